Background: an optimization exercise with open tools, aiming at small area. Do not read the settings as production practice.
At most, simulation tests tie the RTL to the original design; equivalence was not proved.
Order is by start time. A run may have started before the one above it ended, and the first run may already hold edits.
Not every run is shown, and edits may drop behaviour that the tests do not exercise.
Only the layout flow was run in run 1; the RTL was not checked for function there.
No driver is modelled on the clock port, so clocking that relies on it looks cheaper here than on a real chip.
No activity file was given, so power comes from the tool's default toggle rates.

[flow/run.sh]
#!/bin/bash
# synth_recipe.tcl (not shown) runs the flow's synth.tcl, then flattens the netlist and writes it again
# the make line also repeats each setting of config.mk as NAME=value (left out here)
make -C /OpenROAD-flow-scripts/flow DESIGN_CONFIG=/design/flow/config.mk WORK_HOME=/design/flow/orfs CLKGATE_MAP_FILE= SYNTH_SCRIPT=/design/flow/synth_recipe.tcl finish
[flow/design.v]
module Main(
  input  i_Clk,
  input  i_Reset,
  input  i_Switch_1,
  input  i_Switch_2,
  input  i_Switch_3,
  input  i_Switch_4,
  input  io_PMOD_1,
  output io_PMOD_2,
  output o_LED_1,
  output o_LED_2,
  output o_LED_3,
  output o_LED_4,
  output o_VGA_HSync,
  output o_VGA_VSync,
  output o_VGA_Red_0,
  output o_VGA_Red_1,
  output o_VGA_Red_2,
  output o_VGA_Grn_0,
  output o_VGA_Grn_1,
  output o_VGA_Grn_2,
  output o_VGA_Blu_0,
  output o_VGA_Blu_1,
  output o_VGA_Blu_2);
  reg [9:0] x;
  reg [9:0] y;
  wire x_end = x[9] & x[8] & x[5];             
  wire y_end = y[9] & y[3] & y[2] & y[0];      
  wire x_eq1 = ~|x[9:1];
  wire y_eq1 = ~|y[9:1];
  wire x_ge640 = x[9] & (x[8] | x[7]);
  wire x_gt640 = x[9] & (x[8] | (x[7] & |x[6:0]));
  wire y_ge480 = y[9] | &y[8:5];
  wire y_gt480 = y[9] | (&y[8:5] & |y[4:0]);
  always @(posedge i_Clk) begin
    if (i_Reset || x_end)
      x <= 1;
    else
      x <= x + 10'd1;
  end
  always @(posedge i_Clk) begin
    if (i_Reset || (x_end && y_end))
      y <= 1;
    else
      y <= y + x_end;
  end
  wire hr = x_end;
  wire hb = x_ge640 & ~x_end;
  wire vr = (y_eq1 & ~x_end) | (y_end & x_end);
  wire vb = (y_gt480 | (y_ge480 & x_end)) & ~(y_end & x_end);
  wire hr_d = x_eq1;
  wire hb_d = x_gt640;
  wire vr_d = y_eq1;
  wire vb_d = y_gt480;
  assign o_VGA_HSync = x < 657 || x > 752;
  assign o_VGA_VSync = y < 491 || y > 492;
  assign io_PMOD_2   = o_VGA_VSync;
  reg [5:0] paddle;
  wire paddle_on = |paddle;
  wire paddle_video = ~io_PMOD_1 & paddle_on & x >= 32 & x <= 42;
  wire paddle_inc = hr & ~io_PMOD_1 & paddle_on;
  always @(posedge i_Clk) begin
    if (i_Reset || vr)
      paddle <= 9;
    else
      paddle <= paddle + paddle_inc;
  end
  reg [9:0] bh;
  reg [1:0] speed;
  reg [8:0] bv;
  reg hdir_q, vdir_q;
  wire ball_h = bh > 698 && bh <= 708;
  wire ball_v = bv > 267 && bv <= 277;
  wire ball   = ball_h && ball_v;
  wire hit    = ball && paddle_video;
  reg hdir, vdir;
  always @* begin
    hdir = hdir_q;
    vdir = vdir_q;
    if (ball_v && vr_d) vdir = 1'b0;
    if (ball_v && vb_d) vdir = 1'b1;
    if (ball_h && hb_d) hdir = 1'b1;
    if (ball_h && hr_d) hdir = 1'b0;
    if (hit) hdir = 1'b0;
    if (i_Switch_1) begin hdir = 1'b1; vdir = 1'b1; end
    if (i_Switch_2) begin hdir = 1'b1; vdir = 1'b0; end
    if (i_Switch_3) begin hdir = 1'b0; vdir = 1'b1; end
    if (i_Switch_4) begin hdir = 1'b0; vdir = 1'b0; end
    if (i_Reset)    begin hdir = 1'b0; vdir = 1'b1; end
  end
  always @(posedge i_Clk) begin
    hdir_q <= hdir;
    vdir_q <= vdir;
  end
  wire move = vb & |speed;
  wire bh_en = ~hb;
  wire [10:0] bh_inc = bh + bh_en;
  wire bh_wrap = bh_inc[10];
  always @(posedge i_Clk) begin
    if (i_Reset)
      bh <= 383;
    else if (bh_wrap)
      bh <= move ? (hdir ? 10'd385 : 10'd383) : 10'd384;
    else
      bh <= bh_inc[9:0];
  end
  always @(posedge i_Clk) begin
    if (i_Reset || (y_end && x_end))
      speed <= 3;
    else if (bh_wrap && move)
      speed <= speed - 2'd1;
  end
  wire bv_en = hr & ~vb;
  wire [9:0] bv_inc = bv + bv_en;
  wire bv_wrap = bv_inc[9];
  always @(posedge i_Clk) begin
    if (i_Reset)
      bv <= 32;
    else if (bv_wrap)
      bv <= vdir ? 9'd33 : 9'd31;
    else
      bv <= bv_inc[8:0];
  end
  wire [3:0] ny = y[3:0] + 4'd3;
  wire net_video = ny[3] && x >= 317 && x <= 324;
  reg  [23:0] lfsr;
  wire tick = lfsr == 24'hb862c1;
  wire lfsr_load = i_Reset || tick;
  always @(posedge i_Clk) begin
    if (lfsr_load)
      lfsr <= 0;
    else
      lfsr <= {~lfsr[22:0], ~(lfsr[23] ^ lfsr[22] ^ lfsr[21] ^ lfsr[16])};
  end
  reg [1:0] led;
  reg [2:0] five;
  always @(posedge i_Clk) begin
    if (i_Reset) begin
      led  <= 0;
      five <= 0;
    end else if (tick) begin
      led  <= led + 2'd1;
      five <= five == 4 ? 3'd0 : five + 3'd1;
    end
  end
  assign o_LED_4 = led == 0;
  assign o_LED_3 = led == 1;
  assign o_LED_2 = led == 2;
  assign o_LED_1 = led == 3;
  wire [9:0] dig;
  assign dig[0] = led[0] == 1'b0 && five == 3'd0;
  assign dig[1] = led[0] == 1'b1 && five == 3'd1;
  assign dig[2] = led[0] == 1'b0 && five == 3'd2;
  assign dig[3] = led[0] == 1'b1 && five == 3'd3;
  assign dig[4] = led[0] == 1'b0 && five == 3'd4;
  assign dig[5] = led[0] == 1'b1 && five == 3'd0;
  assign dig[6] = led[0] == 1'b0 && five == 3'd1;
  assign dig[7] = led[0] == 1'b1 && five == 3'd2;
  assign dig[8] = led[0] == 1'b0 && five == 3'd3;
  assign dig[9] = led[0] == 1'b1 && five == 3'd4;
  wire [6:0] seg;
  assign seg[6] = dig[0] | dig[2] | dig[3] | dig[5] | dig[6] | dig[7] | dig[8] | dig[9];
  assign seg[5] = dig[0] | dig[1] | dig[2] | dig[3] | dig[4] | dig[7] | dig[8] | dig[9];
  assign seg[4] = dig[0] | dig[1] | dig[3] | dig[4] | dig[5] | dig[6] | dig[7] | dig[8] | dig[9];
  assign seg[3] = dig[0] | dig[2] | dig[3] | dig[5] | dig[6] | dig[8] | dig[9];
  assign seg[2] = dig[0] | dig[2] | dig[6] | dig[8];
  assign seg[1] = dig[0] | dig[4] | dig[5] | dig[6] | dig[8] | dig[9];
  assign seg[0] = dig[2] | dig[3] | dig[4] | dig[5] | dig[6] | dig[8] | dig[9];
  wire in_digit = x[9:5] == 5'b00111 || x[9:5] == 5'b01100;
  wire [2:0] col = {x[4:3] == 2'd0, 1'b0, x[4:3] == 2'd3};
  wire [6:0] row = y[9:3] - 7'd3;
  wire col_l = x[4:3] == 2'd0;
  wire col_r = x[4:3] == 2'd3;
  wire r_a = row == 0;
  wire r_top = row <= 3;
  wire r_bot = row >= 3 && row <= 6;
  wire r_d = row == 6;
  wire r_g = row == 3;
  wire score_video = in_digit && (
       seg[6] && r_a
    || seg[5] && col_r && r_top
    || seg[4] && col_r && r_bot
    || seg[3] && r_d
    || seg[2] && col_l && r_bot
    || seg[1] && col_l && r_top
    || seg[0] && r_g);
  wire video = x <= 640 && y <= 480
    && (paddle_video || ball || net_video || score_video);
  assign o_VGA_Red_0 = video;
  assign o_VGA_Red_1 = video;
  assign o_VGA_Red_2 = video;
  assign o_VGA_Grn_0 = video;
  assign o_VGA_Grn_1 = video;
  assign o_VGA_Grn_2 = video;
  assign o_VGA_Blu_0 = video;
  assign o_VGA_Blu_1 = video;
  assign o_VGA_Blu_2 = video;
endmodule
[flow/config.mk]
export PLATFORM = sky130hd
export DESIGN_NAME = Main
export DESIGN_NICKNAME = Main
export VERILOG_FILES = /design/flow/design.v
export SDC_FILE = /design/flow/constraint.sdc
export NUM_CORES = 4
export LEC_CHECK = 0
export CAP_MARGIN = 20
export CORE_MARGIN = 2
export CORE_UTILIZATION = 40
export SLEW_MARGIN = 20
[flow/constraint.sdc]
create_clock -name core_clock -period 10.0 [get_ports {i_Clk}]
set_input_delay 2.0000 -clock core_clock [delete_from_list [all_inputs] [get_ports {i_Clk}]]
set_output_delay 2.0000 -clock core_clock [all_outputs]
set_load 0.01 [all_outputs]
==> results of run 1 <==
## layout make-up
cell class | count | area, um2 | area share (%)
clock inverters | 7 | 65.1 | 1.46
flip-flops and latches | 78 | 1560 | 35.0
repair buffers | 23 | 228 | 5.11
inverters | 20 | 75.1 | 1.68
well taps | 133 | 166 | 3.73
multi-input cells | 349 | 2240 | 50.2
clock buffers | 9 | 124 | 2.78
## routing by layer
| metal | part of all wire (%) | wire length [um] | GRT usage, % |
|---|---|---|---|
| met1 | 47 | 3790 | 20.1 |
| met2 | 47 | 3800 | 25.4 |
| met3 | 4.1 | 329 | 4.20 |
| met4 | 1.3 | 107 | 5.50 |
| met5 | 0 | 0 | 0 |
## kinds of logic (layout without fill, tap and decap cells)
family / after synthesis / in the layout / share of synthesized area [%]
flip-flops: 78 / 78 / 38.9
AO/OA/AOI/OAI: 68 / 68 / 11.5
buffers and inverters: 51 / 59 / 5.70
XOR/XNOR: 35 / 35 / 7.63
AND/OR/NAND/NOR: 211 / 211 / 25.9
multiplexers: 8 / 8 / 1.99
adder cells (fa/ha/maj): 27 / 27 / 8.41
## layout by cell type (no fill, tap or decap), types with 4 or more instances in the layout
cell type / instances
nor4_1: 4
a31oi_1: 4
dfxtp_1: 78
xor2_1: 18
nor3_1: 10
nand4_1: 10
nand2_1: 36
nand2b_1: 5
or3_1: 4
and2_1: 5
o21a_1: 4
xnor2_1: 17
ha_1: 27
mux2i_1: 8
nand3_1: 23
nor4b_1: 5
clkdlybuf4s50_1: 22
o211ai_1: 5
clkbuf_8: 9
and3_1: 5
a21oi_1: 18
a21o_1: 4
nor2_1: 83
inv_1: 19
o21ai_0: 12
## registers in the layout, summed over array words and instances, names as in the netlist
name    flops
paddle      6
five        3
x          10
y          10
lfsr       24
bh         10
speed       2
vdir_q      1
hdir_q      1
bv          9
led         2
## final timing paths
path                 end  slack, ns
max          o_VGA_Grn_1       3.65
min              lfsr[5]       0.41
max reg2reg        bh[7]       7.04
min reg2reg      lfsr[5]       0.41
## power by group through the flow
stage | logic (W) | registers, W | clock network [W]
finish | 0.0000675 | 0.000348 | 0.000227
global route | 0.0000789 | 0.000351 | 0.000252
CTS | 0.0000684 | 0.000348 | 0.000238
detailed placement | 0.0000679 | 0.000355 | 0
global placement | 0.0000656 | 0.000354 | 0
floorplan | 0.0000559 | 0.000349 | 0
## through the flow
stage | cell area, um2 | util, % | instances | setup slack (ns) | hold WS (ns)
after global placement | 4260 | 43.6 | 603 | 3.37 | 0.392
final | 4460 | 45.6 | 619 | 3.65 | 0.408
after CTS | 4450 | 45.5 | 619 | 3.19 | 0.409
after floorplan | 4020 | - | 478 | 4.25 | 0.383
after detailed placement | 4260 | 43.6 | 603 | 3.20 | 0.397
after global routing | 4460 | 45.6 | 619 | 3.44 | 0.422
## worst register-to-register path: cells and delay by family, from the launching register on
family	cells	cell delay, ns
AO/OA/AOI/OAI	2	0.66
adder cells (fa/ha/maj)	2	0.39
flip-flops	1	0.55
AND/OR/NAND/NOR	6	1.27
==> results.toml, run 1 <==
[layout]
nNetsFinal = 515
fill_cells = 969
drive_gt1_share_pct = 5.76
diodes = 0
areaGrowthSynthToFinish_pct = 10.9

[critical_path]
arrival_ns = 4.35
crit_chain = "clkdlybuf4s50_1, a21oi_1, nand2_1, o22ai_1, a31oi_1, o41ai_2, clkdlybuf4s50_1"
path_common_cell = "clkdlybuf4s50_1"
critPathKind = "in -> out"
critPathTopFamily = "compound AO/OA/AOI/OAI gates"
r2r_cells = 10
worst-path-buf-inv = 2
end_kind = "primary output"
slowest_delay_ns = 0.67
crit_start = "io_PMOD_1"
cp_slowest_cell = "clkdlybuf4s50_1"
worstPathRequired_ns = 8.00
start_kind = "primary input"
worstReg2RegStart = "x[8]"
cp.depth = 7
cp_max_fo = 9

[routing]
first_pass_iters = 4
ant_nets = 0
vias = 3189
drt_iter0_drc = 177
drt-total-wl_um = 8020
detail_route.wl_per_cell_um = 13.0
drcViolationCount = 0
via_per_inst = 5.15

[timing]
fin_setup_tns_ns = 0
rsz0062_at_grt = "no"
slew_violations = 0
hold_violations = 0
fin_crit_sh_pct = 63.5
finalCriticalPeriod_ns = 6.35
max_freq_mhz = 158
skew_ns = 0.00795
finalSetupViolations = 0
relSlewSlack_pct = 42.2
worst_pin_slew_ns = 0.860

[floorplanning]
start_util_pct = 41.1
ios = 23
die_area_um2 = 10900
core_area_um2 = 9770
die_w_um = 104
row_count = 36
die_h_um = 104

[global_routing]
grt_first_pass_wirelength_um = 13900
grt_overflow_total = 0
grt_pass1_vias = 3018
grt.total_usage_pct = 15.7
grt_max_degree = 26
antenna_found_initial = 0

[min_path]
hold_start = "lfsr[4]"
hold_class = "reg -> reg"
min_delay_path_depth = 1

[place]
place_hpwl_um = 5770
io_buffer_count = 22
place.gp.congestion = 0.880

[power_and_ir_drop]
p_clk_share_pct = 35.3
total_power_w = 0.000642
powerDensity_nw_per_um2 = 144
combPwrFrac_pct = 10.5
switching_share_pct = 28.7
cellLeakagePower_nw = 1.73
p_switching_w = 0.000184
p_int_w = 0.000458
ir_worst_vdd_uv = 81.2
seqPwrFrac_pct = 54.2

[synth]
syn_nets = 512
ys.flop_type = "dfxtp_1"
post-synth-top-count-cell = "nor2_1"
seq_area_frac_synth_pct = 38.9
postSynthRegisterBits = 78
synth.area.top_cells = "dfxtp_1, ha_1, nor2_1"
yosysTopAreaCell = "dfxtp_1"
yosysWarnings = 1
synth_cells = 478
synth_area_um2 = 4020
synth_top_cell_area_share_pct = 38.9
synth_area_per_cell_um2 = 8.41
netlist-cell-type-count = 57
synth_edf_count = 0
synth-async-reset-ratio_pct = 0
synth_common_cells = "nor2_1, dfxtp_1, nand2_1"

[clock_tree]
clk_pin_slew_ns = 0.09
cts_sinks = 78
tritoncts = "yes"
htreeDepth = 3
cts_buffers = 9
cts.repair.resized = 0
post_cts_buffers = 0
cts_max_path_buffers = 2
hold_buffers = 0
cts-root-buf = "clkbuf_8"
clock_latency_ns = 0.36

[job]
maxCapViolations = 0

[outcome]
status = "timing/DRC/antenna clean"
==> run 2: changes to the inputs <==
--- a/flow/design.v
+++ b/flow/design.v
@@ -32,17 +32,22 @@
   wire x_gt640 = x[9] & (x[8] | (x[7] & |x[6:0]));
   wire y_ge480 = y[9] | &y[8:5];
   wire y_gt480 = y[9] | (&y[8:5] & |y[4:0]);
-  always @(posedge i_Clk) begin
-    if (i_Reset || x_end)
-      x <= 1;
-    else
-      x <= x + 10'd1;
-  end
-  always @(posedge i_Clk) begin
-    if (i_Reset || (x_end && y_end))
-      y <= 1;
-    else
-      y <= y + x_end;
+  wire [9:0] x_inc, y_inc;
+  wire [10:0] x_c, y_c;
+  assign x_c[0] = 1'b1;
+  assign y_c[0] = x_end;
+  genvar i;
+  generate for (i = 0; i < 10; i = i + 1) begin : g_xy
+    assign x_inc[i] = x[i] ^ x_c[i];
+    assign x_c[i+1] = x[i] & x_c[i];
+    assign y_inc[i] = y[i] ^ y_c[i];
+    assign y_c[i+1] = y[i] & y_c[i];
+  end endgenerate
+  wire x_load = i_Reset | x_end;
+  wire y_load = i_Reset | (x_end & y_end);
+  always @(posedge i_Clk) begin
+    x <= {x_inc[9:1] & {9{~x_load}}, x_inc[0] | x_load};
+    y <= {y_inc[9:1] & {9{~y_load}}, y_inc[0] | y_load};
   end
   wire hr = x_end;
   wire hb = x_ge640 & ~x_end;
@@ -58,21 +63,25 @@
   reg [5:0] paddle;
   wire paddle_on = |paddle;
   wire paddle_video = ~io_PMOD_1 & paddle_on & x >= 32 & x <= 42;
-  wire paddle_inc = hr & ~io_PMOD_1 & paddle_on;
-  always @(posedge i_Clk) begin
-    if (i_Reset || vr)
-      paddle <= 9;
-    else
-      paddle <= paddle + paddle_inc;
-  end
+  wire [5:0] p_inc;
+  wire [6:0] p_c;
+  assign p_c[0] = hr & ~io_PMOD_1 & paddle_on;
+  generate for (i = 0; i < 6; i = i + 1) begin : g_p
+    assign p_inc[i] = paddle[i] ^ p_c[i];
+    assign p_c[i+1] = paddle[i] & p_c[i];
+  end endgenerate
+  wire p_load = i_Reset | vr;
+  always @(posedge i_Clk)
+    paddle <= {p_inc[5:4] & {2{~p_load}}, p_inc[3] | p_load,
+               p_inc[2:1] & {2{~p_load}}, p_inc[0] | p_load};
   reg [9:0] bh;
   reg [1:0] speed;
   reg [8:0] bv;
   reg hdir_q, vdir_q;
-  wire ball_h = bh > 698 && bh <= 708;
-  wire ball_v = bv > 267 && bv <= 277;
-  wire ball   = ball_h && ball_v;
-  wire hit    = ball && paddle_video;
+  wire ball_h = bh >= 316 && bh <= 325;
+  wire ball_v = bv >= 237 && bv <= 246;
+  wire ball   = ball_h & ball_v;
+  wire hit    = ball & paddle_video;
   reg hdir, vdir;
   always @* begin
     hdir = hdir_q;
@@ -93,36 +102,40 @@
     vdir_q <= vdir;
   end
   wire move = vb & |speed;
-  wire bh_en = ~hb;
-  wire [10:0] bh_inc = bh + bh_en;
-  wire bh_wrap = bh_inc[10];
-  always @(posedge i_Clk) begin
-    if (i_Reset)
-      bh <= 383;
-    else if (bh_wrap)
-      bh <= move ? (hdir ? 10'd385 : 10'd383) : 10'd384;
-    else
-      bh <= bh_inc[9:0];
-  end
+  wire [9:0] bh_inc;
+  wire [10:0] bh_c;
+  assign bh_c[0] = ~hb;
+  generate for (i = 0; i < 10; i = i + 1) begin : g_bh
+    assign bh_inc[i] = bh[i] ^ bh_c[i];
+    assign bh_c[i+1] = bh[i] & bh_c[i];
+  end endgenerate
+  wire bh_wrap = ~hb & bh[9] & bh[7];    
+  wire bh_clr  = i_Reset | bh_wrap;
+  always @(posedge i_Clk)
+    bh <= {bh_inc[9:2] & {8{~bh_clr}},
+           ~i_Reset & (bh_wrap ? move & hdir : bh_inc[1]),
+           ~i_Reset & (bh_wrap ? ~move : bh_inc[0])};
   always @(posedge i_Clk) begin
     if (i_Reset || (y_end && x_end))
       speed <= 3;
     else if (bh_wrap && move)
       speed <= speed - 2'd1;
   end
-  wire bv_en = hr & ~vb;
-  wire [9:0] bv_inc = bv + bv_en;
-  wire bv_wrap = bv_inc[9];
-  always @(posedge i_Clk) begin
-    if (i_Reset)
-      bv <= 32;
-    else if (bv_wrap)
-      bv <= vdir ? 9'd33 : 9'd31;
-    else
-      bv <= bv_inc[8:0];
-  end
-  wire [3:0] ny = y[3:0] + 4'd3;
-  wire net_video = ny[3] && x >= 317 && x <= 324;
+  wire [8:0] bv_inc;
+  wire [9:0] bv_c;
+  assign bv_c[0] = hr & ~vb;
+  generate for (i = 0; i < 9; i = i + 1) begin : g_bv
+    assign bv_inc[i] = bv[i] ^ bv_c[i];
+    assign bv_c[i+1] = bv[i] & bv_c[i];
+  end endgenerate
+  wire bv_wrap = bv_c[0] & bv[8] & bv[7] & bv[6] & bv[5];    
+  wire bv_clr  = i_Reset | bv_wrap;
+  always @(posedge i_Clk)
+    bv <= {bv_inc[8:2] & {7{~bv_clr}},
+           ~i_Reset & (bv_wrap ? vdir : bv_inc[1]),
+           i_Reset | (~bv_wrap & bv_inc[0])};
+  wire net_row = y[3] ? ~(y[2] & (y[1] | y[0])) : (y[2] & (y[1] | y[0]));
+  wire net_video = net_row && x >= 317 && x <= 324;
   reg  [23:0] lfsr;
   wire tick = lfsr == 24'hb862c1;
   wire lfsr_load = i_Reset || tick;
@@ -167,15 +180,14 @@
   assign seg[1] = dig[0] | dig[4] | dig[5] | dig[6] | dig[8] | dig[9];
   assign seg[0] = dig[2] | dig[3] | dig[4] | dig[5] | dig[6] | dig[8] | dig[9];
   wire in_digit = x[9:5] == 5'b00111 || x[9:5] == 5'b01100;
-  wire [2:0] col = {x[4:3] == 2'd0, 1'b0, x[4:3] == 2'd3};
-  wire [6:0] row = y[9:3] - 7'd3;
+  wire [6:0] row = y[9:3];    
   wire col_l = x[4:3] == 2'd0;
   wire col_r = x[4:3] == 2'd3;
-  wire r_a = row == 0;
-  wire r_top = row <= 3;
-  wire r_bot = row >= 3 && row <= 6;
-  wire r_d = row == 6;
-  wire r_g = row == 3;
+  wire r_a = row == 3;
+  wire r_top = row >= 3 && row <= 6;
+  wire r_bot = row >= 6 && row <= 9;
+  wire r_d = row == 9;
+  wire r_g = row == 6;
   wire score_video = in_digit && (
        seg[6] && r_a
     || seg[5] && col_r && r_top
--- a/flow/config.mk
+++ b/flow/config.mk
@@ -7,5 +7,5 @@
 export LEC_CHECK = 0
 export CAP_MARGIN = 20
 export CORE_MARGIN = 2
-export CORE_UTILIZATION = 40
+export CORE_UTILIZATION = 65
 export SLEW_MARGIN = 20
==> run 2 against run 1 <==
Die area fell by 40%. Non-clock buffer count unchanged. First-iteration DRC count down 44%. Via count decreased by 14%. Critical path depth shrank 1. Power decreased by 9.6%. Wire length down 19%. Worst hold slack improved by 0.0030 ns. Sequential cell count stayed put. Final cell count decreased by 21%. Setup slack improved by 0.40 ns. Combinational power decreased by 61%.
==> results.toml, run 2 <==
[synth]
synth_top_cell_area_share_pct = 40.8
synth_top_family_by_area = "simple AND/OR/NAND/NOR gates"
synth_cells = 401
synth_common_cells = "dfxtp_1, ha_1, nor2_1"
syn_nets = 460
post-synth-top-count-cell = "dfxtp_1"
synth.area.top_cells = "dfxtp_1, ha_1, and2_1"
synth_area_um2 = 3820
synth_simple_gate_area_share_pct = 23.8
muxShareOfSynthArea_pct = 1.31
synth-async-reset-ratio_pct = 0
seq_area_frac_synth_pct = 40.8
postSynthRegisterBits = 78
synth_edf_count = 0
synthAdderAreaFrac_pct = 17.0
synth-compound-area-share_pct = 9.91
yosysTopAreaCell = "dfxtp_1"
synthXorXnorAreaFrac_pct = 2.52
ys.flop_type = "dfxtp_1"
netlist-cell-type-count = 63
yosysWarnings = 1
synth_area_per_cell_um2 = 9.54

[global_routing]
grt_pass1_vias = 2620
antenna_found_initial = 0
busiest_layer = "met2"
grt.total_usage_pct = 22.5
use_met2_pct = 36.6
grt_max_degree = 26
grt_first_pass_wirelength_um = 11400
met3_usage_pct = 4.04
grt_overflow_total = 0
met1_usage_pct = 28.7

[floorplanning]
core_area_um2 = 5610
die_area_um2 = 6510
start_util_pct = 68.2
ios = 23
row_count = 27
die_h_um = 80.7
die_w_um = 80.7

[layout]
top_register = "lfsr"
fill_cells = 413
nNetsFinal = 473
final_common_cell = "dfxtp_1"
areaGrowthSynthToFinish_pct = 9.98
multiInputGateArea_um2 = 2090
drive_gt1_share_pct = 6.44
stdcell_count = 491
final_cell_mix = "dfxtp_1, ha_1, nor2_1, and2_1, clkdlybuf4s50_1"
diodes = 0
largest_reg_flops = 24
register_area_um2 = 1560
finish.instance_area_um2 = 4210

[routing]
ant_nets = 0
vias = 2751
drcViolationCount = 0
detail_route.wl_per_cell_um = 13.3
via_per_inst = 5.60
drt-total-wl_um = 6540
drt_iter0_drc = 99
first_pass_iters = 4

[clock_tree]
cts-root-buf = "clkbuf_8"
cts.repair.resized = 0
hold_buffers = 0
clock_latency_ns = 0.36
htreeDepth = 3
post_cts_buffers = 0
cts_buffers = 9
tritoncts = "yes"
clk_pin_slew_ns = 0.08
cts_max_path_buffers = 2
cts_sinks = 78

[critical_path]
worstPathRequired_ns = 8.00
r2r_cells = 13
r2r-end = "bv[8]"
end_kind = "primary output"
worstReg2RegStart = "y[5]"
arrival_ns = 3.95
r2r_slack_ns = 7.14
critPathKind = "in -> out"
start_kind = "primary input"
cp_max_fo = 9

[timing]
rsz0062_at_grt = "no"
worst_pin_slew_ns = 0.701
fin_setup_tns_ns = 0
hold_slack_ns = 0.411
relSlewSlack_pct = 52.8
fin_crit_sh_pct = 59.5
finalSetupViolations = 0
max_freq_mhz = 168
finalCriticalPeriod_ns = 5.95
hold_violations = 0
skew_ns = 0.00906
slew_violations = 0

[place]
placedCellCount = 475
io_buffer_count = 22
place_hpwl_um = 4710
postPlaceCellArea_um2 = 4020
place.gp.congestion = 0.882

[power_and_ir_drop]
total_power_w = 0.000580
cellLeakagePower_nw = 1.88
ir_worst_vdd_uv = 116
powerDensity_nw_per_um2 = 138

[min_path]
hold_class = "reg -> reg"
min_delay_path_depth = 1
hold_end = "lfsr[2]"
hold_start = "lfsr[1]"

[outcome]
status = "timing/DRC/antenna clean"

[job]
maxCapViolations = 0
run 2: kinds of logic after synthesis:
group,count (synthesis)
AND/OR/NAND/NOR,165
flip-flops,78
AO/OA/AOI/OAI,55
adder cells (fa/ha/maj),52
buffers and inverters,35
XOR/XNOR,11
multiplexers,5
run 2: how the worst max path moves through the flow:
stage               startpoint           to  slack [ns]  depth (start not counted)
floorplan            io_PMOD_1  o_VGA_Blu_1        4.87                          5
detailed placement   io_PMOD_1  o_VGA_Red_2        4.01                          6
CTS                  io_PMOD_1  o_VGA_Red_2        4.00                          6
global placement     io_PMOD_1  o_VGA_Grn_1        4.13                          6
global route         io_PMOD_1  o_VGA_Red_0        3.86                          6
finish               io_PMOD_1  o_VGA_Red_2        4.05                          6
run 2: stage by stage:
| stage | setup slack, ns | util [%] |
|---|---|---|
| finish | 4.05 | 75.0 |
| detailed placement | 4.01 | 71.7 |
| global route | 3.86 | 75.0 |
| floorplan | 4.87 | - |
| CTS | 4.00 | 75.0 |
| global placement | 4.13 | 71.7 |
run 2: worst max-delay path: stages:
cell and delay, ns:
clkdlybuf4s50_1 0.40, a21oi_1 0.15, o2111a_1 0.22, a311oi_1 0.05
o22ai_1 0.47, clkdlybuf4s50_1 0.65
run 2: area by class of cell:
| class | instances | share of cell area (%) |
|---|---|---|
| inverters | 14 | 1.25 |
| well taps | 72 | 2.14 |
| clock buffers | 9 | 2.95 |
| flip-flops and latches | 78 | 37.1 |
| multi-input cells | 288 | 49.6 |
| clock inverters | 7 | 1.49 |
| repair buffers | 23 | 5.42 |
run 2: where the power goes:
part	internal [W]	switching [W]	leakage [nW]
Clock	0.0000952	0.000131	0.0863
Combinational	0.0000120	0.0000141	1.16
Sequential	0.000321	0.00000688	0.638
Total	0.000428	0.000152	1.88
run 2: per-layer routing:
| metal | part of all wire, % | wire [um] |
|---|---|---|
| met1 | 50 | 3240 |
| met2 | 45 | 2970 |
| met3 | 3.1 | 202 |
| met4 | 1.8 | 120 |
| met5 | 0 | 0 |
==> run 3: changes to the inputs <==
==> flow/flow/run.sh (new file) <==
#!/bin/bash
# Standard ORFS layout with two changes: port buffers use the smallest
# buffer cell, and clock tree synthesis inserts no dummy loads.
set -euo pipefail
bash standard.sh \
  BUFFER_PORTS_ARGS="-buffer_cell sky130_fd_sc_hd__buf_1" \
  CTS_ARGS="-sink_clustering_enable -repair_clock_nets -dont_use_dummy_load" \
  finish > standard.log 2>&1
==> flow/standard.sh (new file) <==
#!/bin/bash
# synth_recipe.tcl (not shown) runs the flow's synth.tcl, then flattens the netlist and writes it again
# the make line also repeats each setting of config.mk as NAME=value (left out here)
make -C /OpenROAD-flow-scripts/flow DESIGN_CONFIG=/design/flow/config.mk WORK_HOME=/design/flow/orfs CLKGATE_MAP_FILE= SYNTH_SCRIPT=/design/flow/synth_recipe.tcl "${@:-finish}"
removed: flow/run.sh
==> run 3 against run 2 <==
Wire length is 0.23% higher. Setup slack better by 0.80 ns. Clock power is 22% lower. Critical path depth unchanged. Sequential power barely moved. Register-to-register slack is essentially flat. Power fell by 8.6%. Critical endpoint is now o_VGA_Red_0. Largest power group unchanged.
==> results.toml, run 3 <==
[timing]
fin_crit_sh_pct = 51.4
worst_pin_slew_ns = 0.695
max_freq_mhz = 194
rsz0062_at_grt = "no"
hold_violations = 0
skew_ns = 0.0150
fin_setup_tns_ns = 0
finalSetupViolations = 0
finalCriticalPeriod_ns = 5.14
slew_violations = 0
relSlewSlack_pct = 53.3

[routing]
met1_length_um = 3200
met2_length_um = 3020
drcViolationCount = 0
wl_met3_um = 197
drt-total-wl_um = 6550
detail_route.wl_per_cell_um = 13.5
top_layer = "met4"
via_per_inst = 5.66
first_pass_iters = 4
vias = 2741
ant_nets = 0
drt_iter0_drc = 90

[global_routing]
grt_pass1_vias = 2616
grt.total_usage_pct = 22.5
grt_overflow_total = 0
grt_max_degree = 26
antenna_found_initial = 0
grt_first_pass_wirelength_um = 11200

[synth]
synth_area_um2 = 3820
yosysTopAreaCell = "dfxtp_1"
syn_nets = 460
synth.area.top_cells = "dfxtp_1, ha_1, and2_1"
synth-async-reset-ratio_pct = 0
post-synth-top-count-cell = "dfxtp_1"
synth_top_cell_area_share_pct = 40.8
synth_edf_count = 0
netlist-cell-type-count = 63
synth_area_per_cell_um2 = 9.54
synth_common_cells = "dfxtp_1, ha_1, nor2_1"
synth_cells = 401
ys.flop_type = "dfxtp_1"
postSynthRegisterBits = 78
yosysWarnings = 1
seq_area_frac_synth_pct = 40.8

[critical_path]
critPathTopFamily = "compound AO/OA/AOI/OAI gates"
cp_slowest_cell = "o22ai_1"
cp_max_fo = 9
worst-path-buf-inv = 2
slowest_delay_ns = 0.44
end_kind = "primary output"
critPathKind = "in -> out"
worstPathRequired_ns = 8.00
path_common_cell = "buf_1"
start_kind = "primary input"
arrival_ns = 3.14
crit_chain = "buf_1, a21oi_1, o2111a_1, a311oi_1, o22ai_1, buf_1"

[clock_tree]
hold_buffers = 0
clk_pin_slew_ns = 0.08
cts_max_path_buffers = 2
post_cts_buffers = 0
tritoncts = "yes"
cts.repair.resized = 0
cts_buffers = 9
htreeDepth = 3
clock_latency_ns = 0.35
cts_sinks = 78
cts-root-buf = "clkbuf_8"

[layout]
diodes = 0
top_register = "lfsr"
drive_gt1_share_pct = 4.85
areaGrowthSynthToFinish_pct = 4.74
nNetsFinal = 473
final_cell_mix = "dfxtp_1, ha_1, nor2_1, and2_1, buf_1"
stdcell_count = 484
final_common_cell = "dfxtp_1"
largest_reg_flops = 24

[power_and_ir_drop]
cellLeakagePower_nw = 1.80
ir_worst_vdd_uv = 110
powerDensity_nw_per_um2 = 132

[floorplanning]
ios = 23
die_area_um2 = 6510
start_util_pct = 68.2
core_area_um2 = 5610
die_w_um = 80.7
row_count = 27
die_h_um = 80.7

[outcome]
status = "timing/DRC/antenna clean"

[min_path]
hold_class = "reg -> reg"

[place]
place.gp.congestion = 0.830
placedCellCount = 475
io_buffer_count = 22
place_hpwl_um = 4740

[job]
maxCapViolations = 0
## run 3: cell type report
class                      instances  area [um2]
fill                             456        1600
tap                               72        90.1
clock buffer                       9         124
multi-input combinational        288        2090
inverter                          14        52.6
sequential                        78        1560
timing repair buffer              23        90.1
## run 3: cells by family (layout without fill, tap and decap cells)
| group | Yosys count | in the layout | synth area share (%) |
|---|---|---|---|
| simple gates | 165 | 165 | 23.8 |
| flops | 78 | 78 | 40.8 |
| compound gates | 55 | 55 | 9.92 |
| fa+ha+maj | 52 | 52 | 17.0 |
| buf+inv | 35 | 46 | 4.58 |
| xor+xnor | 11 | 11 | 2.52 |
| mux | 5 | 5 | 1.31 |
## run 3: metrics by stage
stage	hold WS [ns]	worst slack (ns)	instance area [um2]	total power (W)	util, %
final	0.404	4.86	4010	0.000530	71.4
after global routing	0.412	4.64	4010	0.000554	71.4
after CTS	0.400	4.82	4010	0.000536	71.4
after detailed placement	0.398	4.82	3880	0.000360	69.2
after global placement	0.387	4.91	3880	0.000359	69.2
after floorplan	0.383	4.87	3820	0.000352	-
## run 3: routing by layer
| metal | vias up | track usage [%] |
|---|---|---|
| met5 | - | 0 |
| met4 | 0 | 10.8 |
| met1 | 1284 | 28.0 |
| li1 | 1403 | - |
| met3 | 11 | 3.82 |
| met2 | 43 | 37.7 |
## run 3: report_power, final
part	leakage (nW)	internal [W]	switching (W)
registers	0.638	0.000321	0.00000673
clock network	0.0647	0.0000803	0.0000968
logic	1.10	0.0000106	0.0000142
## run 3: worst paths after layout
kind                  to  slack (ns)  cells past startpoint  startpoint
max          o_VGA_Red_0        4.86                      6   io_PMOD_1
min              lfsr[8]        0.40                      1     lfsr[7]
max reg2reg        bv[8]        7.14                     13        y[5]
min reg2reg      lfsr[8]        0.40                      1     lfsr[7]
==> run 4: changes to the inputs <==
==> flow/flow/run.sh (replaced) <==
#!/bin/bash
# Standard ORFS layout with two changes: port buffers use the smallest
# buffer cell, and a smaller clock tree.
set -euo pipefail
bash standard.sh \
  BUFFER_PORTS_ARGS="-buffer_cell sky130_fd_sc_hd__buf_1" \
  CTS_ARGS="-repair_clock_nets -buf_list sky130_fd_sc_hd__clkbuf_16 -root_buf sky130_fd_sc_hd__clkbuf_16 -dont_use_dummy_load" \
  finish > standard.log 2>&1
==> run 4 against run 3 <==
Power rose by 17%. Global-route usage up 0.28 points. Final cell count is the same. Critical path type unchanged. Maximum frequency is essentially flat. Area after synthesis unchanged. Critical endpoint unchanged. Non-clock buffer count stayed put. Sequential share of layout area decreased by 0.96 points. Combinational power grew 2%.
==> results.toml, run 4 <==
[outcome]
status = "timing/DRC/antenna clean"

[synth]
yosysTopAreaCell = "dfxtp_1"
yosysWarnings = 1
synth_top_cell_area_share_pct = 40.8
synth-async-reset-ratio_pct = 0
ys.flop_type = "dfxtp_1"
synth_edf_count = 0
synth_area_um2 = 3820
netlist-cell-type-count = 63
synth.area.top_cells = "dfxtp_1, ha_1, and2_1"
seq_area_frac_synth_pct = 40.8
postSynthRegisterBits = 78
post-synth-top-count-cell = "dfxtp_1"
synth_area_per_cell_um2 = 9.54
synth_cells = 401
syn_nets = 460
synth_common_cells = "dfxtp_1, ha_1, nor2_1"

[min_path]
hold_end = "lfsr[14]"
hold_class = "reg -> reg"
hold_start = "lfsr[13]"
min_delay_path_depth = 1

[clock_tree]
cts_sinks = 78
htreeDepth = 3
clock_latency_ns = 0.33
clk_pin_slew_ns = 0.06
post_cts_buffers = 0
tritoncts = "yes"
cts_max_path_buffers = 2
cts-root-buf = "clkbuf_16"
hold_buffers = 0
cts_buffers = 9
cts.repair.resized = 0

[power_and_ir_drop]
combPwrFrac_pct = 4.1
ir_worst_vdd_uv = 123
total_power_w = 0.000619
p_clk_share_pct = 42.8
p_switching_w = 0.000128
seqPwrFrac_pct = 53.2
switching_share_pct = 20.7
p_int_w = 0.000490
cellLeakagePower_nw = 1.85
powerDensity_nw_per_um2 = 151

[place]
placedCellCount = 475
io_buffer_count = 22
place_hpwl_um = 4740
place.gp.congestion = 0.830

[layout]
areaGrowthSynthToFinish_pct = 7.40
nNetsFinal = 473
largest_reg_flops = 24
multiInputGateArea_um2 = 2090
fill_cells = 434
top_register = "lfsr"
final_util_pct = 73.2
final_common_cell = "dfxtp_1"
register_area_um2 = 1560
stdcell_count = 484
diodes = 0
final_cell_mix = "dfxtp_1, ha_1, nor2_1, and2_1, buf_1"
drive_gt1_share_pct = 4.85

[timing]
hold_violations = 0
skew_ns = 0.0110
fin_crit_sh_pct = 51.5
slew_violations = 0
finalCriticalPeriod_ns = 5.15
relSlewSlack_pct = 52.1
fin_setup_tns_ns = 0
rsz0062_at_grt = "no"
max_freq_mhz = 194
worst_pin_slew_ns = 0.712
finalSetupViolations = 0

[floorplanning]
row_count = 27
start_util_pct = 68.2
core_area_um2 = 5610
die_area_um2 = 6510
ios = 23
die_h_um = 80.7
die_w_um = 80.7

[global_routing]
grt.total_usage_pct = 22.8
grt_pass1_vias = 2641
grt_overflow_total = 0
antenna_found_initial = 0
grt_max_degree = 26
grt_first_pass_wirelength_um = 11300

[routing]
drt-total-wl_um = 6650
drcViolationCount = 0
first_pass_iters = 4
via_per_inst = 5.71
ant_nets = 0
detail_route.wl_per_cell_um = 13.7
vias = 2764
drt_iter0_drc = 97

[critical_path]
critPathKind = "in -> out"
cp_max_fo = 9
r2r-end = "bv[8]"
start_kind = "primary input"
worstReg2RegStart = "y[5]"
worstPathRequired_ns = 8.00
r2r_slack_ns = 7.11
r2r_cells = 13
end_kind = "primary output"
arrival_ns = 3.15

[job]
maxCapViolations = 0
run 4: cell counts after synthesis:
No cell type changed its count.
run 4: layer usage:
| metal | vias to the layer above | track usage [%] | routed length, um |
|---|---|---|---|
| met5 | - | 0 | 0 |
| met4 | 0 | 10.5 | 131 |
| met3 | 13 | 4.27 | 280 |
| met2 | 61 | 38.6 | 3080 |
| met1 | 1280 | 27.9 | 3160 |
| li1 | 1410 | - | - |
run 4: area by class of cell:
class                           instances  area share, %
Multi-Input combinational cell        288           50.8
Sequential cell                        78           38.0
Clock buffer                            9           5.48
Timing Repair Buffer                   23           2.19
Tap cell                               72           2.19
Inverter                               14           1.28
run 4: worst max path at each step:
stage / from / end / cells past startpoint
after floorplan: io_PMOD_1 / o_VGA_Blu_1 / 5
after global placement: io_PMOD_1 / o_VGA_Grn_1 / 6
after global routing: io_PMOD_1 / o_VGA_Red_0 / 6
final: io_PMOD_1 / o_VGA_Red_0 / 6
after CTS: io_PMOD_1 / o_VGA_Red_0 / 6
after detailed placement: io_PMOD_1 / o_VGA_Red_0 / 6
run 4: logic make-up (layout without fill, tap and decap cells):
kind of cell,count (synthesis),count (layout),share of synthesized area [%]
DFF,78,78,40.8
and+or+nand+nor,165,165,23.8
muxes,5,5,1.31
AOI/OAI and AO/OA,55,55,9.92
buffers and inverters,35,46,4.58
xor gates and xnor gates,11,11,2.52
adders and majority gates,52,52,17.0
run 4: critical path: stages:
cell,delay [ns]
buf_1,0.07
a21oi_1,0.16
o2111a_1,0.23
a311oi_1,0.05
o22ai_1,0.44
buf_1,0.20
run 4: power groups by stage:
stage	clock, W	combinational, W	sequential (W)
2_1_floorplan	0	0.0000186	0.000333
3_3_place_gp	0	0.0000238	0.000335
3_5_place_dp	0	0.0000249	0.000335
4_1_cts	0.000270	0.0000253	0.000329
5_1_grt	0.000284	0.0000292	0.000330
6_report	0.000264	0.0000252	0.000329
run 4: per-stage QoR:
step	hold slack (ns)	area, um2	setup WS, ns
final	0.405	4110	4.85
after global routing	0.416	4110	4.64
after floorplan	0.383	3820	4.87
after detailed placement	0.398	3880	4.82
after CTS	0.405	4110	4.82
after global placement	0.387	3880	4.91
==> run 5: changes to the inputs <==
==> flow/flow/run.sh (replaced) <==
#!/bin/bash
# Standard ORFS layout with two changes: port buffers use the smallest
# buffer cell, and a smaller clock tree.
set -euo pipefail
bash standard.sh \
  BUFFER_PORTS_ARGS="-buffer_cell sky130_fd_sc_hd__buf_1" \
  CTS_ARGS="-sink_clustering_enable -repair_clock_nets -sink_clustering_size 80 -sink_clustering_max_diameter 300 -dont_use_dummy_load" \
  finish > standard.log 2>&1
==> run 5 against run 4 <==
Wire length is 1.6% lower. Combinational power is 2% lower. Count of clock-buffer cells in the layout stayed put. Area after synthesis stayed put. Critical path depth stayed put. Worst hold slack worse by 0.0013 ns. Core utilization is 1.8 points lower. First-iteration DRC count is 7.2% lower. Sequential power hardly changed. Design area is 2.5% lower. Final cell count stayed put. Setup slack better by 0.0046 ns. Critical path type unchanged. Largest power group unchanged.
==> results.toml, run 5 <==
[outcome]
status = "timing/DRC/antenna clean"

[min_path]
hold_class = "reg -> reg"
hold_end = "lfsr[8]"
hold_start = "lfsr[7]"
min_delay_path_depth = 1

[synth]
synth_top_cell_area_share_pct = 40.8
netlist-cell-type-count = 63
postSynthRegisterBits = 78
synth_area_per_cell_um2 = 9.54
synth_common_cells = "dfxtp_1, ha_1, nor2_1"
synth_edf_count = 0
synth.area.top_cells = "dfxtp_1, ha_1, and2_1"
yosysWarnings = 1
syn_nets = 460
synth_cells = 401
seq_area_frac_synth_pct = 40.8
synth_area_um2 = 3820
ys.flop_type = "dfxtp_1"
yosysTopAreaCell = "dfxtp_1"
synth-async-reset-ratio_pct = 0
post-synth-top-count-cell = "dfxtp_1"

[power_and_ir_drop]
cellLeakagePower_nw = 1.80
powerDensity_nw_per_um2 = 132
ir_worst_vdd_uv = 110

[layout]
areaGrowthSynthToFinish_pct = 4.74
largest_reg_flops = 24
top_register = "lfsr"
diodes = 0
nNetsFinal = 473
final_cell_mix = "dfxtp_1, ha_1, nor2_1, and2_1, buf_1"
fill_cells = 456
drive_gt1_share_pct = 4.85
final_common_cell = "dfxtp_1"

[critical_path]
r2r_slack_ns = 7.14
r2r-end = "bv[8]"
slowest_delay_ns = 0.44
arrival_ns = 3.14
path_common_cell = "buf_1"
worstPathRequired_ns = 8.00
worst-path-buf-inv = 2
critPathTopFamily = "compound AO/OA/AOI/OAI gates"
critPathKind = "in -> out"
r2r_cells = 13
cp_slowest_cell = "o22ai_1"
cp_max_fo = 9
crit_chain = "buf_1, a21oi_1, o2111a_1, a311oi_1, o22ai_1, buf_1"
start_kind = "primary input"
end_kind = "primary output"
worstReg2RegStart = "y[5]"

[global_routing]
grt_overflow_total = 0
grt_max_degree = 26
grt_pass1_vias = 2616
antenna_found_initial = 0
met3_usage_pct = 3.82
grt.total_usage_pct = 22.5
use_met2_pct = 37.7
busiest_layer = "met2"
met1_usage_pct = 28.0
grt_first_pass_wirelength_um = 11200

[timing]
rsz0062_at_grt = "no"
finalCriticalPeriod_ns = 5.14
fin_crit_sh_pct = 51.4
skew_ns = 0.0150
hold_slack_ns = 0.404
hold_violations = 0
slew_violations = 0
max_freq_mhz = 194
relSlewSlack_pct = 53.3
fin_setup_tns_ns = 0
worst_pin_slew_ns = 0.695
finalSetupViolations = 0

[floorplanning]
die_w_um = 80.7
ios = 23
core_area_um2 = 5610
start_util_pct = 68.2
die_area_um2 = 6510
row_count = 27
die_h_um = 80.7

[routing]
ant_nets = 0
drcViolationCount = 0
via_per_inst = 5.66
first_pass_iters = 4
vias = 2741
drt_iter0_drc = 90
detail_route.wl_per_cell_um = 13.5
drt-total-wl_um = 6550

[clock_tree]
cts.repair.resized = 0
hold_buffers = 0
cts_sinks = 78
cts-root-buf = "clkbuf_8"
tritoncts = "yes"
cts_buffers = 9
htreeDepth = 3
post_cts_buffers = 0
clock_latency_ns = 0.35
cts_max_path_buffers = 2
clk_pin_slew_ns = 0.08

[place]
io_buffer_count = 22
place_hpwl_um = 4740
place.gp.congestion = 0.830

[job]
maxCapViolations = 0
==> run 5: cell counts after synthesis <==
Identical to the previous run, type by type.
==> run 5: logic make-up (layout without fill, tap and decap cells) <==
group	count (synthesis)	after routing	synth area share, %
xor+xnor	11	11	2.52
compound gates	55	55	9.92
fa+ha+maj	52	52	17.0
mux	5	5	1.31
flops	78	78	40.8
buf+inv	35	46	4.58
simple gates	165	165	23.8
==> run 5: routing by layer <==
| metal | vias up | routed length [um] |
|---|---|---|
| met5 | - | 0 |
| met4 | 0 | 134 |
| met3 | 11 | 197 |
| met2 | 43 | 3020 |
| met1 | 1284 | 3200 |
| li1 | 1403 | - |
==> run 5: how the worst max path moves through the flow <==
| stage | start | endpoint | slack, ns | cells past startpoint |
|---|---|---|---|---|
| global placement | io_PMOD_1 | o_VGA_Grn_1 | 4.91 | 6 |
| global route | io_PMOD_1 | o_VGA_Red_0 | 4.64 | 6 |
| floorplan | io_PMOD_1 | o_VGA_Blu_1 | 4.87 | 5 |
| detailed placement | io_PMOD_1 | o_VGA_Red_0 | 4.82 | 6 |
| CTS | io_PMOD_1 | o_VGA_Red_0 | 4.82 | 6 |
| finish | io_PMOD_1 | o_VGA_Red_0 | 4.86 | 6 |
==> run 5: final cells by class <==
cell class                      instances  area (um2)  share of cell area (%)
Multi-Input combinational cell        288        2090                    52.1
Sequential cell                        78        1560                    39.0
Clock buffer                            9         124                    3.09
Timing Repair Buffer                   23        90.1                    2.25
Tap cell                               72        90.1                    2.25
Inverter                               14        52.6                    1.31
==> run 5: metrics by stage <==
stage          utilization (%)  cell area, um2  total power [W]  std cells  setup WS (ns)
5_1_grt                   71.4            4010         0.000554        484           4.64
3_5_place_dp              69.2            3880         0.000360        475           4.82
2_1_floorplan                -            3820         0.000352        401           4.87
6_report                  71.4            4010         0.000530        484           4.86
4_1_cts                   71.4            4010         0.000536        484           4.82
3_3_place_gp              69.2            3880         0.000359        475           4.91
==> run 5: worst reg2reg max path, stage by stage, from the launching register on <==
cell and delay, ns:
dfxtp_1 0.48, and4_1 0.25, or2_2 0.15, a21oi_1 0.12
ha_1 0.20, ha_1 0.19, ha_1 0.18, ha_1 0.18
ha_1 0.18, ha_1 0.18, ha_1 0.18, ha_1 0.18
xor2_1 0.13, and2_1 0.15
==> run 5: power by group <==
part	internal (W)	switching, W	leakage (nW)	total (W)
clock network	0.0000803	0.0000968	0.0647	0.000177
registers	0.000321	0.00000673	0.638	0.000328
logic	0.0000106	0.0000142	1.10	0.0000248
total	0.000412	0.000118	1.80	0.000530
==> run 6: changes to the inputs <==
==> flow/flow/run.sh (replaced) <==
#!/bin/bash
# Standard ORFS layout with two changes: port buffers use the smallest
# buffer cell, and a smaller clock tree.
set -euo pipefail
bash standard.sh \
  BUFFER_PORTS_ARGS="-buffer_cell sky130_fd_sc_hd__buf_1" \
  CTS_ARGS="-sink_clustering_enable -repair_clock_nets -sink_clustering_size 40 -sink_clustering_max_diameter 300 -buf_list sky130_fd_sc_hd__clkbuf_8 -dont_use_dummy_load" \
  finish > standard.log 2>&1
==> run 6 against run 5 <==
Register-to-register slack is essentially flat. Global-route usage did not move. Worst hold slack did not move. Sequential power about the same. Combinational power hardly changed. Still clean on timing, DRC and antenna. Maximum frequency unchanged. Largest cell class unchanged. Power unchanged.
==> results.toml, run 6 <==
[timing]
fin_setup_tns_ns = 0
hold_violations = 0
rsz0062_at_grt = "no"
finalSetupViolations = 0
max_freq_mhz = 194
worst_pin_slew_ns = 0.695
skew_ns = 0.0150
slew_violations = 0
finalCriticalPeriod_ns = 5.14
relSlewSlack_pct = 53.3
fin_crit_sh_pct = 51.4

[critical_path]
worstPathRequired_ns = 8.00
r2r_slack_ns = 7.14
cp-endpoint = "o_VGA_Red_0"
path_common_cell = "buf_1"
start_kind = "primary input"
cp_slowest_cell = "o22ai_1"
critPathKind = "in -> out"
r2r-end = "bv[8]"
slowest_delay_ns = 0.44
crit_start = "io_PMOD_1"
crit_chain = "buf_1, a21oi_1, o2111a_1, a311oi_1, o22ai_1, buf_1"
r2r_cells = 13
end_kind = "primary output"
worstReg2RegStart = "y[5]"
cp_max_fo = 9
arrival_ns = 3.14

[outcome]
status = "timing/DRC/antenna clean"

[power_and_ir_drop]
p_int_w = 0.000412
cellLeakagePower_nw = 1.80
p_switching_w = 0.000118
powerDensity_nw_per_um2 = 132
ir_worst_vdd_uv = 110
p_clk_share_pct = 33.4
combPwrFrac_pct = 4.7
seqPwrFrac_pct = 61.9
switching_share_pct = 22.2

[routing]
drt_iter0_drc = 90
detail_route.wl_per_cell_um = 13.5
via_per_inst = 5.66
first_pass_iters = 4
ant_nets = 0
drt-total-wl_um = 6550
drcViolationCount = 0
vias = 2741

[synth]
postSynthRegisterBits = 78
synth_common_cells = "dfxtp_1, ha_1, nor2_1"
yosysTopAreaCell = "dfxtp_1"
synth.area.top_cells = "dfxtp_1, ha_1, and2_1"
synth_area_um2 = 3820
post-synth-top-count-cell = "dfxtp_1"
syn_nets = 460
synth_area_per_cell_um2 = 9.54
synth_cells = 401
synth_top_cell_area_share_pct = 40.8
yosysWarnings = 1
synth_edf_count = 0
synth-async-reset-ratio_pct = 0
seq_area_frac_synth_pct = 40.8
netlist-cell-type-count = 63
ys.flop_type = "dfxtp_1"

[min_path]
hold_class = "reg -> reg"

[layout]
final_cell_mix = "dfxtp_1, ha_1, nor2_1, and2_1, buf_1"
nNetsFinal = 473
register_area_um2 = 1560
top_register = "lfsr"
finish.instance_area_um2 = 4010
drive_gt1_share_pct = 4.85
fill_cells = 456
final_common_cell = "dfxtp_1"
diodes = 0
areaGrowthSynthToFinish_pct = 4.74
largest_reg_flops = 24
multiInputGateArea_um2 = 2090

[clock_tree]
clk_pin_slew_ns = 0.08
cts-root-buf = "clkbuf_8"
cts.repair.resized = 0
tritoncts = "yes"
hold_buffers = 0
htreeDepth = 3
clock_latency_ns = 0.35
post_cts_buffers = 0
cts_max_path_buffers = 2
cts_buffers = 9
cts_sinks = 78

[global_routing]
grt_overflow_total = 0
grt_first_pass_wirelength_um = 11200
antenna_found_initial = 0
grt_pass1_vias = 2616
grt_max_degree = 26
grt.total_usage_pct = 22.5

[floorplanning]
die_w_um = 80.7
die_h_um = 80.7
row_count = 27
ios = 23
die_area_um2 = 6510
start_util_pct = 68.2
core_area_um2 = 5610

[place]
place.gp.congestion = 0.830
postPlaceCellArea_um2 = 3880
io_buffer_count = 22
place_hpwl_um = 4740

[job]
maxCapViolations = 0
run 6: worst min path at each step:
stage	start	endpoint	slack (ns)	cells past startpoint
6_report	lfsr[7]	lfsr[8]	0.40	1
5_1_grt	lfsr[7]	lfsr[8]	0.41	1
4_1_cts	lfsr[7]	lfsr[8]	0.40	1
3_5_place_dp	lfsr[13]	lfsr[14]	0.40	1
3_3_place_gp	lfsr[19]	lfsr[20]	0.39	1
2_1_floorplan	lfsr[4]	lfsr[5]	0.38	1
run 6: cell type report:
cell class	count	area share (%)
sequential	78	39.0
timing repair buffer	23	2.25
clock buffer	9	3.09
tap	72	2.25
multi-input combinational	288	52.1
inverter	14	1.31
run 6: power groups by stage:
stage               Sequential [W]  Combinational (W)  Clock, W
CTS                       0.000328          0.0000252  0.000183
finish                    0.000328          0.0000248  0.000177
floorplan                 0.000333          0.0000186         0
detailed placement        0.000335          0.0000249         0
global route              0.000329          0.0000290  0.000196
global placement          0.000335          0.0000238         0
run 6: critical path, delay by kind of cell:
kind                   cells  cell delay [ns]
AOI/OAI and AO/OA          4             0.88
buffers and inverters      2             0.27
run 6: per-layer routing:
layer | GRT usage [%] | routed length [um] | part of all wire (%) | vias to the layer above
li1 | - | - | - | 1403
met1 | 28.0 | 3200 | 49 | 1284
met2 | 37.7 | 3020 | 46 | 43
met3 | 3.82 | 197 | 3.0 | 11
met4 | 10.8 | 134 | 2.0 | 0
met5 | 0 | 0 | 0 | -
run 6: stage by stage:
stage                     hold WS, ns  util, %  power, W  setup slack, ns  cells
after floorplan                 0.383        -  0.000352             4.87    401
after global placement          0.387     69.2  0.000359             4.91    475
after detailed placement        0.398     69.2  0.000360             4.82    475
after CTS                       0.400     71.4  0.000536             4.82    484
after global routing            0.412     71.4  0.000554             4.64    484
final                           0.404     71.4  0.000530             4.86    484
run 6: cells by family after synthesis:
logic type,count (synthesis),share of synthesized area [%]
XOR/XNOR,11,2.52
adder cells (fa/ha/maj),52,17.0
multiplexers,5,1.31
AO/OA/AOI/OAI,55,9.92
AND/OR/NAND/NOR,165,23.8
buffers and inverters,35,4.58
flip-flops,78,40.8
==> run 7: changes to the inputs <==
==> flow/flow/run.sh (replaced) <==
#!/bin/bash
# The standard ORFS layout (standard.sh) with three changes:
#  - synthesis is the standard flow's own script, but abc maps the logic with
#    flow/abc.script, an area-oriented script, instead of abc_speed;
#    everything before abc (and so every register) is unchanged;
#  - port buffers use the smallest buffer cell;
#  - clock tree synthesis inserts no dummy loads.
set -euo pipefail
F=$PWD/flow
# synth_recipe.tcl with synth.tcl swapped for a copy that calls abc with
# flow/abc.script.
sed "s|^  log_cmd abc {\*}\$abc_args|  set abc_args [lreplace \$abc_args 1 1 $F/abc.script]\n  log_cmd abc {*}\$abc_args|" \
  "$FLOW_HOME/scripts/synth.tcl" > synth_area.tcl
grep -q "flow/abc.script" synth_area.tcl
sed "s|\$::env(SCRIPTS_DIR)/synth.tcl|$PWD/synth_area.tcl|" synth_recipe.tcl > synth_top.tcl
grep -q synth_area.tcl synth_top.tcl
bash standard.sh \
  SYNTH_SCRIPT="$PWD/synth_top.tcl" \
  BUFFER_PORTS_ARGS="-buffer_cell sky130_fd_sc_hd__buf_1" \
  CTS_ARGS="-sink_clustering_enable -repair_clock_nets -dont_use_dummy_load" \
  finish > standard.log 2>&1
==> flow/flow/abc.script (new file) <==
&get -n
&st
&deepsyn -T 60
&dch -f
&nf -a -R 20
&put
==> run 7 against run 6 <==
Still clean on timing, DRC and antenna. Combinational power down 2%. Maximum frequency is 0.88% lower. Count of clock-buffer cells in the layout did not move. First-iteration DRC count grew 22%. Sequential power about the same. Power decreased by 0.14%. Synthesized cell count is 7.0% lower. Non-clock buffer count stayed put. Setup slack lost 0.046 ns. Largest power group unchanged.
==> results.toml, run 7 <==
[global_routing]
grt_overflow_total = 0
grt_first_pass_wirelength_um = 10900
grt.total_usage_pct = 22.6
grt_pass1_vias = 2503
grt_max_degree = 27
antenna_found_initial = 0

[floorplanning]
die_h_um = 78.1
ios = 23
start_util_pct = 68.6
row_count = 26
core_area_um2 = 5200
die_w_um = 78.1
die_area_um2 = 6100

[routing]
drcViolationCount = 0
ant_nets = 0
vias = 2625
via_per_inst = 5.63
detail_route.wl_per_cell_um = 13.4
drt_iter0_drc = 110
drt-total-wl_um = 6230
first_pass_iters = 4

[power_and_ir_drop]
p_clk_share_pct = 33.4
p_switching_w = 0.000117
powerDensity_nw_per_um2 = 139
p_int_w = 0.000412
seqPwrFrac_pct = 62.0
combPwrFrac_pct = 4.6
cellLeakagePower_nw = 1.71
ir_worst_vdd_uv = 112
switching_share_pct = 22.1

[timing]
slew_violations = 0
skew_ns = 0.0132
max_freq_mhz = 193
fin_setup_tns_ns = 0
finalCriticalPeriod_ns = 5.19
rsz0062_at_grt = "no"
relSlewSlack_pct = 44.0
hold_violations = 0
finalSetupViolations = 0
worst_pin_slew_ns = 0.832
fin_crit_sh_pct = 51.9

[outcome]
status = "timing/DRC/antenna clean"

[synth]
synth_common_cells = "dfxtp_1, ha_1, nor2_1"
synth_area_per_cell_um2 = 9.57
ys.flop_type = "dfxtp_1"
yosysTopAreaCell = "dfxtp_1"
synth_edf_count = 0
synth_cells = 373
synth-async-reset-ratio_pct = 0
synth_top_cell_area_share_pct = 43.8
synth_area_um2 = 3570
syn_nets = 432
postSynthRegisterBits = 78
yosysWarnings = 1
post-synth-top-count-cell = "dfxtp_1"
synth.area.top_cells = "dfxtp_1, ha_1, nor2_1"
seq_area_frac_synth_pct = 43.8
netlist-cell-type-count = 43

[layout]
final_cell_mix = "dfxtp_1, ha_1, nor2_1, nand2_1, buf_1"
final_common_cell = "dfxtp_1"
drive_gt1_share_pct = 2.78
multiInputGateArea_um2 = 1900
nNetsFinal = 457
diodes = 0
finish.instance_area_um2 = 3810
largest_reg_flops = 24
top_register = "lfsr"
areaGrowthSynthToFinish_pct = 6.70
register_area_um2 = 1560
fill_cells = 394

[clock_tree]
cts.repair.resized = 0
cts_buffers = 9
cts-root-buf = "clkbuf_8"
tritoncts = "yes"
htreeDepth = 3
hold_buffers = 0
clk_pin_slew_ns = 0.06
post_cts_buffers = 0
cts_max_path_buffers = 2
clock_latency_ns = 0.34
cts_sinks = 78

[critical_path]
start_kind = "primary input"
r2r-end = "bv[8]"
critPathKind = "in -> out"
worstPathRequired_ns = 8.00
cp-endpoint = "o_VGA_Grn_2"
r2r_slack_ns = 6.76
r2r_cells = 14
crit_start = "io_PMOD_1"
cp_max_fo = 9
arrival_ns = 3.19
end_kind = "primary output"
worstReg2RegStart = "x[5]"

[place]
io_buffer_count = 22
place_hpwl_um = 4640
postPlaceCellArea_um2 = 3680
place.gp.congestion = 0.905

[min_path]
hold_class = "reg -> reg"

[job]
maxCapViolations = 0
-- run 7: cell types whose count changed in the layout (fill, tap and decap cells not counted), moves of 4 or more --
| cell | change |
|---|---|
| and2_1 | -36 |
| and2_0 | +19 |
| and3_1 | +15 |
| clkinv_1 | +13 |
| inv_1 | -13 |
| nand3_1 | +9 |
| nor2_1 | -9 |
| o21ai_0 | +6 |
| nand2_1 | +5 |
| nor4_1 | +5 |
| mux2i_1 | -4 |
| nand4_1 | +4 |
-- run 7: critical path, stage by stage --
cell and delay (ns):
buf_1 0.08, a221oi_1 0.26, nand3_1 0.14, a41oi_1 0.49
buf_1 0.21
-- run 7: worst min path at each step --
stage,to,slack [ns],depth (start not counted),start
final,lfsr[15],0.40,1,lfsr[14]
after global routing,lfsr[10],0.42,1,lfsr[9]
after CTS,lfsr[15],0.40,1,lfsr[14]
after detailed placement,lfsr[15],0.39,1,lfsr[14]
after global placement,lfsr[15],0.39,1,lfsr[14]
after floorplan,lfsr[10],0.38,1,lfsr[9]
-- run 7: power by group through the flow --
stage / clock network, W / registers [W] / logic, W
2_1_floorplan: 0 / 0.000333 / 0.0000180
3_3_place_gp: 0 / 0.000335 / 0.0000242
3_5_place_dp: 0 / 0.000335 / 0.0000247
4_1_cts: 0.000182 / 0.000328 / 0.0000248
5_1_grt: 0.000195 / 0.000329 / 0.0000293
6_report: 0.000177 / 0.000328 / 0.0000244
-- run 7: logic make-up (layout without fill, tap and decap cells) --
family	Yosys count	in the layout	share of synthesized area [%]
compound gates	52	52	9.19
flops	78	78	43.8
buf+inv	22	45	3.26
mux	1	1	0.281
fa+ha+maj	52	52	18.2
simple gates	159	159	23.1
xor+xnor	9	9	2.21
-- run 7: layer usage --
| metal | vias up | share of wire, % | global-route usage, % |
|---|---|---|---|
| met5 | - | 0 | 0 |
| met4 | 0 | 1.2 | 8.42 |
| met3 | 9 | 4.3 | 5.98 |
| met2 | 54 | 47 | 36.6 |
| met1 | 1199 | 48 | 29.0 |
| li1 | 1363 | - | - |
-- run 7: final cells by class --
cell class	instances	share of cell area [%]
flip-flops and latches	78	41.0
clock buffers	9	3.25
repair buffers	23	2.37
inverters	13	1.28
well taps	70	2.30
multi-input cells	273	49.8
-- run 7: stage by stage --
| step | util, % | power, W | cells | hold WS, ns | worst slack [ns] |
|---|---|---|---|---|---|
| after floorplan | - | 0.000351 | 373 | 0.380 | 4.89 |
| after global placement | 70.8 | 0.000359 | 457 | 0.395 | 4.85 |
| after detailed placement | 70.8 | 0.000360 | 457 | 0.393 | 4.78 |
| after CTS | 73.1 | 0.000535 | 466 | 0.403 | 4.77 |
| after global routing | 73.1 | 0.000554 | 466 | 0.423 | 4.61 |
| final | 73.1 | 0.000529 | 466 | 0.403 | 4.81 |
==> run 8: changes to the inputs <==
--- a/flow/flow/run.sh
+++ b/flow/flow/run.sh
@@ -1,8 +1,9 @@
 #!/bin/bash
 # The standard ORFS layout (standard.sh) with three changes:
-#  - synthesis is the standard flow's own script, but abc maps the logic with
+#  - synthesis is the standard flow's own script, but adders are left to abc as plain
+#    logic (no half/full adder cells), and abc maps the logic with
 #    flow/abc.script, an area-oriented script, instead of abc_speed;
-#    everything before abc (and so every register) is unchanged;
+#    the register mapping (and so every register) is unchanged;
 #  - port buffers use the smallest buffer cell;
 #  - clock tree synthesis inserts no dummy loads.
 set -euo pipefail
@@ -16,6 +17,7 @@
 grep -q synth_area.tcl synth_top.tcl
 bash standard.sh \
   SYNTH_SCRIPT="$PWD/synth_top.tcl" \
+  ADDER_MAP_FILE= \
   BUFFER_PORTS_ARGS="-buffer_cell sky130_fd_sc_hd__buf_1" \
   CTS_ARGS="-sink_clustering_enable -repair_clock_nets -dont_use_dummy_load" \
   finish > standard.log 2>&1
==> flow/flow/abc.script (replaced) <==
&get -n
&st
&deepsyn -T 60
&dch -f
&nf -a -R 50
&put
&get -n
&st
&dch -f
&nf -a -R 50
&put
==> run 8 against run 7 <==
Critical path type unchanged. Count of clock-buffer cells in the layout did not move. Combinational power fell by 7%. Global-route usage rose by 1.8 points. Still clean on timing, DRC and antenna. Sequential share of layout area rose by 4.1 points. Largest power group unchanged. Area after synthesis fell by 9.9%. Critical endpoint is now o_VGA_Red_2. Non-clock buffer count rose by 2. Synthesized cell count rose by 2.7%.
==> results.toml, run 8 <==
[synth]
post-synth-top-count-cell = "dfxtp_1"
synth_edf_count = 0
seq_area_frac_synth_pct = 48.6
synth_top_cell_area_share_pct = 48.6
synth_cells = 383
yosysTopAreaCell = "dfxtp_1"
netlist-cell-type-count = 44
synth-async-reset-ratio_pct = 0
synth_area_per_cell_um2 = 8.40
synth.area.top_cells = "dfxtp_1, nor2_1, a21oi_1"
synth_area_um2 = 3220
ys.flop_type = "dfxtp_1"
yosysWarnings = 1
synth_common_cells = "dfxtp_1, nor2_1, a21oi_1"
syn_nets = 390
postSynthRegisterBits = 78

[floorplanning]
ios = 23
die_h_um = 74.3
die_w_um = 74.3
die_area_um2 = 5530
row_count = 25
core_area_um2 = 4750
start_util_pct = 67.6

[timing]
fin_crit_sh_pct = 54.2
relSlewSlack_pct = 46.5
skew_ns = 0.0184
rsz0062_at_grt = "no"
max_freq_mhz = 184
setup_ws_ns = 4.58
fin_setup_tns_ns = 0
finalCriticalPeriod_ns = 5.42
finalSetupViolations = 0
hold_violations = 0
slew_violations = 0
worst_pin_slew_ns = 0.796

[layout]
multiInputGateArea_um2 = 1550
largest_reg_flops = 24
areaGrowthSynthToFinish_pct = 7.63
drive_gt1_share_pct = 2.94
register_area_um2 = 1560
final_common_cell = "dfxtp_1"
top_register = "lfsr"
nNetsFinal = 417
fill_cells = 390
final_cell_mix = "dfxtp_1, nor2_1, a21oi_1, o21ai_0, nor3_1"
diodes = 0

[clock_tree]
cts_sinks = 78
tritoncts = "yes"
cts.repair.resized = 0
post_cts_buffers = 0
cts_max_path_buffers = 2
clock_latency_ns = 0.35
cts_buffers = 9
cts-root-buf = "clkbuf_8"
htreeDepth = 3
clk_pin_slew_ns = 0.08
hold_buffers = 0

[critical_path]
end_kind = "primary output"
slowest_delay_ns = 0.62
r2r-end = "bv[6]"
cp_max_fo = 9
r2r_slack_ns = 7.28
arrival_ns = 3.42
r2r_cells = 9
critPathKind = "in -> out"
worstReg2RegStart = "x[5]"
start_kind = "primary input"
worstPathRequired_ns = 8.00
crit_chain = "buf_1, a21oi_1, o211ai_1, nand2_1, nor3_1, nor3_1, buf_1"
cp_slowest_cell = "nor3_1"

[place]
io_buffer_count = 22
place_ws_ns = 4.61
place.gp.congestion = 0.858
place_hpwl_um = 4490

[power_and_ir_drop]
ir_worst_vdd_uv = 145
p_switching_w = 0.000117
powerDensity_nw_per_um2 = 152
switching_share_pct = 22.1
seqPwrFrac_pct = 62.4
p_clk_share_pct = 33.3
combPwrFrac_pct = 4.3
p_int_w = 0.000411
cellLeakagePower_nw = 1.32

[global_routing]
grt_pass1_vias = 2381
antenna_found_initial = 0
grt_max_degree = 22
grt_overflow_total = 0
grt_first_pass_wirelength_um = 10200
grt.total_usage_pct = 24.4

[routing]
ant_nets = 0
via_per_inst = 5.81
drcViolationCount = 0
first_pass_iters = 5
drt_iter0_drc = 95
drt-total-wl_um = 6340
vias = 2758
detail_route.wl_per_cell_um = 13.3

[min_path]
min_delay_path_depth = 1
hold_class = "reg -> reg"
hold_start = "lfsr[14]"
hold_end = "lfsr[15]"

[outcome]
status = "timing/DRC/antenna clean"

[job]
maxCapViolations = 0
run 8: stage by stage:
stage / total power, W / hold WS [ns] / instance area (um2) / instances / utilization (%)
2_1_floorplan: 0.000351 / 0.380 / 3220 / 383 / -
3_3_place_gp: 0.000358 / 0.390 / 3340 / 466 / 70.2
3_5_place_dp: 0.000359 / 0.398 / 3340 / 466 / 70.2
4_1_cts: 0.000530 / 0.408 / 3460 / 475 / 72.8
5_1_grt: 0.000545 / 0.424 / 3460 / 475 / 72.8
6_report: 0.000528 / 0.401 / 3460 / 475 / 72.8
run 8: worst max-delay path: cells and delay by family:
kind / cells / cell delay [ns]
AO/OA/AOI/OAI: 2 / 0.36
AND/OR/NAND/NOR: 3 / 0.77
buffers and inverters: 2 / 0.29
run 8: worst max-delay path by stage:
stage / end / start
after floorplan: o_VGA_Blu_1 / io_PMOD_1
after global placement: o_VGA_Grn_0 / io_PMOD_1
after detailed placement: o_VGA_Red_2 / io_PMOD_1
after CTS: o_VGA_Red_2 / io_PMOD_1
after global routing: o_VGA_Blu_1 / io_PMOD_1
final: o_VGA_Red_2 / io_PMOD_1
run 8: area by class of cell:
type | count | share of cell area [%]
multi-input cells | 287 | 44.9
well taps | 67 | 2.42
inverters | 9 | 0.976
flip-flops and latches | 78 | 45.1
repair buffers | 25 | 3.04
clock buffers | 9 | 3.58
run 8: per-layer routing:
layer | part of all wire [%] | vias to the layer above | routed length [um] | track usage (%)
li1 | - | 1427 | - | -
met1 | 48 | 1273 | 3050 | 29.0
met2 | 46 | 46 | 2890 | 41.9
met3 | 4.4 | 12 | 280 | 8.40
met4 | 1.8 | 0 | 115 | 7.34
met5 | 0 | - | 0 | 0
run 8: power by group through the flow:
stage          clock [W]  sequential [W]  combinational [W]
2_1_floorplan          0        0.000334          0.0000165
6_report        0.000176        0.000329          0.0000227
5_1_grt         0.000189        0.000330          0.0000256
3_3_place_gp           0        0.000336          0.0000218
3_5_place_dp           0        0.000336          0.0000227
4_1_cts         0.000178        0.000329          0.0000228
run 8: kinds of logic after synthesis:
| logic type | share of synthesized area [%] |
|---|---|
| DFF | 48.6 |
| buffers and inverters | 3.15 |
| and+or+nand+nor | 25.8 |
| muxes | 0.973 |
| xor gates and xnor gates | 2.72 |
| AOI/OAI and AO/OA | 18.8 |
==> run 9: changes to the inputs <==
==> flow/flow/run.sh (replaced) <==
#!/bin/bash
# Standard ORFS layout with two changes: port buffers use the smallest
# buffer cell, and clock tree synthesis inserts no dummy loads.
set -euo pipefail
bash standard.sh \
  BUFFER_PORTS_ARGS="-buffer_cell sky130_fd_sc_hd__buf_1" \
  CTS_ARGS="-repair_clock_nets -dont_use_dummy_load -wire_unit 200" \
  finish > standard.log 2>&1
removed: flow/flow/abc.script
==> run 9 against run 8 <==
Sequential cell count is the same. Global-route usage shrank 1.9 points. Largest power group unchanged. Setup slack improved by 0.28 ns. Highest routed layer unchanged. Power is 0.47% higher. Sequential power about the same. Critical path type unchanged. Core utilization fell by 1.4 points. Count of clock-buffer cells in the layout unchanged.
==> results.toml, run 9 <==
[outcome]
status = "timing/DRC/antenna clean"

[critical_path]
crit_chain = "buf_1, a21oi_1, o2111a_1, a311oi_1, o22ai_1, buf_1"
r2r_slack_ns = 7.14
r2r-end = "bv[8]"
cp.depth = 6
path_common_cell = "buf_1"
end_kind = "primary output"
worstReg2RegStart = "y[5]"
cp_slowest_cell = "o22ai_1"
slowest_delay_ns = 0.44
worstPathRequired_ns = 8.00
start_kind = "primary input"
arrival_ns = 3.14
critPathKind = "in -> out"
r2r_cells = 13
cp_max_fo = 9
critPathTopFamily = "compound AO/OA/AOI/OAI gates"
worst-path-buf-inv = 2

[synth]
postSynthRegisterBits = 78
yosysTopAreaCell = "dfxtp_1"
synth_common_cells = "dfxtp_1, ha_1, nor2_1"
synth.area.top_cells = "dfxtp_1, ha_1, and2_1"
netlist-cell-type-count = 63
synth_edf_count = 0
synth_cells = 401
yosysWarnings = 1
synth-async-reset-ratio_pct = 0
ys.flop_type = "dfxtp_1"
syn_nets = 460
synth_area_per_cell_um2 = 9.54
seq_area_frac_synth_pct = 40.8
synth_area_um2 = 3820
post-synth-top-count-cell = "dfxtp_1"
synth_top_cell_area_share_pct = 40.8

[layout]
final_cell_mix = "dfxtp_1, ha_1, nor2_1, and2_1, buf_1"
register_area_um2 = 1560
final_common_cell = "dfxtp_1"
diodes = 0
areaGrowthSynthToFinish_pct = 4.74
multiInputGateArea_um2 = 2090
top_register = "lfsr"
largest_reg_flops = 24
drive_gt1_share_pct = 4.85
fill_cells = 456
stdcell_count = 484
nNetsFinal = 473

[floorplanning]
row_count = 27
ios = 23
die_h_um = 80.7
start_util_pct = 68.2
core_area_um2 = 5610
die_area_um2 = 6510
die_w_um = 80.7

[timing]
setup_ws_ns = 4.86
max_freq_mhz = 194
fin_crit_sh_pct = 51.4
hold_violations = 0
finalSetupViolations = 0
skew_ns = 0.0150
relSlewSlack_pct = 53.3
slew_violations = 0
fin_setup_tns_ns = 0
rsz0062_at_grt = "no"
worst_pin_slew_ns = 0.695
finalCriticalPeriod_ns = 5.14

[clock_tree]
cts_max_path_buffers = 2
htreeDepth = 3
cts_buffers = 9
cts.repair.resized = 0
cts_sinks = 78
clock_latency_ns = 0.35
cts-root-buf = "clkbuf_8"
post_cts_buffers = 0
hold_buffers = 0
tritoncts = "yes"
clk_pin_slew_ns = 0.08

[global_routing]
grt.total_usage_pct = 22.5
grt_pass1_vias = 2616
grt_max_degree = 26
grt_overflow_total = 0
grt_first_pass_wirelength_um = 11200
antenna_found_initial = 0

[routing]
vias = 2741
first_pass_iters = 4
ant_nets = 0
detail_route.wl_per_cell_um = 13.5
drt_iter0_drc = 90
drcViolationCount = 0
drt-total-wl_um = 6550
via_per_inst = 5.66

[min_path]
min_delay_path_depth = 1
hold_end = "lfsr[8]"
hold_start = "lfsr[7]"
hold_class = "reg -> reg"

[place]
place_ws_ns = 4.82
placedCellCount = 475
place_hpwl_um = 4740
io_buffer_count = 22
place.gp.congestion = 0.830

[power_and_ir_drop]
ir_worst_vdd_uv = 110
p_int_w = 0.000412
p_switching_w = 0.000118
combPwrFrac_pct = 4.7
powerDensity_nw_per_um2 = 132
cellLeakagePower_nw = 1.80
p_clk_share_pct = 33.4
switching_share_pct = 22.2
seqPwrFrac_pct = 61.9

[job]
maxCapViolations = 0
==> run 9: changes by cell type after synthesis, moves of 5 or more <==
cell,change
inv_1,+13
clkbuf_1,+8
o21ai_0,-17
ha_1,+52
and2_1,+36
clkinv_1,-9
nand3_1,-5
a21oi_1,-29
and3_1,-14
nand2_1,-6
nor3_1,-15
nor2_1,-17
==> run 9: cells by family after synthesis <==
| kind of cell | Yosys count | synth area share, % |
|---|---|---|
| XOR/XNOR | 11 | 2.52 |
| flip-flops | 78 | 40.8 |
| AND/OR/NAND/NOR | 165 | 23.8 |
| adder cells (fa/ha/maj) | 52 | 17.0 |
| multiplexers | 5 | 1.31 |
| AO/OA/AOI/OAI | 55 | 9.92 |
| buffers and inverters | 35 | 4.58 |
==> run 9: metrics by stage <==
step | util (%) | hold WS (ns) | total power (W) | instance area, um2
2_1_floorplan | - | 0.383 | 0.000352 | 3820
3_3_place_gp | 69.2 | 0.387 | 0.000359 | 3880
3_5_place_dp | 69.2 | 0.398 | 0.000360 | 3880
4_1_cts | 71.4 | 0.400 | 0.000536 | 4010
5_1_grt | 71.4 | 0.412 | 0.000554 | 4010
6_report | 71.4 | 0.404 | 0.000530 | 4010
==> run 9: layout make-up <==
class | count | share of cell area, %
Multi-Input combinational cell | 288 | 52.1
Tap cell | 72 | 2.25
Sequential cell | 78 | 39.0
Inverter | 14 | 1.31
Timing Repair Buffer | 23 | 2.25
Clock buffer | 9 | 3.09
==> run 9: how the worst max path moves through the flow <==
stage                          from          end  slack (ns)
after floorplan           io_PMOD_1  o_VGA_Blu_1        4.87
after global placement    io_PMOD_1  o_VGA_Grn_1        4.91
after detailed placement  io_PMOD_1  o_VGA_Red_0        4.82
after CTS                 io_PMOD_1  o_VGA_Red_0        4.82
after global routing      io_PMOD_1  o_VGA_Red_0        4.64
final                     io_PMOD_1  o_VGA_Red_0        4.86
==> run 9: worst reg2reg max path, delay by kind of cell, from the launching register on <==
family                   cells  cell delay, ns
adder cells (fa/ha/maj)      8            1.47
AND/OR/NAND/NOR              3            0.55
flip-flops                   1            0.48
XOR/XNOR                     1            0.13
AO/OA/AOI/OAI                1            0.12
==> run 9: power groups by stage <==
stage | combinational (W) | sequential, W | clock (W)
2_1_floorplan | 0.0000186 | 0.000333 | 0
3_3_place_gp | 0.0000238 | 0.000335 | 0
3_5_place_dp | 0.0000249 | 0.000335 | 0
4_1_cts | 0.0000252 | 0.000328 | 0.000183
5_1_grt | 0.0000290 | 0.000329 | 0.000196
6_report | 0.0000248 | 0.000328 | 0.000177
==> run 9: routing by layer <==
metal	share of wire, %	up-vias	wire length (um)	global-route usage [%]
li1	-	1403	-	-
met1	49	1284	3200	28.0
met2	46	43	3020	37.7
met3	3.0	11	197	3.82
met4	2.0	0	134	10.8
met5	0	-	0	0
==> run 10: changes to the inputs <==
--- a/flow/flow/run.sh
+++ b/flow/flow/run.sh
@@ -4,5 +4,5 @@
 set -euo pipefail
 bash standard.sh \
   BUFFER_PORTS_ARGS="-buffer_cell sky130_fd_sc_hd__buf_1" \
-  CTS_ARGS="-repair_clock_nets -dont_use_dummy_load -wire_unit 200" \
+  CTS_ARGS="-sink_clustering_enable -repair_clock_nets -dont_use_dummy_load -sink_clustering_size 40 -sink_clustering_max_diameter 1000 -sink_clustering_levels 1" \
   finish > standard.log 2>&1
==> run 10 against run 9 <==
Core utilization unchanged. Largest cell class unchanged. Power unchanged. Highest routed layer unchanged. Area after synthesis did not move. Design area unchanged. First-iteration DRC count stayed put. Final cell count unchanged. Clock power about the same. Die area stayed put. Register-to-register slack about the same. Sequential cell count unchanged. Synthesized cell count unchanged. Sequential share of layout area did not move.
==> results.toml, run 10 <==
[outcome]
status = "timing/DRC/antenna clean"

[job]
maxCapViolations = 0

[floorplanning]
row_count = 27
core_area_um2 = 5610
start_util_pct = 68.2
die_w_um = 80.7
die_area_um2 = 6510
die_h_um = 80.7
ios = 23

[routing]
ant_nets = 0
via_per_inst = 5.66
drt_iter0_drc = 90
detail_route.wl_per_cell_um = 13.5
top_layer = "met4"
first_pass_iters = 4
drt-total-wl_um = 6550
wl_met3_um = 197
met2_length_um = 3020
met1_length_um = 3200
vias = 2741
drcViolationCount = 0

[synth]
synth_cells = 401
syn_nets = 460
synth_common_cells = "dfxtp_1, ha_1, nor2_1"
ys.flop_type = "dfxtp_1"
synth_area_per_cell_um2 = 9.54
synth_area_um2 = 3820
post-synth-top-count-cell = "dfxtp_1"
synth.area.top_cells = "dfxtp_1, ha_1, and2_1"
yosysTopAreaCell = "dfxtp_1"
seq_area_frac_synth_pct = 40.8
synth_top_family_by_area = "simple AND/OR/NAND/NOR gates"
synth-compound-area-share_pct = 9.91
yosysWarnings = 1
synth-async-reset-ratio_pct = 0
muxShareOfSynthArea_pct = 1.31
synthAdderAreaFrac_pct = 17.0
synthXorXnorAreaFrac_pct = 2.52
postSynthRegisterBits = 78
synth_top_cell_area_share_pct = 40.8
synth_edf_count = 0
netlist-cell-type-count = 63
synth_simple_gate_area_share_pct = 23.8

[layout]
top_register = "lfsr"
areaGrowthSynthToFinish_pct = 4.74
register_area_um2 = 1560
nNetsFinal = 473
drive_gt1_share_pct = 4.85
final_cell_mix = "dfxtp_1, ha_1, nor2_1, and2_1, buf_1"
final_common_cell = "dfxtp_1"
multiInputGateArea_um2 = 2090
largest_reg_flops = 24
fill_cells = 456
diodes = 0

[global_routing]
grt_overflow_total = 0
grt_max_degree = 26
grt.total_usage_pct = 22.5
grt_pass1_vias = 2616
antenna_found_initial = 0
grt_first_pass_wirelength_um = 11200

[min_path]
hold_start = "lfsr[7]"
hold_class = "reg -> reg"
hold_end = "lfsr[8]"
min_delay_path_depth = 1

[timing]
worst_pin_slew_ns = 0.695
finalCriticalPeriod_ns = 5.14
fin_crit_sh_pct = 51.4
hold_slack_ns = 0.404
finalSetupViolations = 0
rsz0062_at_grt = "no"
slew_violations = 0
relSlewSlack_pct = 53.3
hold_violations = 0
max_freq_mhz = 194
fin_setup_tns_ns = 0
skew_ns = 0.0150

[critical_path]
cp_max_fo = 9
worstPathRequired_ns = 8.00
start_kind = "primary input"
r2r_cells = 13
r2r-end = "bv[8]"
arrival_ns = 3.14
critPathKind = "in -> out"
end_kind = "primary output"
worstReg2RegStart = "y[5]"
r2r_slack_ns = 7.14

[place]
io_buffer_count = 22
place_hpwl_um = 4740
place.gp.congestion = 0.830

[power_and_ir_drop]
powerDensity_nw_per_um2 = 132
ir_worst_vdd_uv = 110
cellLeakagePower_nw = 1.80

[clock_tree]
cts.repair.resized = 0
clock_latency_ns = 0.35
cts-root-buf = "clkbuf_8"
cts_buffers = 9
tritoncts = "yes"
hold_buffers = 0
htreeDepth = 3
cts_max_path_buffers = 2
cts_sinks = 78
clk_pin_slew_ns = 0.08
post_cts_buffers = 0
## run 10: cell counts after synthesis
No cell type changed its count.
## run 10: how the worst max path moves through the flow
stage / endpoint / slack (ns) / depth (start not counted) / start
6_report: o_VGA_Red_0 / 4.86 / 6 / io_PMOD_1
5_1_grt: o_VGA_Red_0 / 4.64 / 6 / io_PMOD_1
4_1_cts: o_VGA_Red_0 / 4.82 / 6 / io_PMOD_1
3_5_place_dp: o_VGA_Red_0 / 4.82 / 6 / io_PMOD_1
3_3_place_gp: o_VGA_Grn_1 / 4.91 / 6 / io_PMOD_1
2_1_floorplan: o_VGA_Blu_1 / 4.87 / 5 / io_PMOD_1
## run 10: kinds of logic after synthesis
family	count (synthesis)
DFF	78
AOI/OAI and AO/OA	55
and+or+nand+nor	165
buffers and inverters	35
xor gates and xnor gates	11
muxes	5
adders and majority gates	52
## run 10: metal layers
metal  GRT usage, %  vias to the layer above
met5              0                        -
met3           3.82                       11
met2           37.7                       43
met4           10.8                        0
li1               -                     1403
met1           28.0                     1284
## run 10: power by group
part / internal, W / switching, W / leakage, nW / total, W
sequential: 0.000321 / 0.00000673 / 0.638 / 0.000328
clock: 0.0000803 / 0.0000968 / 0.0647 / 0.000177
combinational: 0.0000106 / 0.0000142 / 1.10 / 0.0000248
total: 0.000412 / 0.000118 / 1.80 / 0.000530
## run 10: metrics by stage
| stage | util (%) | instance area [um2] | setup WS [ns] | std cells | total power, W |
|---|---|---|---|---|---|
| 4_1_cts | 71.4 | 4010 | 4.82 | 484 | 0.000536 |
| 3_5_place_dp | 69.2 | 3880 | 4.82 | 475 | 0.000360 |
| 6_report | 71.4 | 4010 | 4.86 | 484 | 0.000530 |
| 2_1_floorplan | - | 3820 | 4.87 | 401 | 0.000352 |
| 5_1_grt | 71.4 | 4010 | 4.64 | 484 | 0.000554 |
| 3_3_place_gp | 69.2 | 3880 | 4.91 | 475 | 0.000359 |
## run 10: critical path: stages
cell and delay (ns):
buf_1 0.07, a21oi_1 0.16, o2111a_1 0.23, a311oi_1 0.05, o22ai_1 0.44, buf_1 0.20
## run 10: area by class of cell
type                       instances  share of cell area, %
clock buffer                       9                   3.09
inverter                          14                   1.31
multi-input combinational        288                   52.1
sequential                        78                   39.0
tap                               72                   2.25
timing repair buffer              23                   2.25
==> run 11: changes to the inputs <==
==> flow/flow/run.sh (replaced) <==
#!/bin/bash
# The standard ORFS layout (standard.sh) with three changes:
#  - synthesis is the standard flow's own script, but adders are left to abc as plain
#    logic (no half/full adder cells), and abc maps the logic with
#    flow/abc.script, an area-oriented script, instead of abc_speed;
#    the register mapping (and so every register) is unchanged;
#  - port buffers use the smallest buffer cell;
#  - the clock tree is flow/pre_cts.tcl's: the clock port drives three
#    clock buffers, each driving a third of the registers.
set -euo pipefail
F=$PWD/flow
# synth_recipe.tcl with synth.tcl swapped for a copy that calls abc with
# flow/abc.script.
sed "s|^  log_cmd abc {\*}\$abc_args|  set abc_args [lreplace \$abc_args 1 1 $F/abc.script]\n  log_cmd abc {*}\$abc_args|" \
  "$FLOW_HOME/scripts/synth.tcl" > synth_area.tcl
grep -q "flow/abc.script" synth_area.tcl
sed "s|\$::env(SCRIPTS_DIR)/synth.tcl|$PWD/synth_area.tcl|" synth_recipe.tcl > synth_top.tcl
grep -q synth_area.tcl synth_top.tcl
bash standard.sh \
  SYNTH_SCRIPT="$PWD/synth_top.tcl" \
  ADDER_MAP_FILE= \
  BUFFER_PORTS_ARGS="-buffer_cell sky130_fd_sc_hd__buf_1" \
  PRE_CTS_TCL="$F/pre_cts.tcl" CLK_LEAVES=3 CLK_LEAF_BUF=sky130_fd_sc_hd__clkbuf_16 \
  CTS_ARGS="-repair_clock_nets -dont_use_dummy_load" \
  finish > standard.log 2>&1
==> flow/flow/abc.script (new file) <==
&get -n
&st
&deepsyn -T 60
&dch -f
&nf -a -R 50
&put
&get -n
&st
&dch -f
&nf -a -R 50
&put
==> flow/flow/pre_cts.tcl (new file) <==
# Clock tree built by hand: the registers' clock pins, sorted by x, are
# split into CLK_LEAVES groups of equal size; each group gets its own clock
# buffer at the group's centroid, driven by the clock port. Clock tree
# synthesis then has only the port's net (CLK_LEAVES sinks) to handle.
set block [ord::get_db_block]
set db [ord::get_db]
set clk [$block findNet i_Clk]
set master [$db findMaster $::env(CLK_LEAF_BUF)]
set k $::env(CLK_LEAVES)
set sinks {}
foreach it [$clk getITerms] {
  lassign [[$it getInst] getLocation] x y
  lappend sinks [list $x $y $it]
}
set sinks [lsort -integer -index 0 $sinks]
set n [llength $sinks]
for {set g 0} {$g < $k} {incr g} {
  set lo [expr {($g * $n) / $k}]
  set hi [expr {(($g + 1) * $n) / $k - 1}]
  set buf [odb::dbInst_create $block $master clkleaf_$g]
  set net [odb::dbNet_create $block clknet_leaf_$g]
  $net setSigType CLOCK
  set sx 0
  set sy 0
  foreach s [lrange $sinks $lo $hi] {
    lassign $s x y it
    set sx [expr {$sx + $x}]
    set sy [expr {$sy + $y}]
    $it disconnect
    $it connect $net
  }
  set m [expr {$hi - $lo + 1}]
  [$buf findITerm A] connect $clk
  [$buf findITerm X] connect $net
  $buf setLocation [expr {$sx / $m}] [expr {$sy / $m}]
  $buf setPlacementStatus PLACED
  puts "pre_cts: clkleaf_$g ([$master getName]) drives $m clock pins"
}
global_connect
# Clock tree synthesis leaves the port's net as it is.
set_cts_config -skip_nets {i_Clk}
==> run 11 against run 10 <==
Critical path depth up 1. Maximum frequency down 5.1%. Area after synthesis is 16% lower. First-iteration DRC count stayed put. Largest power group unchanged.
==> results.toml, run 11 <==
[outcome]
status = "timing/DRC/antenna clean"

[critical_path]
r2r-end = "bv[6]"
r2r_cells = 9
r2r_slack_ns = 7.30
crit_chain = "buf_1, a21oi_1, o211ai_1, nand2_1, nor3_1, nor3_1, buf_1"
critPathKind = "in -> out"
slowest_delay_ns = 0.62
cp_max_fo = 9
end_kind = "primary output"
start_kind = "primary input"
cp_slowest_cell = "nor3_1"
arrival_ns = 3.42
worstReg2RegStart = "x[8]"
worstPathRequired_ns = 8.00

[clock_tree]
clk_pin_slew_ns = 0.09
clock_latency_ns = 0.16
post_cts_buffers = 0
hold_buffers = 0
cts.repair.resized = 0

[global_routing]
grt_first_pass_wirelength_um = 10000
grt.total_usage_pct = 22.3
grt_overflow_total = 0
grt_max_degree = 27
antenna_found_initial = 0
grt_pass1_vias = 2323

[timing]
finalCriticalPeriod_ns = 5.42
hold_violations = 0
worst_pin_slew_ns = 0.791
hold_slack_ns = 0.408
skew_ns = 0.00804
finalSetupViolations = 0
max_freq_mhz = 185
rsz0062_at_grt = "no"
fin_crit_sh_pct = 54.2
relSlewSlack_pct = 46.8
fin_setup_tns_ns = 0
slew_violations = 0

[synth]
syn_nets = 390
synth_top_cell_area_share_pct = 48.6
synth-async-reset-ratio_pct = 0
synth_cells = 383
yosysWarnings = 1
post-synth-top-count-cell = "dfxtp_1"
synth_area_per_cell_um2 = 8.40
ys.flop_type = "dfxtp_1"
postSynthRegisterBits = 78
synth_common_cells = "dfxtp_1, nor2_1, a21oi_1"
synth_area_um2 = 3220
yosysTopAreaCell = "dfxtp_1"
synth_edf_count = 0
seq_area_frac_synth_pct = 48.6
synth.area.top_cells = "dfxtp_1, nor2_1, a21oi_1"
netlist-cell-type-count = 44

[power_and_ir_drop]
cellLeakagePower_nw = 1.29
ir_worst_vdd_uv = 171
powerDensity_nw_per_um2 = 140

[layout]
nNetsFinal = 411
stdcell_count = 469
final_common_cell = "dfxtp_1"
diodes = 0
top_register = "lfsr"
largest_reg_flops = 24
drive_gt1_share_pct = 1.49
final_cell_mix = "dfxtp_1, nor2_1, a21oi_1, o21ai_0, nor3_1"
fill_cells = 397
areaGrowthSynthToFinish_pct = 6.11

[floorplanning]
die_w_um = 74.3
die_area_um2 = 5530
row_count = 25
core_area_um2 = 4750
die_h_um = 74.3
start_util_pct = 67.6
ios = 23

[routing]
drt-total-wl_um = 6090
drt_iter0_drc = 90
via_per_inst = 5.77
vias = 2707
first_pass_iters = 4
drcViolationCount = 0
detail_route.wl_per_cell_um = 13.0
ant_nets = 0

[min_path]
hold_class = "reg -> reg"
hold_start = "lfsr[14]"
min_delay_path_depth = 1
hold_end = "lfsr[15]"

[place]
place_hpwl_um = 4490
placedCellCount = 466
io_buffer_count = 22
place.gp.congestion = 0.858

[job]
maxCapViolations = 0
run 11: changes by cell type after synthesis, moves of 5 or more:
cell / change
ha_1: -52
and2_1: -36
a21oi_1: +29
nor2_1: +17
o21ai_0: +17
nor3_1: +15
and3_1: +14
inv_1: -13
clkinv_1: +9
clkbuf_1: -8
nand2_1: +6
nand3_1: +5
run 11: cell type report:
type	count	area [um2]	share of cell area (%)
Sequential cell	78	1560	45.8
Multi-Input combinational cell	287	1550	45.5
Timing Repair Buffer	25	105	3.08
Tap cell	67	83.8	2.46
Buffer	3	75.1	2.20
Inverter	9	33.8	0.990
run 11: power by group:
part	internal, W	leakage, nW	total [W]	switching (W)
combinational	0.00000950	0.615	0.0000226	0.0000131
clock	0.0000551	0.0370	0.000127	0.0000724
sequential	0.000321	0.639	0.000329	0.00000804
total	0.000386	1.29	0.000479	0.0000935
run 11: per-layer routing:
layer	up-vias	global-route usage (%)	share of wire, %
met5	-	0	0
met4	0	1.39	0.53
met2	38	42.7	48
met1	1255	29.2	48
met3	2	1.08	3.3
li1	1412	-	-
run 11: critical path: cells and delay by family:
| family | cells | cell delay, ns |
|---|---|---|
| simple gates | 3 | 0.77 |
| compound gates | 2 | 0.36 |
| buf+inv | 2 | 0.29 |
run 11: how the worst max path moves through the flow:
stage / start / endpoint / slack, ns
floorplan: io_PMOD_1 / o_VGA_Blu_1 / 4.68
global placement: io_PMOD_1 / o_VGA_Grn_0 / 4.69
detailed placement: io_PMOD_1 / o_VGA_Red_2 / 4.61
CTS: io_PMOD_1 / o_VGA_Red_2 / 4.61
global route: io_PMOD_1 / o_VGA_Blu_1 / 4.42
finish: io_PMOD_1 / o_VGA_Red_2 / 4.58
run 11: kinds of logic after synthesis:
kind of cell / synth area share (%)
muxes: 0.973
buffers and inverters: 3.15
AOI/OAI and AO/OA: 18.8
and+or+nand+nor: 25.8
xor gates and xnor gates: 2.72
DFF: 48.6
run 11: metrics by stage:
step	setup slack [ns]	utilization, %	area [um2]	power [W]
final	4.58	71.8	3410	0.000479
after detailed placement	4.61	70.2	3340	0.000359
after global routing	4.42	71.8	3410	0.000497
after CTS	4.61	71.8	3410	0.000460
after floorplan	4.68	-	3220	0.000351
after global placement	4.69	70.2	3340	0.000358
==> run 12: changes to the inputs <==
--- a/flow/design.v
+++ b/flow/design.v
@@ -61,7 +61,7 @@
   assign o_VGA_VSync = y < 491 || y > 492;
   assign io_PMOD_2   = o_VGA_VSync;
   reg [5:0] paddle;
-  wire paddle_on = |paddle;
+  wire paddle_on = |paddle[5:3];    
   wire paddle_video = ~io_PMOD_1 & paddle_on & x >= 32 & x <= 42;
   wire [5:0] p_inc;
   wire [6:0] p_c;
@@ -153,24 +153,29 @@
       five <= 0;
     end else if (tick) begin
       led  <= led + 2'd1;
-      five <= five == 4 ? 3'd0 : five + 3'd1;
+      five <= {five[1] & five[0], five[1] ^ five[0], ~five[2] & ~five[0]};
     end
   end
   assign o_LED_4 = led == 0;
   assign o_LED_3 = led == 1;
   assign o_LED_2 = led == 2;
   assign o_LED_1 = led == 3;
+  wire f0 = ~five[2] & ~five[1] & ~five[0];
+  wire f1 = ~five[1] & five[0];
+  wire f2 = five[1] & ~five[0];
+  wire f3 = five[1] & five[0];
+  wire f4 = five[2];
   wire [9:0] dig;
-  assign dig[0] = led[0] == 1'b0 && five == 3'd0;
-  assign dig[1] = led[0] == 1'b1 && five == 3'd1;
-  assign dig[2] = led[0] == 1'b0 && five == 3'd2;
-  assign dig[3] = led[0] == 1'b1 && five == 3'd3;
-  assign dig[4] = led[0] == 1'b0 && five == 3'd4;
-  assign dig[5] = led[0] == 1'b1 && five == 3'd0;
-  assign dig[6] = led[0] == 1'b0 && five == 3'd1;
-  assign dig[7] = led[0] == 1'b1 && five == 3'd2;
-  assign dig[8] = led[0] == 1'b0 && five == 3'd3;
-  assign dig[9] = led[0] == 1'b1 && five == 3'd4;
+  assign dig[0] = ~led[0] & f0;
+  assign dig[1] = led[0] & f1;
+  assign dig[2] = ~led[0] & f2;
+  assign dig[3] = led[0] & f3;
+  assign dig[4] = ~led[0] & f4;
+  assign dig[5] = led[0] & f0;
+  assign dig[6] = ~led[0] & f1;
+  assign dig[7] = led[0] & f2;
+  assign dig[8] = ~led[0] & f3;
+  assign dig[9] = led[0] & f4;
   wire [6:0] seg;
   assign seg[6] = dig[0] | dig[2] | dig[3] | dig[5] | dig[6] | dig[7] | dig[8] | dig[9];
   assign seg[5] = dig[0] | dig[1] | dig[2] | dig[3] | dig[4] | dig[7] | dig[8] | dig[9];
@@ -196,7 +201,7 @@
     || seg[2] && col_l && r_bot
     || seg[1] && col_l && r_top
     || seg[0] && r_g);
-  wire video = x <= 640 && y <= 480
+  wire video = ~x_gt640 & ~y_gt480
     && (paddle_video || ball || net_video || score_video);
   assign o_VGA_Red_0 = video;
   assign o_VGA_Red_1 = video;
==> run 12 against run 11 <==
Register-to-register slack worse by 0.04 ns. Synthesized cell count is 0.52% higher. First-iteration DRC count is 5.6% lower. Wire length is 0.25% lower. Global-route usage is 0.59 points lower. Critical path type unchanged. Critical path depth stayed put. Sequential cell count stayed put. Critical endpoint is now o_VGA_Blu_2. Sequential power hardly changed. Maximum frequency hardly changed. Core utilization is 0.48 points lower. Design area is 1.3% lower. Area after synthesis is 0.93% lower.
==> results.toml, run 12 <==
[layout]
stdcell_count = 469
final_common_cell = "dfxtp_1"
fill_cells = 403
top_register = "lfsr"
final_cell_mix = "dfxtp_1, nor2_1, a21oi_1, o21ai_0, nor3_1"
largest_reg_flops = 24
areaGrowthSynthToFinish_pct = 5.70
diodes = 0
nNetsFinal = 411
drive_gt1_share_pct = 0.995
final_util_pct = 71.3

[routing]
vias = 2724
drcViolationCount = 0
drt-total-wl_um = 6070
drt_iter0_drc = 85
detail_route.wl_per_cell_um = 12.9
first_pass_iters = 5
ant_nets = 0
via_per_inst = 5.81

[critical_path]
slowest_delay_ns = 0.58
crit_chain = "buf_1, nor2_1, nand3_1, o21ai_0, a211oi_1, nor3_1, buf_1"
worstPathRequired_ns = 8.00
path_common_cell = "buf_1"
r2r_slack_ns = 7.26
cp_max_fo = 9
start_kind = "primary input"
crit_start = "io_PMOD_1"
arrival_ns = 3.42
end_kind = "primary output"
critPathKind = "in -> out"
worstReg2RegStart = "bh[6]"
cp_slowest_cell = "nor3_1"

[synth]
synth_top_cell_area_share_pct = 49.0
syn_nets = 392
synth-async-reset-ratio_pct = 0
synth.area.top_cells = "dfxtp_1, nor2_1, a21oi_1"
yosysTopAreaCell = "dfxtp_1"
synth_area_um2 = 3190
post-synth-top-count-cell = "dfxtp_1"
synth_common_cells = "dfxtp_1, nor2_1, a21oi_1"
seq_area_frac_synth_pct = 49.0
synth_edf_count = 0
synth_area_per_cell_um2 = 8.27
yosysWarnings = 1
ys.flop_type = "dfxtp_1"
netlist-cell-type-count = 37
postSynthRegisterBits = 78
synth_cells = 385

[outcome]
status = "timing/DRC/antenna clean"

[clock_tree]
hold_buffers = 0
post_cts_buffers = 0
clk_pin_slew_ns = 0.09
clock_latency_ns = 0.16
cts.repair.resized = 0

[place]
place_hpwl_um = 4430
placedCellCount = 466
place.gp.congestion = 0.882
io_buffer_count = 22

[floorplanning]
start_util_pct = 67.4
ios = 23
die_h_um = 74.0
die_w_um = 74.0
die_area_um2 = 5480
core_area_um2 = 4720
row_count = 25

[global_routing]
grt_pass1_vias = 2282
grt_first_pass_wirelength_um = 9880
grt.total_usage_pct = 21.7
grt_max_degree = 27
antenna_found_initial = 0
grt_overflow_total = 0

[timing]
finalCriticalPeriod_ns = 5.42
skew_ns = 0.00446
finalSetupViolations = 0
max_freq_mhz = 185
relSlewSlack_pct = 41.7
worst_pin_slew_ns = 0.853
hold_violations = 0
fin_crit_sh_pct = 54.2
rsz0062_at_grt = "no"
fin_setup_tns_ns = 0
slew_violations = 0

[job]
maxCapViolations = 0

[power_and_ir_drop]
powerDensity_nw_per_um2 = 142
ir_worst_vdd_uv = 207
cellLeakagePower_nw = 1.23
p_int_w = 0.000385
seqPwrFrac_pct = 68.7
p_switching_w = 0.0000928
combPwrFrac_pct = 4.5
switching_share_pct = 19.4
p_clk_share_pct = 26.9
total_power_w = 0.000478

[min_path]
hold_start = "lfsr[18]"
hold_class = "reg -> reg"
## run 12: path summary, 6_finish.rpt
path | cells after the start | endpoint
min reg2reg | 1 | lfsr[19]
min | 1 | lfsr[19]
max | 7 | o_VGA_Blu_2
max reg2reg | 9 | bh[1]
## run 12: critical path: cells and delay by family
family | cells | cell delay, ns
AND/OR/NAND/NOR | 3 | 0.95
buffers and inverters | 2 | 0.29
AO/OA/AOI/OAI | 2 | 0.19
## run 12: area by class of cell
cell class	count	area [um2]	area share, %
sequential	78	1560	46.4
inverter	8	30.0	0.892
buffer	3	75.1	2.23
multi-input combinational	290	1530	45.3
tap	67	83.8	2.49
timing repair buffer	23	90.1	2.68
## run 12: power by group through the flow
| stage | Clock, W | Sequential [W] | Combinational [W] |
|---|---|---|---|
| final | 0.000128 | 0.000328 | 0.0000215 |
| after global routing | 0.000142 | 0.000330 | 0.0000245 |
| after CTS | 0.000101 | 0.000335 | 0.0000217 |
| after detailed placement | 0 | 0.000335 | 0.0000216 |
| after global placement | 0 | 0.000335 | 0.0000211 |
| after floorplan | 0 | 0.000334 | 0.0000159 |
## run 12: kinds of logic (layout without fill, tap and decap cells)
logic type | after synthesis | count (layout) | synth area share, %
flip-flops | 78 | 78 | 49.0
XOR/XNOR | 9 | 9 | 2.47
buffers and inverters | 17 | 34 | 3.06
AND/OR/NAND/NOR | 182 | 182 | 27.6
AO/OA/AOI/OAI | 99 | 99 | 17.8
## run 12: layer usage
metal  vias up  global-route usage [%]  routed length [um]
met5         -                       0                   0
met4         0                    3.64                  91
met3         8                    1.49                 259
met2        61                    36.0                2790
met1      1244                    31.8                2930
li1       1411                       -                   -
## run 12: per-stage QoR
stage | worst slack, ns | instance area (um2) | hold WS, ns
after floorplan | 4.66 | 3190 | 0.383
after CTS | 4.56 | 3370 | 0.403
after detailed placement | 4.58 | 3290 | 0.401
after global routing | 4.38 | 3370 | 0.435
final | 4.58 | 3370 | 0.417
after global placement | 4.65 | 3290 | 0.396
==> run 13: changes to the inputs <==
--- a/flow/flow/run.sh
+++ b/flow/flow/run.sh
@@ -5,8 +5,8 @@
 #    flow/abc.script, an area-oriented script, instead of abc_speed;
 #    the register mapping (and so every register) is unchanged;
 #  - port buffers use the smallest buffer cell;
-#  - the clock tree is flow/pre_cts.tcl's: the clock port drives three
-#    clock buffers, each driving a third of the registers.
+#  - the clock tree is flow/pre_cts.tcl's: the clock port drives four
+#    clock buffers, each driving a quarter of the registers.
 set -euo pipefail
 F=$PWD/flow
 # synth_recipe.tcl with synth.tcl swapped for a copy that calls abc with
@@ -20,6 +20,6 @@
   SYNTH_SCRIPT="$PWD/synth_top.tcl" \
   ADDER_MAP_FILE= \
   BUFFER_PORTS_ARGS="-buffer_cell sky130_fd_sc_hd__buf_1" \
-  PRE_CTS_TCL="$F/pre_cts.tcl" CLK_LEAVES=3 CLK_LEAF_BUF=sky130_fd_sc_hd__clkbuf_16 \
+  PRE_CTS_TCL="$F/pre_cts.tcl" CLK_LEAVES=4 CLK_LEAF_BUF=sky130_fd_sc_hd__clkbuf_8 \
   CTS_ARGS="-repair_clock_nets -dont_use_dummy_load" \
   finish > standard.log 2>&1
==> run 13 against run 12 <==
Synthesized cell count did not move. Sequential share of layout area rose by 0.28 points. Sequential power barely moved. Setup slack improved by 0.0086 ns. Power fell by 4.0%. Via count rose by 0.18%. Global-route usage fell by 0.11 points. First-iteration DRC count rose by 48%. Core utilization fell by 0.42 points. Largest cell class unchanged. Highest routed layer unchanged.
==> results.toml, run 13 <==
[outcome]
status = "timing/DRC/antenna clean"

[floorplanning]
row_count = 25
die_w_um = 74.0
start_util_pct = 67.4
die_h_um = 74.0
ios = 23
core_area_um2 = 4720
die_area_um2 = 5480

[layout]
areaGrowthSynthToFinish_pct = 5.07
largest_reg_flops = 24
final_cell_mix = "dfxtp_1, nor2_1, a21oi_1, o21ai_0, nor3_1"
diodes = 0
finish.instance_area_um2 = 3350
top_register = "lfsr"
nNetsFinal = 412
stdcell_count = 470
final_common_cell = "dfxtp_1"
drive_gt1_share_pct = 1.24

[routing]
drcViolationCount = 0
detail_route.wl_per_cell_um = 12.7
drt-total-wl_um = 5970
ant_nets = 0
via_per_inst = 5.81
vias = 2729
first_pass_iters = 5
drt_iter0_drc = 126

[job]
maxCapViolations = 0

[place]
place.gp.congestion = 0.882
place_ws_ns = 4.58
placedCellCount = 466
io_buffer_count = 22
postPlaceCellArea_um2 = 3290
place_hpwl_um = 4430

[min_path]
hold_end = "lfsr[20]"
hold_class = "reg -> reg"
min_delay_path_depth = 1
hold_start = "lfsr[19]"

[synth]
ys.flop_type = "dfxtp_1"
synth_cells = 385
netlist-cell-type-count = 37
synth-async-reset-ratio_pct = 0
synth_area_um2 = 3190
synth_common_cells = "dfxtp_1, nor2_1, a21oi_1"
post-synth-top-count-cell = "dfxtp_1"
synth_top_cell_area_share_pct = 49.0
synth_area_per_cell_um2 = 8.27
synth_edf_count = 0
yosysWarnings = 1
postSynthRegisterBits = 78
yosysTopAreaCell = "dfxtp_1"
syn_nets = 392
seq_area_frac_synth_pct = 49.0
synth.area.top_cells = "dfxtp_1, nor2_1, a21oi_1"

[critical_path]
arrival_ns = 3.41
r2r_slack_ns = 7.26
r2r_cells = 9
r2r-end = "bh[1]"
end_kind = "primary output"
worstPathRequired_ns = 8.00
cp_max_fo = 9
critPathKind = "in -> out"
worstReg2RegStart = "bh[6]"
start_kind = "primary input"

[timing]
relSlewSlack_pct = 41.9
fin_crit_sh_pct = 54.1
worst_pin_slew_ns = 0.849
finalCriticalPeriod_ns = 5.41
skew_ns = 0.0163
max_freq_mhz = 185
slew_violations = 0
setup_ws_ns = 4.59
finalSetupViolations = 0
fin_setup_tns_ns = 0
hold_violations = 0
rsz0062_at_grt = "no"

[global_routing]
grt_overflow_total = 0
grt_first_pass_wirelength_um = 9800
grt.total_usage_pct = 21.6
antenna_found_initial = 0
grt_pass1_vias = 2260
grt_max_degree = 21

[power_and_ir_drop]
cellLeakagePower_nw = 1.22
total_power_w = 0.000459
ir_worst_vdd_uv = 181
powerDensity_nw_per_um2 = 137

[clock_tree]
clk_pin_slew_ns = 0.12
clock_latency_ns = 0.17
post_cts_buffers = 0
hold_buffers = 0
cts.repair.resized = 0
[run 13: cell counts after synthesis]
No cell type changed its count.
[run 13: kinds of logic after synthesis]
family / share of synthesized area, %
compound gates: 17.8
xor+xnor: 2.47
flops: 49.0
simple gates: 27.6
buf+inv: 3.06
[run 13: area by class of cell]
cell class	instances	area, um2
plain buffers	4	55.1
fillers	402	1380
inverters	8	30.0
multi-input cells	290	1530
flip-flops and latches	78	1560
well taps	67	83.8
repair buffers	23	90.1
[run 13: how the worst max path moves through the flow]
| stage | start | to | slack (ns) | cells after the start |
|---|---|---|---|---|
| after global placement | io_PMOD_1 | o_VGA_Blu_0 | 4.65 | 7 |
| after detailed placement | io_PMOD_1 | o_VGA_Blu_2 | 4.58 | 7 |
| final | io_PMOD_1 | o_VGA_Blu_2 | 4.59 | 7 |
| after CTS | io_PMOD_1 | o_VGA_Blu_2 | 4.58 | 7 |
| after global routing | io_PMOD_1 | o_VGA_Blu_1 | 4.38 | 7 |
| after floorplan | io_PMOD_1 | o_VGA_Blu_1 | 4.66 | 6 |
[run 13: worst max-delay path, cell delays in order]
cell and delay [ns]:
buf_1 0.07, nor2_1 0.23, nand3_1 0.12, o21ai_0 0.12, a211oi_1 0.07, nor3_1 0.58
buf_1 0.22
[run 13: stage by stage]
stage	hold slack [ns]	utilization [%]
2_1_floorplan	0.383	-
3_3_place_gp	0.396	69.7
3_5_place_dp	0.401	69.7
4_1_cts	0.402	70.9
5_1_grt	0.414	70.9
6_report	0.409	70.9
[run 13: power breakdown]
part           switching (W)  internal, W
sequential        0.00000713     0.000321
combinational      0.0000124   0.00000914
clock              0.0000720    0.0000373
total              0.0000915     0.000368
[run 13: per-layer routing]
metal | GRT usage, % | routed length, um
met5 | 0 | 0
met4 | 3.84 | 94
met3 | 1.63 | 318
met2 | 36.1 | 2710
met1 | 31.2 | 2850
==> run 14: changes to the inputs <==
--- a/flow/design.v
+++ b/flow/design.v
@@ -78,8 +78,8 @@
   reg [1:0] speed;
   reg [8:0] bv;
   reg hdir_q, vdir_q;
-  wire ball_h = bh >= 316 && bh <= 325;
-  wire ball_v = bv >= 237 && bv <= 246;
+  wire ball_h = bh >= 320 && bh <= 329;
+  wire ball_v = bv >= 240 && bv <= 249;
   wire ball   = ball_h & ball_v;
   wire hit    = ball & paddle_video;
   reg hdir, vdir;
@@ -109,10 +109,11 @@
     assign bh_inc[i] = bh[i] ^ bh_c[i];
     assign bh_c[i+1] = bh[i] & bh_c[i];
   end endgenerate
-  wire bh_wrap = ~hb & bh[9] & bh[7];    
+  wire bh_wrap = ~hb & bh[9] & bh[7] & bh[2];    
   wire bh_clr  = i_Reset | bh_wrap;
   always @(posedge i_Clk)
-    bh <= {bh_inc[9:2] & {8{~bh_clr}},
+    bh <= {bh_inc[9:3] & {7{~bh_clr}},
+           i_Reset | bh_wrap | bh_inc[2],
            ~i_Reset & (bh_wrap ? move & hdir : bh_inc[1]),
            ~i_Reset & (bh_wrap ? ~move : bh_inc[0])};
   always @(posedge i_Clk) begin
@@ -128,12 +129,13 @@
     assign bv_inc[i] = bv[i] ^ bv_c[i];
     assign bv_c[i+1] = bv[i] & bv_c[i];
   end endgenerate
-  wire bv_wrap = bv_c[0] & bv[8] & bv[7] & bv[6] & bv[5];    
+  wire bv_wrap = bv_c[0] & bv[8] & bv[7] & bv[6] & bv[5] & bv[1] & bv[0];    
   wire bv_clr  = i_Reset | bv_wrap;
   always @(posedge i_Clk)
-    bv <= {bv_inc[8:2] & {7{~bv_clr}},
-           ~i_Reset & (bv_wrap ? vdir : bv_inc[1]),
-           i_Reset | (~bv_wrap & bv_inc[0])};
+    bv <= {bv_inc[8:3] & {6{~bv_clr}},
+           i_Reset | (bv_wrap ? vdir : bv_inc[2]),
+           ~i_Reset & (bv_wrap ? ~vdir : bv_inc[1]),
+           ~i_Reset & (bv_wrap | bv_inc[0])};
   wire net_row = y[3] ? ~(y[2] & (y[1] | y[0])) : (y[2] & (y[1] | y[0]));
   wire net_video = net_row && x >= 317 && x <= 324;
   reg  [23:0] lfsr;
==> run 14 against run 13 <==
Die area down 1.1%. Setup slack got worse by 0.14 ns. Clock skew rose by 0.0010 ns. Critical path depth did not move. Core utilization down 0.70 points. Design area is 1.6% lower. Power increased by 0.45%. Clock power is essentially flat. Sequential share of layout area grew 0.78 points. Critical endpoint unchanged. Largest cell class unchanged. Largest power group unchanged.
==> results.toml, run 14 <==
[power_and_ir_drop]
ir_worst_vdd_uv = 145
powerDensity_nw_per_um2 = 140
cellLeakagePower_nw = 1.25

[synth]
yosysTopAreaCell = "dfxtp_1"
synth_area_um2 = 3150
postSynthRegisterBits = 78
synth_cells = 375
netlist-cell-type-count = 37
synth_area_per_cell_um2 = 8.39
post-synth-top-count-cell = "dfxtp_1"
synth.area.top_cells = "dfxtp_1, nor2_1, a21oi_1"
yosysWarnings = 1
synth_edf_count = 0
synth_common_cells = "dfxtp_1, nor2_1, a21oi_1"
syn_nets = 382
synth-async-reset-ratio_pct = 0
seq_area_frac_synth_pct = 49.6
synth_top_cell_area_share_pct = 49.6
ys.flop_type = "dfxtp_1"

[routing]
drt_iter0_drc = 131
vias = 2598
via_per_inst = 5.81
detail_route.wl_per_cell_um = 12.5
ant_nets = 0
drcViolationCount = 0
first_pass_iters = 4
drt-total-wl_um = 5610

[outcome]
status = "timing/DRC/antenna clean"

[global_routing]
grt_first_pass_wirelength_um = 9390
grt.total_usage_pct = 20.9
grt_pass1_vias = 2198
antenna_found_initial = 0
grt_max_degree = 23
grt_overflow_total = 0

[place]
place.gp.congestion = 0.905
place_hpwl_um = 4270
io_buffer_count = 22

[layout]
areaGrowthSynthToFinish_pct = 4.61
diodes = 0
drive_gt1_share_pct = 1.27
top_register = "lfsr"
largest_reg_flops = 24
final_cell_mix = "dfxtp_1, nor2_1, a21oi_1, nor3_1, o21ai_0"
fill_cells = 401
nNetsFinal = 402
final_common_cell = "dfxtp_1"

[floorplanning]
die_area_um2 = 5410
die_h_um = 73.6
start_util_pct = 67.1
die_w_um = 73.6
row_count = 25
core_area_um2 = 4690
ios = 23

[critical_path]
start_kind = "primary input"
end_kind = "primary output"
cp_slowest_cell = "nor3_1"
slowest_delay_ns = 0.56
arrival_ns = 3.55
critPathKind = "in -> out"
worstPathRequired_ns = 8.00
cp_max_fo = 9
path_common_cell = "buf_1"
crit_chain = "buf_1, nor3b_1, o211ai_1, nand3_1, a31oi_1, nor3_1, buf_1"

[timing]
hold_slack_ns = 0.417
fin_setup_tns_ns = 0
finalSetupViolations = 0
worst_pin_slew_ns = 0.706
fin_crit_sh_pct = 55.5
finalCriticalPeriod_ns = 5.55
slew_violations = 0
skew_ns = 0.0173
relSlewSlack_pct = 52.6
hold_violations = 0
rsz0062_at_grt = "no"
max_freq_mhz = 180

[clock_tree]
clock_latency_ns = 0.17
cts.repair.resized = 0
post_cts_buffers = 0
clk_pin_slew_ns = 0.09
hold_buffers = 0

[job]
maxCapViolations = 0

[min_path]
hold_class = "reg -> reg"
run 14: cell count changes after synthesis, sizes merged, moves of 3 or more:
cell	delta
nand2b	-3
o21ai	-7
a2111oi	-3
nor2b	+3
nand2	-7
o21a	+3
xnor2	+3
nor2	-4
and4	-3
nor3	+5
nor4	+3
run 14: worst paths after layout:
kind              slack (ns)      start           to  depth (start not counted)
hold reg to reg         0.42   lfsr[10]     lfsr[11]                          1
setup reg to reg        7.35       x[5]        bv[6]                          9
setup / recovery        4.45  io_PMOD_1  o_VGA_Blu_2                          7
hold / removal          0.42   lfsr[10]     lfsr[11]                          1
run 14: layer usage:
layer | vias up | track usage [%] | part of all wire [%]
met2 | 33 | 38.5 | 49
met1 | 1192 | 28.2 | 47
li1 | 1370 | - | -
met3 | 3 | 1.10 | 2.6
met5 | - | 0 | 0
met4 | 0 | 1.82 | 0.82
run 14: critical path: cells and delay by family:
kind                   cells  cell delay [ns]
AOI/OAI and AO/OA          2             0.24
buffers and inverters      2             0.29
and+or+nand+nor            3             1.02
run 14: cell families (layout without fill, tap and decap cells):
logic type,after synthesis,in the layout,share of synthesized area [%]
buffers and inverters,16,34,2.98
XOR/XNOR,10,10,2.78
flip-flops,78,78,49.6
AO/OA/AOI/OAI,87,87,15.6
AND/OR/NAND/NOR,184,184,29.0
run 14: area by class of cell:
type	count	area (um2)	share of cell area, %
multi-input cells	281	1490	45.3
well taps	54	67.6	2.05
plain buffers	4	55.1	1.67
inverters	7	26.3	0.798
flip-flops and latches	78	1560	47.4
repair buffers	23	90.1	2.74
run 14: through the flow:
stage	setup WS, ns	util, %	power (W)	std cells	cell area [um2]
finish	4.45	70.2	0.000461	447	3290
floorplan	4.54	-	0.000351	375	3150
detailed placement	4.44	69.0	0.000358	443	3240
CTS	4.44	70.2	0.000442	447	3290
global placement	4.55	69.0	0.000357	443	3240
global route	4.22	70.2	0.000479	447	3290
run 14: where the power goes:
| part | switching (W) | internal [W] |
|---|---|---|
| Clock | 0.0000729 | 0.0000374 |
| Combinational | 0.0000127 | 0.00000951 |
| Sequential | 0.00000733 | 0.000321 |
==> run 15: changes to the inputs <==
--- a/flow/flow/run.sh
+++ b/flow/flow/run.sh
@@ -5,8 +5,8 @@
 #    flow/abc.script, an area-oriented script, instead of abc_speed;
 #    the register mapping (and so every register) is unchanged;
 #  - port buffers use the smallest buffer cell;
-#  - the clock tree is flow/pre_cts.tcl's: the clock port drives four
-#    clock buffers, each driving a quarter of the registers.
+#  - the clock tree is flow/pre_cts.tcl's: the clock port drives three
+#    clock buffers, each driving a third of the registers.
 set -euo pipefail
 F=$PWD/flow
 # synth_recipe.tcl with synth.tcl swapped for a copy that calls abc with
@@ -20,6 +20,6 @@
   SYNTH_SCRIPT="$PWD/synth_top.tcl" \
   ADDER_MAP_FILE= \
   BUFFER_PORTS_ARGS="-buffer_cell sky130_fd_sc_hd__buf_1" \
-  PRE_CTS_TCL="$F/pre_cts.tcl" CLK_LEAVES=4 CLK_LEAF_BUF=sky130_fd_sc_hd__clkbuf_8 \
+  PRE_CTS_TCL="$F/pre_cts.tcl" CLK_LEAVES=3 CLK_LEAF_BUF=sky130_fd_sc_hd__clkbuf_16 \
   CTS_ARGS="-repair_clock_nets -dont_use_dummy_load" \
   finish > standard.log 2>&1
==> run 15 against run 14 <==
Largest cell class unchanged. Sequential cell count is the same. Sequential power barely moved. Via count grew 0.92%. Die area unchanged. Worst hold slack worse by 0.012 ns. Wire length grew 0.98%.
==> results.toml, run 15 <==
[critical_path]
crit_chain = "buf_1, nor3b_1, o211ai_1, nand3_1, a31oi_1, nor3_1, buf_1"
start_kind = "primary input"
worstPathRequired_ns = 8.00
critPathKind = "in -> out"
cp_max_fo = 9
critPathTopFamily = "simple AND/OR/NAND/NOR gates"
path_common_cell = "buf_1"
arrival_ns = 3.55
cp_slowest_cell = "nor3_1"
end_kind = "primary output"
slowest_delay_ns = 0.56
worst-path-buf-inv = 2

[synth]
synth.area.top_cells = "dfxtp_1, nor2_1, a21oi_1"
synth-async-reset-ratio_pct = 0
synth_top_cell_area_share_pct = 49.6
netlist-cell-type-count = 37
syn_nets = 382
synth_common_cells = "dfxtp_1, nor2_1, a21oi_1"
seq_area_frac_synth_pct = 49.6
synth_cells = 375
muxShareOfSynthArea_pct = 0
synth-compound-area-share_pct = 15.6
synthXorXnorAreaFrac_pct = 2.78
synth_edf_count = 0
synthAdderAreaFrac_pct = 0
synth_area_per_cell_um2 = 8.39
synth_area_um2 = 3150
post-synth-top-count-cell = "dfxtp_1"
ys.flop_type = "dfxtp_1"
yosysWarnings = 1
synth_top_family_by_area = "simple AND/OR/NAND/NOR gates"
synth_simple_gate_area_share_pct = 29.0
postSynthRegisterBits = 78
yosysTopAreaCell = "dfxtp_1"

[place]
place_hpwl_um = 4270
place.gp.congestion = 0.905
io_buffer_count = 22

[layout]
fill_cells = 401
final_cell_mix = "dfxtp_1, nor2_1, a21oi_1, nor3_1, o21ai_0"
final_common_cell = "dfxtp_1"
diodes = 0
drive_gt1_share_pct = 1.02
largest_reg_flops = 24
final_util_pct = 70.6
top_register = "lfsr"
areaGrowthSynthToFinish_pct = 5.25
nNetsFinal = 401

[clock_tree]
hold_buffers = 0
clock_latency_ns = 0.16
post_cts_buffers = 0
clk_pin_slew_ns = 0.09
cts.repair.resized = 0

[timing]
hold_violations = 0
max_freq_mhz = 180
fin_setup_tns_ns = 0
finalCriticalPeriod_ns = 5.55
slew_violations = 0
relSlewSlack_pct = 52.6
worst_pin_slew_ns = 0.706
fin_crit_sh_pct = 55.5
finalSetupViolations = 0
skew_ns = 0.0114
rsz0062_at_grt = "no"

[floorplanning]
die_w_um = 73.6
row_count = 25
start_util_pct = 67.1
ios = 23
die_area_um2 = 5410
core_area_um2 = 4690
die_h_um = 73.6

[power_and_ir_drop]
powerDensity_nw_per_um2 = 144
ir_worst_vdd_uv = 195
cellLeakagePower_nw = 1.26

[routing]
ant_nets = 0
drt_iter0_drc = 135
vias = 2622
first_pass_iters = 4
via_per_inst = 5.88
detail_route.wl_per_cell_um = 12.7
drt-total-wl_um = 5660
drcViolationCount = 0

[global_routing]
grt_max_degree = 27
grt_overflow_total = 0
grt.total_usage_pct = 21.1
antenna_found_initial = 0
grt_first_pass_wirelength_um = 9460
grt_pass1_vias = 2230

[min_path]
hold_class = "reg -> reg"

[outcome]
status = "timing/DRC/antenna clean"

[job]
maxCapViolations = 0
## run 15: cell counts after synthesis
No cell type changed its count.
## run 15: final timing paths
kind / cells after the start / to / slack, ns / from
max: 7 / o_VGA_Blu_2 / 4.45 / io_PMOD_1
min: 1 / lfsr[3] / 0.41 / lfsr[2]
max reg2reg: 9 / bv[6] / 7.38 / x[5]
min reg2reg: 1 / lfsr[3] / 0.41 / lfsr[2]
## run 15: layer usage
layer	vias to the layer above	GRT usage, %	wire (um)
li1	1371	-	-
met1	1214	28.5	2690
met2	35	39.2	2790
met3	2	0.960	147
met4	0	1.21	33
met5	-	0	0
## run 15: cells by family (layout without fill, tap and decap cells)
group	count (synthesis)	after routing
xor gates and xnor gates	10	10
and+or+nand+nor	184	184
AOI/OAI and AO/OA	87	87
buffers and inverters	16	33
DFF	78	78
## run 15: where the power goes
part | internal (W) | switching (W)
Combinational | 0.00000951 | 0.0000127
Sequential | 0.000321 | 0.00000748
Clock | 0.0000550 | 0.0000714
Total | 0.000386 | 0.0000916
## run 15: cell type report
cell class | instances | area (um2) | share of cell area (%)
Timing Repair Buffer | 23 | 90.1 | 2.72
Inverter | 7 | 26.3 | 0.793
Tap cell | 54 | 67.6 | 2.04
Buffer | 3 | 75.1 | 2.27
Sequential cell | 78 | 1560 | 47.1
Multi-Input combinational cell | 281 | 1490 | 45.0
## run 15: through the flow
| step | setup slack (ns) | hold slack (ns) | instance area [um2] | total power [W] | instances |
|---|---|---|---|---|---|
| after CTS | 4.44 | 0.405 | 3310 | 0.000460 | 446 |
| after floorplan | 4.54 | 0.383 | 3150 | 0.000351 | 375 |
| final | 4.45 | 0.405 | 3310 | 0.000477 | 446 |
| after global routing | 4.22 | 0.435 | 3310 | 0.000497 | 446 |
| after global placement | 4.55 | 0.389 | 3240 | 0.000357 | 443 |
| after detailed placement | 4.44 | 0.405 | 3240 | 0.000358 | 443 |
==> run 16: changes to the inputs <==
--- a/flow/flow/run.sh
+++ b/flow/flow/run.sh
@@ -5,8 +5,8 @@
 #    flow/abc.script, an area-oriented script, instead of abc_speed;
 #    the register mapping (and so every register) is unchanged;
 #  - port buffers use the smallest buffer cell;
-#  - the clock tree is flow/pre_cts.tcl's: the clock port drives three
-#    clock buffers, each driving a third of the registers.
+#  - the clock tree is flow/pre_cts.tcl's: the clock port drives four
+#    clock buffers, each driving a quarter of the registers.
 set -euo pipefail
 F=$PWD/flow
 # synth_recipe.tcl with synth.tcl swapped for a copy that calls abc with
@@ -20,6 +20,6 @@
   SYNTH_SCRIPT="$PWD/synth_top.tcl" \
   ADDER_MAP_FILE= \
   BUFFER_PORTS_ARGS="-buffer_cell sky130_fd_sc_hd__buf_1" \
-  PRE_CTS_TCL="$F/pre_cts.tcl" CLK_LEAVES=3 CLK_LEAF_BUF=sky130_fd_sc_hd__clkbuf_16 \
+  PRE_CTS_TCL="$F/pre_cts.tcl" CLK_LEAVES=4 CLK_LEAF_BUF=sky130_fd_sc_hd__clkbuf_8 \
   CTS_ARGS="-repair_clock_nets -dont_use_dummy_load" \
   finish > standard.log 2>&1
--- a/flow/config.mk
+++ b/flow/config.mk
@@ -7,5 +7,5 @@
 export LEC_CHECK = 0
 export CAP_MARGIN = 20
 export CORE_MARGIN = 2
-export CORE_UTILIZATION = 65
+export CORE_UTILIZATION = 75
 export SLEW_MARGIN = 20
==> run 16 against run 15 <==
Still clean on timing, DRC and antenna. Global-route usage is 4.5 points higher. Clock skew is 0.010 ns higher. Maximum frequency hardly changed. Clock power is 13% lower. Critical path type unchanged. Largest cell class unchanged. Highest routed layer unchanged.
==> results.toml, run 16 <==
[outcome]
status = "timing/DRC/antenna clean"

[timing]
rsz0062_at_grt = "no"
max_freq_mhz = 180
finalCriticalPeriod_ns = 5.55
slew_violations = 0
fin_crit_sh_pct = 55.5
skew_ns = 0.0219
fin_setup_tns_ns = 0
relSlewSlack_pct = 50.7
hold_violations = 0
finalSetupViolations = 0
worst_pin_slew_ns = 0.733

[layout]
finish.instance_area_um2 = 3290
final_common_cell = "dfxtp_1"
diodes = 0
fill_cells = 282
final_cell_mix = "dfxtp_1, nor2_1, a21oi_1, nor3_1, o21ai_0"
areaGrowthSynthToFinish_pct = 4.45
largest_reg_flops = 24
final_util_pct = 81.6
nNetsFinal = 402
drive_gt1_share_pct = 1.27
top_register = "lfsr"

[synth]
synth-compound-area-share_pct = 15.6
ys.flop_type = "dfxtp_1"
postSynthRegisterBits = 78
netlist-cell-type-count = 37
synth_top_family_by_area = "simple AND/OR/NAND/NOR gates"
synth_area_um2 = 3150
yosysWarnings = 1
synth_cells = 375
muxShareOfSynthArea_pct = 0
synth_top_cell_area_share_pct = 49.6
synth_common_cells = "dfxtp_1, nor2_1, a21oi_1"
synthAdderAreaFrac_pct = 0
synth_area_per_cell_um2 = 8.39
seq_area_frac_synth_pct = 49.6
synth_edf_count = 0
synth-async-reset-ratio_pct = 0
synth.area.top_cells = "dfxtp_1, nor2_1, a21oi_1"
synth_simple_gate_area_share_pct = 29.0
post-synth-top-count-cell = "dfxtp_1"
syn_nets = 382
synthXorXnorAreaFrac_pct = 2.78
yosysTopAreaCell = "dfxtp_1"

[floorplanning]
row_count = 23
die_w_um = 68.8
ios = 23
die_area_um2 = 4730
core_area_um2 = 4030
die_h_um = 68.8
start_util_pct = 78.1

[global_routing]
antenna_found_initial = 0
grt_overflow_total = 0
grt_pass1_vias = 2359
grt.total_usage_pct = 25.6
grt_first_pass_wirelength_um = 9720
grt_max_degree = 21

[critical_path]
arrival_ns = 3.55
worstPathRequired_ns = 8.00
end_kind = "primary output"
cp_max_fo = 9
critPathKind = "in -> out"
start_kind = "primary input"

[routing]
drt-total-wl_um = 5900
ant_nets = 0
drt_iter0_drc = 192
vias = 2675
drcViolationCount = 0
via_per_inst = 6.04
detail_route.wl_per_cell_um = 13.3
first_pass_iters = 5

[power_and_ir_drop]
powerDensity_nw_per_um2 = 140
ir_worst_vdd_uv = 146
cellLeakagePower_nw = 1.25

[clock_tree]
clock_latency_ns = 0.17
clk_pin_slew_ns = 0.11
cts.repair.resized = 0
hold_buffers = 0
post_cts_buffers = 0

[place]
place.gp.congestion = 0.839
place_hpwl_um = 4360
postPlaceCellArea_um2 = 3230
io_buffer_count = 22

[min_path]
hold_class = "reg -> reg"

[job]
maxCapViolations = 0
## run 16: cells by family after synthesis
logic type / count (synthesis)
flops: 78
buf+inv: 16
xor+xnor: 10
simple gates: 184
compound gates: 87
## run 16: worst max-delay path: stages
cell	delay (ns)
buf_1	0.07
nor3b_1	0.32
o211ai_1	0.19
nand3_1	0.13
a31oi_1	0.05
nor3_1	0.58
buf_1	0.21
## run 16: where the power goes
group | switching, W | leakage [nW] | internal (W)
logic | 0.0000129 | 0.582 | 0.00000952
registers | 0.00000739 | 0.638 | 0.000321
clock network | 0.0000720 | 0.0288 | 0.0000373
total | 0.0000923 | 1.25 | 0.000368
## run 16: per-layer routing
metal	part of all wire [%]	global-route usage [%]
met5	0	0
met3	4.4	1.79
met2	49	47.2
met4	0.76	4.90
met1	45	33.0
## run 16: layout make-up
class                   count  area (um2)  area share [%]
plain buffers               4        55.1            1.67
inverters                   7        26.3           0.799
multi-input cells         281        1490            45.4
flip-flops and latches     78        1560            47.5
well taps                  50        62.6            1.90
repair buffers             23        90.1            2.74
## run 16: final timing paths
check | start | end | slack (ns) | depth (start not counted)
worst max-delay path | io_PMOD_1 | o_VGA_Grn_0 | 4.45 | 7
worst min-delay path | lfsr[15] | lfsr[16] | 0.39 | 1
worst max register to register | x[8] | bv[6] | 7.30 | 9
worst min register to register | lfsr[15] | lfsr[16] | 0.39 | 1
## run 16: per-stage QoR
stage / hold WS [ns] / worst slack [ns] / power [W] / cells
after global routing: 0.419 / 4.08 / 0.000478 / 443
after floorplan: 0.383 / 4.54 / 0.000351 / 375
after CTS: 0.402 / 4.43 / 0.000442 / 443
after detailed placement: 0.402 / 4.43 / 0.000358 / 439
after global placement: 0.396 / 4.51 / 0.000357 / 439
final: 0.388 / 4.45 / 0.000460 / 443

separate check: timing with driven ports:
The flow's constraints put no driver on any port. The routed layouts listed below were extracted and timed again, unchanged, in two steps. Step 1 sets driving cells, clkbuf_16 on the clock port and buf_2 on the other inputs (assumed; they add their load-dependent delay and slew). Step 2 times the ports against the registers' clock, not the clock port: input delays grow and output delays shrink by t, the midpoint of the rising clock arrivals with the driver on. Slacks: ideal / step 1 / step 2; pairs: ideal / step 1.
| run | t (ns) | setup WS [ns] | worst hold slack (ns) | slew at the worst register clock pin (ns) | worst slew at a driven data input, ns |
|---|---|---|---|---|---|
| run 1 | 0.387 | 3.653 / 3.631 / 3.631 | 0.408 / 0.408 / 0.408 | 0.09 / 0.09 | 0.04 |
| run 2 | 0.384 | 4.052 / 4.030 / 4.030 | 0.411 / 0.411 / 0.411 | 0.09 / 0.09 | 0.03 |
| run 3 | 0.371 | 4.856 / 4.835 / 4.835 | 0.404 / 0.404 / 0.404 | 0.08 / 0.08 | 0.03 |
| run 4 | 0.356 | 4.852 / 4.830 / 4.830 | 0.405 / 0.405 / 0.405 | 0.06 / 0.06 | 0.03 |
| run 5 | 0.371 | 4.856 / 4.835 / 4.835 | 0.404 / 0.404 / 0.404 | 0.08 / 0.08 | 0.03 |
| run 6 | 0.371 | 4.856 / 4.835 / 4.835 | 0.404 / 0.404 / 0.404 | 0.08 / 0.08 | 0.03 |
| run 7 | 0.361 | 4.810 / 4.789 / 4.789 | 0.403 / 0.403 / 0.403 | 0.07 / 0.07 | 0.03 |
| run 8 | 0.368 | 4.577 / 4.557 / 4.557 | 0.401 / 0.401 / 0.401 | 0.08 / 0.08 | 0.03 |
| run 9 | 0.371 | 4.856 / 4.835 / 4.835 | 0.404 / 0.404 / 0.404 | 0.08 / 0.08 | 0.03 |
| run 10 | 0.371 | 4.856 / 4.835 / 4.835 | 0.404 / 0.404 / 0.404 | 0.08 / 0.08 | 0.03 |
| run 11 | 0.208 | 4.580 / 4.561 / 4.561 | 0.408 / 0.408 / 0.408 | 0.10 / 0.10 | 0.03 |
| run 12 | 0.211 | 4.581 / 4.562 / 4.562 | 0.417 / 0.417 / 0.417 | 0.09 / 0.09 | 0.03 |
| run 13 | 0.217 | 4.590 / 4.570 / 4.570 | 0.409 / 0.409 / 0.409 | 0.12 / 0.12 | 0.03 |
| run 14 | 0.212 | 4.447 / 4.426 / 4.426 | 0.417 / 0.417 / 0.417 | 0.11 / 0.11 | 0.03 |
| run 15 | 0.207 | 4.449 / 4.428 / 4.428 | 0.405 / 0.405 / 0.405 | 0.09 / 0.09 | 0.03 |
| run 16 | 0.208 | 4.453 / 4.430 / 4.430 | 0.388 / 0.388 / 0.388 | 0.11 / 0.11 | 0.04 |
After both steps every run listed still meets setup and hold. For run 16, which loses most, drivers alone change the setup slack by -0.023 ns; drivers and shift together by -0.023 ns.
